Background: an optimization exercise with open tools, aiming at a short achievable clock period and few clock cycles. Do not read the settings as production practice.
RTL that was checked went through simulation tests only; none was proved equivalent to the original.
Order is by start time. A run may have started before the one above it ended, and the first run may already hold edits.
Some runs may be left out. An edit can pass the tests and still lose a function that they never use.
For run 2, only the layout was checked, not whether the RTL still works.
Power and IR drop assume default switching activity.

<file path="flow/design.v">
`timescale  1ns / 1ps
module ProgramCounter (
         clk,
         reset,
         wen,
         pc_next,
         pc
       );
input clk, reset, wen;
input [31: 0] pc_next;
output reg [31: 0] pc;
always @(posedge clk)
  begin
    if (reset)
      begin
        pc <= 32'h80000000;
      end
    else
      begin
        if (wen)
          pc <= pc_next;
      end
  end
endmodule
`timescale 1ns / 1ps
module Register (
         clk,
         reset,
         wen,
         read_register_1,
         read_register_2,
         write_register,
         din,
         dout1,
         dout2
       );
input clk, reset, wen;
input [4: 0] read_register_1, read_register_2, write_register;
input [31: 0] din;
output [31: 0] dout1, dout2;
reg [31: 0] registers [31: 1];
assign dout1 = (read_register_1 == 5'b0) ? 32'h0 : registers[read_register_1];
assign dout2 = (read_register_2 == 5'b0) ? 32'h0 : registers[read_register_2];
integer i;
always @(posedge clk)
  if (reset)
    begin
      for (i = 1; i < 32; i = i + 1)
        registers[i] <= 32'h00000000;
      registers[29] <= 32'h00002000;
    end
  else if (wen && (write_register != 5'b00000))
    registers[write_register] <= din;
endmodule
`timescale  1ns / 1ps
module Control (
         OpCode,
         Funct,
         ImmSrc,
         PCSrc,
         BranchOp,
         RegDst,
         ALUSrc,
         ALUOp,
         ExtOp,
         RegWrite,
         MemWrite,
         MemRead,
         MemToReg,
         jump_hazard,
         Supervised,
         IRQ,
         Exception,
         Interrupt
       );
input [5: 0] OpCode, Funct;
input IRQ, Supervised;
output ImmSrc, RegWrite, MemWrite, MemRead, ExtOp, jump_hazard;
output [2: 0] PCSrc, ALUSrc, BranchOp;
output [3: 0] ALUOp;
output [1: 0] MemToReg, RegDst;
output reg Exception;
output Interrupt;
wire is_R;
assign is_R = OpCode == 6'h0;
assign Interrupt = ~Supervised && IRQ;
always @( * )
  begin
    if (is_R)
      begin
        case (Funct)
          6'h00:
            Exception <= 0;  
          6'h02:
            Exception <= 0;  
          6'h03:
            Exception <= 0;  
          6'h08:
            Exception <= 0;  
          6'h09:
            Exception <= 0;  
          6'h20:
            Exception <= 0;  
          6'h21:
            Exception <= 0;  
          6'h22:
            Exception <= 0;  
          6'h23:
            Exception <= 0;  
          6'h24:
            Exception <= 0;  
          6'h25:
            Exception <= 0;  
          6'h26:
            Exception <= 0;  
          6'h27:
            Exception <= 0;  
          6'h2A:
            Exception <= 0;  
          6'h2B:
            Exception <= 0;  
          default:
            Exception <= Supervised ? 0 : 1;
        endcase
      end
    else
      begin
        case (OpCode)
          6'h01:
            Exception <= 0;  
          6'h02:
            Exception <= 0;  
          6'h03:
            Exception <= 0;  
          6'h04:
            Exception <= 0;  
          6'h05:
            Exception <= 0;  
          6'h06:
            Exception <= 0;  
          6'h07:
            Exception <= 0;  
          6'h08:
            Exception <= 0;  
          6'h09:
            Exception <= 0;  
          6'h0A:
            Exception <= 0;  
          6'h0B:
            Exception <= 0;  
          6'h0C:
            Exception <= 0;  
          6'h0D:
            Exception <= 0;  
          6'h0E:
            Exception <= 0;  
          6'h0F:
            Exception <= 0;  
          6'h23:
            Exception <= 0;  
          6'h2B :
            Exception <= 0;  
          default:
            Exception <= Supervised ? 0 : 1;
        endcase
      end
  end
assign ImmSrc = ~(OpCode == 6'h0F);
assign ExtOp =
       ~is_R &&
       OpCode != 6'h0C &&
       OpCode != 6'h0D &&
       OpCode != 6'h0E;
assign PCSrc =
       Interrupt ? 3'b011 :
       Exception ? 3'b100 :
       (OpCode == 6'h02 || OpCode == 6'h03) ? 3'b001 :
       (OpCode == 6'h00 && (Funct == 6'h08 || Funct == 6'h09)) ? 3'b010 :
       3'b000;
assign BranchOp =
       ~Interrupt &&
       ~Exception &&
       (OpCode == 6'h1 ||
        OpCode == 6'h4 ||
        OpCode == 6'h5 ||
        OpCode == 6'h6 ||
        OpCode == 6'h7) ?
       OpCode[2 : 0] :
       3'h0;
assign RegWrite =
       Interrupt ||
       Exception ||
       ~(OpCode == 6'h2B ||
         ( | BranchOp) ||
         OpCode == 6'h02 ||
         (OpCode == 6'h00 && Funct == 6'h08));
assign MemRead = (OpCode == 6'h23) && ~(Interrupt || Exception);
assign MemWrite = (OpCode == 6'h2B) && ~(Interrupt || Exception);
assign RegDst =
       (Interrupt || Exception) ? 2'b11 :
       (OpCode == 6'h03 || (OpCode == 6'h00 && Funct == 6'h09)) ? 2'b10 :
       is_R ? 2'b01 :
       2'b00;
assign ALUOp[2: 0] =
       (OpCode == 6'h00) ? 3'b001 :
       (OpCode == 6'h0C) ? 3'b010 :
       (OpCode == 6'h0D) ? 3'b011 :
       (OpCode == 6'h0E) ? 3'b100 :
       (OpCode == 6'h0A || OpCode == 6'h0B) ? 3'b101 :
       3'b000;
assign ALUOp[3] = OpCode[0];
assign ALUSrc[1: 0] =
       (is_R &&
        (Funct == 6'h00 ||
         Funct == 6'h02 ||
         Funct == 6'h03)) ? 2'b01 :
       (OpCode == 6'h0F) ? 2'b10 :
       2'b00;
assign ALUSrc[2] = ~is_R;
assign MemToReg =
       (Interrupt ||
        Exception ||
        (OpCode == 6'h03 ||
         (OpCode == 6'h00 &&
          Funct == 6'h09))) ? 2'b10 :
       (OpCode == 6'h23) ? 2'b01 :
       2'b00;
assign jump_hazard =
       (OpCode == 6'h2) ||
       (OpCode == 6'h3) ||
       (is_R && (Funct == 6'h8 || Funct == 6'h9));
endmodule
`timescale  1ns / 1ps
module ALUControl (
         ALUOp,
         Funct,
         ALUCtrl,
         sign
       );
input [3: 0] ALUOp;
input [5: 0] Funct;
output reg [4: 0] ALUCtrl;
output sign;
parameter alu_AND = 5'b00000;
parameter alu_OR = 5'b00001;
parameter alu_ADD = 5'b00010;
parameter alu_SUB = 5'b00110;
parameter alu_SLT = 5'b00111;
parameter alu_NOR = 5'b01100;
parameter alu_XOR = 5'b01101;
parameter alu_SLL = 5'b10000;
parameter alu_SRL = 5'b10001;
parameter alu_SRA = 5'b10010;
assign sign = (ALUOp[2: 0] == 3'b001) ? ~Funct[0] : ~ALUOp[3];
reg [4: 0] alu_R_Funct;
always @( * )
  begin
    case (Funct)
      6'h00:
        alu_R_Funct <= alu_SLL;
      6'h02:
        alu_R_Funct <= alu_SRL;
      6'h03:
        alu_R_Funct <= alu_SRA;
      6'h20:
        alu_R_Funct <= alu_ADD;
      6'h21:
        alu_R_Funct <= alu_ADD;
      6'h22:
        alu_R_Funct <= alu_SUB;
      6'h23:
        alu_R_Funct <= alu_SUB;
      6'h24:
        alu_R_Funct <= alu_AND;
      6'h25:
        alu_R_Funct <= alu_OR;
      6'h26:
        alu_R_Funct <= alu_XOR;
      6'h27:
        alu_R_Funct <= alu_NOR;
      6'h2A:
        alu_R_Funct <= alu_SLT;
      6'h2B:
        alu_R_Funct <= alu_SLT;
      default:
        alu_R_Funct <= alu_ADD;
    endcase
  end
always @( * )
  begin
    case (ALUOp[2: 0])
      3'b000 :
        ALUCtrl <= alu_ADD;
      3'b001 :
        ALUCtrl <= alu_R_Funct;
      3'b010:
        ALUCtrl <= alu_AND;
      3'b011:
        ALUCtrl <= alu_OR;
      3'b100:
        ALUCtrl <= alu_XOR;
      3'b101:
        ALUCtrl <= alu_SLT;
      default:
        ALUCtrl <= alu_ADD;
    endcase
  end
endmodule
`timescale  1ns / 1ps
module ALU (
         input_1,
         input_2,
         ALUCtrl,
         sign,
         zero,
         result
       );
input [31: 0] input_1, input_2;
input [4: 0] ALUCtrl;
input sign;
output zero;
output reg [31 : 0] result;
assign zero = (result == 0);
wire [1: 0] ss;
assign ss = {input_1[31], input_2[31]};
wire lt_31;
assign lt_31 = (input_1[30: 0] < input_2[30: 0]);
wire lt_signed;
assign lt_signed = (input_1[31] ^ input_2[31]) ?
       ((ss == 2'b01) ? 0 : 1) : lt_31;
always @( * )
  begin
    case (ALUCtrl)
      5'b00000:
        result <= input_1 & input_2;
      5'b00001:
        result <= input_1 | input_2;
      5'b00010:
        result <= input_1 + input_2;
      5'b00110:
        result <= input_1 - input_2;
      5'b00111:
        result <= {31'h00000000, sign ? lt_signed : (input_1 < input_2)};
      5'b01100:
        result <= ~(input_1 | input_2);
      5'b01101:
        result <= input_1 ^ input_2;
      5'b10000:
        result <= (input_2 << input_1[10: 6]);
      5'b10001:
        result <= (input_2 >> input_1[10: 6]);
      5'b10010:
        result <= ({{32{input_2[31]}}, input_2} >> input_1[10: 6]);
      default:
        result <= 32'h00000000;
    endcase
  end
endmodule
`timescale  1ns / 1ps
module Branch (
         input_1,
         input_2,
         BranchOp,
         flag,
         branch_hazard
       );
input [31: 0] input_1, input_2;
input [2: 0] BranchOp;
input [4: 0] flag;
output reg branch_hazard;
always @( * )
  begin
    case (BranchOp)
      3'h4:        
        branch_hazard <= input_1 == input_2;
      3'h7:        
        branch_hazard <= ~input_1[31] && | input_1;
      3'h6:        
        branch_hazard <= input_1[31] || ~| input_1;
      3'h1:        
        branch_hazard <= (flag == 5'b00001) ? ~input_1[31] :
          (flag == 5'b0) ? input_1[31] : 0;
      3'h5:        
        branch_hazard <= ~(input_1 == input_2);
      default:
        branch_hazard <= 0;
    endcase
  end
endmodule
`timescale 1ns / 1ps
module Hazard (
         reset,
         PCSrc,
         branch_hazard,
         jump_hazard,
         ID_EX_MemRead,
         ID_EX_Rt,
         IF_ID_Rs,
         IF_ID_Rt,
         PC_wen,
         IF_Flush,
         IF_wen,
         ID_Flush
       );
input branch_hazard, jump_hazard, ID_EX_MemRead, reset;
input wire [2: 0] PCSrc;
input [4: 0] ID_EX_Rt, IF_ID_Rs, IF_ID_Rt;
output PC_wen, IF_Flush, IF_wen, ID_Flush;
wire load_use_hazard;
assign load_use_hazard =
       reset ? 1'b0 :
       ID_EX_MemRead &&
       (ID_EX_Rt == IF_ID_Rs ||
        ID_EX_Rt == IF_ID_Rt);
assign PC_wen = ~load_use_hazard;
assign IF_wen = ~load_use_hazard;
assign IF_Flush = reset ? 1'b0 : jump_hazard || branch_hazard || PCSrc == 3'b011 || PCSrc == 3'b100;
assign ID_Flush = reset ? 1'b0 : branch_hazard || load_use_hazard;
endmodule
`timescale  1ns / 1ps
module ID_Forward (
         EX_MEM_Rd,
         MEM_WB_Rd,
         EX_MEM_RegWrite,
         MEM_WB_RegWrite,
         IF_ID_Rs,
         IF_ID_Rt,
         ID_Forward_1,
         ID_Forward_2
       );
input EX_MEM_RegWrite, MEM_WB_RegWrite;
input [4: 0] EX_MEM_Rd, MEM_WB_Rd, IF_ID_Rs, IF_ID_Rt;
output [1: 0] ID_Forward_1;
output ID_Forward_2;
assign ID_Forward_1 =
       (EX_MEM_RegWrite &&
        (EX_MEM_Rd != 5'h00) &&
        (EX_MEM_Rd == IF_ID_Rs))
       ? 2'b01
       : (MEM_WB_RegWrite &&
          (MEM_WB_Rd != 5'h00) &&
          (MEM_WB_Rd == IF_ID_Rs))
       ? 2'b10
       : 2'b00;
assign ID_Forward_2 =
       (MEM_WB_RegWrite &&
        (MEM_WB_Rd != 5'h00) &&
        (MEM_WB_Rd == IF_ID_Rt));
endmodule
`timescale  1ns / 1ps
module EX_Forward (
         EX_MEM_Rd,
         MEM_WB_Rd,
         EX_MEM_RegWrite,
         MEM_WB_RegWrite,
         ID_EX_Rs,
         ID_EX_Rt,
         EX_Forward_1,
         EX_Forward_2
       );
input EX_MEM_RegWrite, MEM_WB_RegWrite;
input [4: 0] EX_MEM_Rd, MEM_WB_Rd, ID_EX_Rs, ID_EX_Rt;
output [1: 0] EX_Forward_1, EX_Forward_2;
assign EX_Forward_1 =
       (EX_MEM_RegWrite &&
        (EX_MEM_Rd != 5'h00) &&
        (EX_MEM_Rd == ID_EX_Rs))
       ? 2'b01
       : (MEM_WB_RegWrite &&
          (MEM_WB_Rd != 5'h00) &&
          (MEM_WB_Rd == ID_EX_Rs))
       ? 2'b10
       : 2'b00;
assign EX_Forward_2 =
       (EX_MEM_RegWrite &&
        (EX_MEM_Rd != 5'h00) &&
        (EX_MEM_Rd == ID_EX_Rt))
       ? 2'b01
       : (MEM_WB_RegWrite &&
          (MEM_WB_Rd != 5'h00) &&
          (MEM_WB_Rd == ID_EX_Rt))
       ? 2'b10
       : 2'b00;
endmodule
module IF_ID_Reg (
         clk,
         reset,
         wen,
         Flush,
         IF_Instruction,
         IF_PC_p4,
         Instruction,
         PC_p4
       );
input clk, reset, wen, Flush;
input [31: 0] IF_Instruction, IF_PC_p4;
output reg [31: 0] Instruction, PC_p4;
always @(posedge clk)
  begin
    if (reset)
      begin
        Instruction <= 32'h0;
        PC_p4 <= 32'h0;
      end
    else
      begin
        if (wen)
          begin
            Instruction <= Flush ? 32'h0 : IF_Instruction;
            PC_p4 <= IF_PC_p4;
          end
      end
  end
endmodule
module ID_EX_Reg (
         clk,
         reset,
         Flush,
         ID_PC_p4,
         ID_rs_data,
         ID_rt_data,
         ID_Imm,
         ID_Rs,
         ID_Rt,
         ID_Rd,
         ID_BranchOp,
         ID_ALUSrc,
         ID_ALUOp,
         ID_RegDst,
         ID_MemWrite,
         ID_MemRead,
         ID_MemToReg,
         ID_RegWrite,
         PC_p4,
         rs_data,
         rt_data,
         Imm,
         Rs,
         Rt,
         Rd,
         ALUOp,
         ALUSrc,
         BranchOp,
         RegDst,
         MemToReg,
         MemWrite,
         MemRead,
         RegWrite
       );
input clk, reset, Flush;
input [31: 0] ID_PC_p4, ID_rs_data, ID_rt_data, ID_Imm;
input [4: 0] ID_Rs, ID_Rt, ID_Rd;
input [3: 0] ID_ALUOp;
input [2: 0] ID_ALUSrc, ID_BranchOp;
input [1: 0] ID_RegDst, ID_MemToReg;
input ID_MemWrite, ID_MemRead, ID_RegWrite;
output reg [31: 0] PC_p4, rs_data, rt_data, Imm;
output reg [4: 0] Rs, Rt, Rd;
output reg [3: 0] ALUOp;
output reg [2: 0] ALUSrc, BranchOp;
output reg [1: 0] RegDst, MemToReg;
output reg MemWrite, MemRead, RegWrite;
always @(posedge clk)
  begin
    if (reset)
      begin
        PC_p4 <= 32'h0;
        rs_data <= 32'h0;
        rt_data <= 32'h0;
        Imm <= 32'h0;
        Rs <= 5'h0;
        Rt <= 5'h0;
        Rd <= 5'h0;
        ALUOp <= 4'h0;
        BranchOp <= 3'b0;
        ALUSrc <= 3'b0;
        RegDst <= 2'b0;
        MemToReg <= 2'b0;
        MemWrite <= 1'b0;
        MemRead <= 1'b0;
        RegWrite <= 1'b0;
      end
    else
      begin
        PC_p4 <= ID_PC_p4;
        rs_data <= ID_rs_data;
        rt_data <= ID_rt_data;
        Imm <= ID_Imm;
        Rs <= ID_Rs;
        Rt <= ID_Rt;
        Rd <= ID_Rd;
        ALUOp <= ID_ALUOp;
        BranchOp <= Flush ? 3'b0 : ID_BranchOp;
        ALUSrc <= ID_ALUSrc;
        RegDst <= ID_RegDst;
        MemToReg <= ID_MemToReg;
        MemWrite <= Flush ? 1'b0 : ID_MemWrite;
        MemRead <= Flush ? 1'b0 : ID_MemRead;
        RegWrite <= Flush ? 1'b0 : ID_RegWrite;
      end
  end
endmodule
module EX_MEM_Reg (
         clk,
         reset,
         EX_PC_p4,
         EX_alu_out,
         EX_rt_data,
         EX_Rd,
         EX_MemWrite,
         EX_MemRead,
         EX_MemToReg,
         EX_RegWrite,
         PC_p4,
         alu_out,
         rt_data,
         Rd,
         MemToReg,
         MemWrite,
         MemRead,
         RegWrite
       );
input clk, reset;
input [31: 0] EX_PC_p4, EX_alu_out, EX_rt_data;
input [4: 0] EX_Rd;
input [1: 0] EX_MemToReg;
input EX_MemWrite, EX_MemRead, EX_RegWrite;
output reg [31: 0] PC_p4, alu_out, rt_data;
output reg [4: 0] Rd;
output reg [1: 0] MemToReg;
output reg MemWrite, MemRead, RegWrite;
always @(posedge clk)
  begin
    if (reset)
      begin
        PC_p4 <= 32'h0;
        alu_out <= 32'h0;
        rt_data <= 32'h0;
        Rd <= 5'h0;
        MemToReg <= 2'h0;
        MemWrite <= 1'b0;
        MemRead <= 1'b0;
        RegWrite <= 1'b0;
      end
    else
      begin
        PC_p4 <= EX_PC_p4;
        alu_out <= EX_alu_out;
        rt_data <= EX_rt_data;
        Rd <= EX_Rd;
        MemToReg <= EX_MemToReg;
        MemWrite <= EX_MemWrite;
        MemRead <= EX_MemRead;
        RegWrite <= EX_RegWrite;
      end
  end
endmodule
module MEM_WB_Reg (
         clk,
         reset,
         MEM_write_data,
         MEM_Rd,
         MEM_RegWrite,
         write_data,
         Rd,
         RegWrite
       );
input clk, reset;
input [31: 0] MEM_write_data;
input [4: 0] MEM_Rd;
input MEM_RegWrite;
output reg [31: 0] write_data;
output reg [4: 0] Rd;
output reg RegWrite;
always @(posedge clk)
  begin
    if (reset)
      begin
        write_data <= 32'b0;
        Rd <= 5'b0;
        RegWrite <= 1'b0;
      end
    else
      begin
        write_data <= MEM_write_data;
        Rd <= MEM_Rd;
        RegWrite <= MEM_RegWrite;
      end
  end
endmodule
`timescale  1ns / 1ps
module CPU (
         clk,
         reset,
         imem_addr,
         imem_data,
         dmem_addr,
         dmem_wdata,
         dmem_wen,
         dmem_rdata
       );
input wire clk, reset;
output [8: 0] imem_addr;
input [31: 0] imem_data;
output [31: 0] dmem_addr;
output [31: 0] dmem_wdata;
output dmem_wen;
input [31: 0] dmem_rdata;
wire Supervised, Exception, Interrupt;
wire IF_wen, IF_Flush, ID_Flush;
wire IRQ;
assign IRQ = 1'b0;
wire [31: 0] if_id_Instruction, if_id_PC_p4;
wire [31: 0] id_ex_PC_p4, id_ex_rs_data, id_ex_rt_data, id_ex_Imm;
wire [4: 0] id_ex_Rs, id_ex_Rt, id_ex_Rd;
wire [3: 0] id_ex_ALUOp;
wire [2: 0] id_ex_ALUSrc, id_ex_BranchOp;
wire [1: 0] id_ex_RegDst, id_ex_MemToReg;
wire id_ex_MemWrite, id_ex_MemRead, id_ex_RegWrite;
wire [31: 0] ex_mem_PC_p4, ex_mem_alu_out, ex_mem_rt_data;
wire [4: 0] ex_mem_Rd;
wire [1: 0] ex_mem_MemToReg;
wire ex_mem_MemWrite, ex_mem_MemRead, ex_mem_RegWrite;
wire [31: 0] mem_wb_write_data;
wire [4: 0] mem_wb_Rd;
wire mem_wb_RegWrite;
wire ins_en, ins_wen;
wire [31: 0] branch_target;
wire [31: 0] jump_target;
wire [31: 0] jr_target;
wire branch_hazard;
wire [2: 0] PCSrc;
wire [31: 0] PC, PC_next, PC_p4;
wire PC_wen;
assign PC_p4 = {PC[31], PC[30: 0] + 31'd4};
assign PC_next =
       branch_hazard ? branch_target :
       (PCSrc == 3'b000) ? PC_p4 :
       (PCSrc == 3'b001) ? jump_target :
       (PCSrc == 3'b010) ? jr_target :
       (PCSrc == 3'b011) ? 32'h80000004 :
       (PCSrc == 3'b100) ? 32'h80000008 :
       32'h80000000;
ProgramCounter program_counter(
                 .clk(clk),
                 .reset(reset),
                 .wen(PC_wen),
                 .pc_next(PC_next),
                 .pc(PC)
               );
wire [31: 0] Instruction;
assign imem_addr = PC[10: 2];
assign Instruction = imem_data;
IF_ID_Reg if_id(
            .clk(clk),
            .reset(reset),
            .wen(IF_wen),
            .Flush(IF_Flush),
            .IF_Instruction(Instruction),
            .IF_PC_p4(PC_p4),
            .Instruction(if_id_Instruction),
            .PC_p4(if_id_PC_p4)
          );
assign Supervised = PC[31] || if_id_PC_p4[31];
wire ImmSrc;
wire [2: 0] BranchOp;
wire [1: 0] RegDst;
wire [2: 0] ALUSrc;
wire [3: 0] ALUOp;
wire ExtOp;
wire RegWrite;
wire MemWrite;
wire MemRead;
wire jump_hazard;
wire [1: 0] MemToReg;
Control ctrl(
          .OpCode(if_id_Instruction[31: 26]),
          .Funct(if_id_Instruction[5: 0]),
          .ImmSrc(ImmSrc),
          .PCSrc(PCSrc),
          .BranchOp(BranchOp),
          .RegDst(RegDst),
          .ALUSrc(ALUSrc),
          .ALUOp(ALUOp),
          .ExtOp(ExtOp),
          .RegWrite(RegWrite),
          .MemWrite(MemWrite),
          .MemRead(MemRead),
          .MemToReg(MemToReg),
          .jump_hazard(jump_hazard),
          .Supervised(Supervised),
          .IRQ(IRQ),
          .Exception(Exception),
          .Interrupt(Interrupt)
        );
Hazard hazard(
         .reset(reset),
         .PCSrc(PCSrc),
         .branch_hazard(branch_hazard),
         .jump_hazard(jump_hazard),
         .ID_EX_MemRead(id_ex_MemRead),
         .ID_EX_Rt(id_ex_Rt),
         .IF_ID_Rs(if_id_Instruction[25: 21]),
         .IF_ID_Rt(if_id_Instruction[20: 16]),
         .PC_wen(PC_wen),
         .IF_Flush(IF_Flush),
         .IF_wen(IF_wen),
         .ID_Flush(ID_Flush)
       );
wire [31: 0] rs_data, rt_data;
Register regs(
           .clk(clk),
           .reset(reset),
           .wen(mem_wb_RegWrite),
           .read_register_1(if_id_Instruction[25: 21]),
           .read_register_2(if_id_Instruction[20: 16]),
           .write_register(mem_wb_Rd),
           .din(mem_wb_write_data),
           .dout1(rs_data),
           .dout2(rt_data)
         );
wire [31: 0] Imm;
assign Imm = ImmSrc ?
       (ExtOp ?
        {{17{if_id_Instruction[15]}}, if_id_Instruction[14 : 0]}
        : {16'b0, if_id_Instruction[15 : 0]})
       : {if_id_Instruction[15 : 0], 16'b0};
assign jump_target = {if_id_PC_p4[31: 28], if_id_Instruction[25: 0], 2'b00};
wire [1: 0] id_forward_1;
wire id_forward_2;
ID_Forward ID_Forward_ctrl(
             .EX_MEM_Rd(ex_mem_Rd),
             .MEM_WB_Rd(mem_wb_Rd),
             .EX_MEM_RegWrite(ex_mem_RegWrite),
             .MEM_WB_RegWrite(mem_wb_RegWrite),
             .IF_ID_Rs(if_id_Instruction[25: 21]),
             .IF_ID_Rt(if_id_Instruction[20: 16]),
             .ID_Forward_1(id_forward_1),
             .ID_Forward_2(id_forward_2)
           );
wire [31: 0] rs_data_forward_id, rt_data_forward_id;
assign rs_data_forward_id =
       (id_forward_1 == 2'b00) ? rs_data :
       (id_forward_1 == 2'b01) ? ex_mem_alu_out :
       mem_wb_write_data;
assign rt_data_forward_id = id_forward_2 ? mem_wb_write_data : rt_data;
assign jr_target = rs_data_forward_id;
ID_EX_Reg id_ex(
            .clk(clk),
            .reset(reset),
            .Flush(ID_Flush),
            .ID_PC_p4(if_id_PC_p4),
            .ID_rs_data(rs_data_forward_id),
            .ID_rt_data(rt_data_forward_id),
            .ID_Imm(Imm),
            .ID_Rs(if_id_Instruction[25: 21]),
            .ID_Rt(if_id_Instruction[20: 16]),
            .ID_Rd(if_id_Instruction[15: 11]),
            .ID_BranchOp(BranchOp),
            .ID_ALUSrc(ALUSrc),
            .ID_ALUOp(ALUOp),
            .ID_RegDst(RegDst),
            .ID_MemWrite(MemWrite),
            .ID_MemRead(MemRead),
            .ID_MemToReg(MemToReg),
            .ID_RegWrite(RegWrite),
            .PC_p4(id_ex_PC_p4),
            .rs_data(id_ex_rs_data),
            .rt_data(id_ex_rt_data),
            .Imm(id_ex_Imm),
            .Rs(id_ex_Rs),
            .Rt(id_ex_Rt),
            .Rd(id_ex_Rd),
            .ALUOp(id_ex_ALUOp),
            .ALUSrc(id_ex_ALUSrc),
            .BranchOp(id_ex_BranchOp),
            .RegDst(id_ex_RegDst),
            .MemToReg(id_ex_MemToReg),
            .MemWrite(id_ex_MemWrite),
            .MemRead(id_ex_MemRead),
            .RegWrite(id_ex_RegWrite)
          );
wire [4: 0] ALUCtrl;
wire sign;
ALUControl ALU_ctrl(
             .ALUOp(id_ex_ALUOp),
             .Funct(id_ex_Imm[5: 0]),
             .ALUCtrl(ALUCtrl),
             .sign(sign)
           );
wire [1: 0] ex_forward_1, ex_forward_2;
EX_Forward EX_Forward_ctrl(
             .EX_MEM_Rd(ex_mem_Rd),
             .MEM_WB_Rd(mem_wb_Rd),
             .EX_MEM_RegWrite(ex_mem_RegWrite),
             .MEM_WB_RegWrite(mem_wb_RegWrite),
             .ID_EX_Rs(id_ex_Rs),
             .ID_EX_Rt(id_ex_Rt),
             .EX_Forward_1(ex_forward_1),
             .EX_Forward_2(ex_forward_2)
           );
wire [31: 0] rs_data_forward_ex, rt_data_forward_ex;
assign rs_data_forward_ex =
       (ex_forward_1 == 2'b01) ? ex_mem_alu_out :
       (ex_forward_1 == 2'b10) ? mem_wb_write_data :
       id_ex_rs_data;
assign rt_data_forward_ex =
       (ex_forward_2 == 2'b01) ? ex_mem_alu_out :
       (ex_forward_2 == 2'b10) ? mem_wb_write_data :
       id_ex_rt_data;
wire [31: 0] alu_src1, alu_src2;
assign alu_src1 =
       (id_ex_ALUSrc[1 : 0] == 2'b01) ? id_ex_Imm :
       (id_ex_ALUSrc[1 : 0] == 2'b10) ? 32'h0 :
       rs_data_forward_ex;
assign alu_src2 = id_ex_ALUSrc[2] ? id_ex_Imm : rt_data_forward_ex;
wire [31: 0] alu_out;
wire ZF;
ALU alu(
      .input_1(alu_src1),
      .input_2(alu_src2),
      .ALUCtrl(ALUCtrl),
      .sign(sign),
      .zero(ZF),
      .result(alu_out)
    );
assign branch_target = id_ex_PC_p4 + {id_ex_Imm[29: 0], 2'b00};
Branch branch(
         .input_1(rs_data_forward_ex),
         .input_2(rt_data_forward_ex),
         .BranchOp(id_ex_BranchOp),
         .flag(id_ex_Rt),
         .branch_hazard(branch_hazard)
       );
wire [4: 0] Rd;
assign Rd =
       (id_ex_RegDst == 2'b01) ? id_ex_Rd :
       (id_ex_RegDst == 2'b10) ? 5'd31 :
       (id_ex_RegDst == 2'b11) ? 5'd26 :
       id_ex_Rt;
EX_MEM_Reg ex_mem(
             .clk(clk),
             .reset(reset),
             .EX_PC_p4(id_ex_PC_p4),
             .EX_alu_out(alu_out),
             .EX_rt_data(rt_data_forward_ex),
             .EX_Rd(Rd),
             .EX_MemWrite(id_ex_MemWrite),
             .EX_MemRead(id_ex_MemRead),
             .EX_MemToReg(id_ex_MemToReg),
             .EX_RegWrite(id_ex_RegWrite),
             .PC_p4(ex_mem_PC_p4),
             .alu_out(ex_mem_alu_out),
             .rt_data(ex_mem_rt_data),
             .Rd(ex_mem_Rd),
             .MemToReg(ex_mem_MemToReg),
             .MemWrite(ex_mem_MemWrite),
             .MemRead(ex_mem_MemRead),
             .RegWrite(ex_mem_RegWrite)
           );
wire [31: 0] mem_out;
assign dmem_addr = ex_mem_alu_out;
assign dmem_wdata = ex_mem_rt_data;
assign dmem_wen = ex_mem_MemWrite;
assign mem_out = dmem_rdata;
wire [31: 0] write_data;
assign write_data =
       (ex_mem_MemToReg == 2'b10) ?
       (ex_mem_Rd == 5'd26 ?
        ex_mem_PC_p4 - 32'h4 :
        ex_mem_PC_p4) :
       (ex_mem_MemToReg == 2'b01) ? mem_out :
       ex_mem_alu_out;
MEM_WB_Reg mem_wb(
             .clk(clk),
             .reset(reset),
             .MEM_write_data(write_data),
             .MEM_Rd(ex_mem_Rd),
             .MEM_RegWrite(ex_mem_RegWrite),
             .write_data(mem_wb_write_data),
             .Rd(mem_wb_Rd),
             .RegWrite(mem_wb_RegWrite)
           );
endmodule
</file>
<file path="flow/run.sh">
#!/bin/bash
# synth_recipe.tcl (not shown) runs the flow's synth.tcl, then flattens the netlist and writes it again
# the make line also repeats each setting of config.mk as NAME=value (left out here)
make -C /OpenROAD-flow-scripts/flow DESIGN_CONFIG=/design/flow/config.mk WORK_HOME=/design/flow/orfs CLKGATE_MAP_FILE= SYNTH_SCRIPT=/design/flow/synth_recipe.tcl finish
</file>
<file path="flow/config.mk">
export PLATFORM = sky130hd
export DESIGN_NAME = CPU
export DESIGN_NICKNAME = CPU
export VERILOG_FILES = /design/flow/design.v
export SDC_FILE = /design/flow/constraint.sdc
export NUM_CORES = 4
export LEC_CHECK = 0
export CAP_MARGIN = 20
export CORE_MARGIN = 2
export CORE_UTILIZATION = 40
export SLEW_MARGIN = 20
</file>
<file path="flow/constraint.sdc">
create_clock -name core_clock -period 7.0 [get_ports {clk}]
set_input_delay 1.4000 -clock core_clock [delete_from_list [all_inputs] [get_ports {clk}]]
set_output_delay 1.4000 -clock core_clock [all_outputs]
set_load 0.01 [all_outputs]
</file>
==> results of run 1 <==
## placed cells by master (no fill, tap or decap), types with 41 or more instances in the layout
cell             instances
a211oi_1                52
a21o_1                  52
a21oi_1                237
a221oi_1                54
a22oi_1                 74
a31oi_1                 62
and2_1                1023
and3_1                  49
buf_4                  372
clkbuf_16              166
clkdlybuf4s50_1        138
dfxtp_1                398
edfxtp_1              1024
ha_1                   143
inv_1                  123
mux2_2                  48
mux2i_1                263
mux4_2                 642
nand2_1                319
nand3_1                118
nor2_1                 328
nor2b_1                102
nor3_1                 114
nor4_1                  53
o21ai_0                185
o22ai_1                 41
xnor2_1                104
xor2_1                  57
## metrics by stage
stage	cells	setup WS [ns]	total power [mW]	utilization
after floorplan	6954	0.190	13.5	-
after global placement	9602	0.0339	16.4	0.432
after detailed placement	9611	0.0234	16.4	0.433
after CTS	9905	0.0198	25.0	0.458
after global routing	9908	0.0662	25.8	0.459
final	9918	0.401	25.2	0.459
## metal layers
| metal | vias to the layer above | part of all wire | global-route usage |
|---|---|---|---|
| met3 | 871 | 0.11 | 0.0757 |
| met4 | 10 | 0.074 | 0.201 |
| li1 | 26273 | - | - |
| met1 | 31984 | 0.38 | 0.411 |
| met2 | 4057 | 0.44 | 0.488 |
| met5 | - | 0.00017 | 0 |
## worst paths after layout
check                                     from                             to  slack, ns  cells past startpoint
setup reg to reg       mem_wb.Rd[2]$_SDFF_PP0_  ex_mem.alu_out[31]$_SDFF_PP0_       0.40                     29
hold / removal    id_ex.MemToReg[0]$_SDFF_PP0_  ex_mem.MemToReg[0]$_SDFF_PP0_       0.44                      1
hold reg to reg   id_ex.MemToReg[0]$_SDFF_PP0_  ex_mem.MemToReg[0]$_SDFF_PP0_       0.44                      1
setup / recovery       mem_wb.Rd[2]$_SDFF_PP0_  ex_mem.alu_out[31]$_SDFF_PP0_       0.40                     29
## cell families (layout without fill, tap and decap cells)
kind of cell / Yosys count / in the layout / share of synthesized area
and+or+nand+nor: 2303 / 2303 / 0.151
DFF: 1437 / 1437 / 0.468
buffers and inverters: 794 / 959 / 0.0380
adders and majority gates: 147 / 147 / 0.0224
AOI/OAI and AO/OA: 1124 / 1124 / 0.0914
xor gates and xnor gates: 161 / 161 / 0.0169
other: 1 / 43 / 0.0000450
muxes: 956 / 956 / 0.212
## power by group
part / leakage, nW / internal, mW / switching [mW]
clock network: 2.58 / 4.97 / 3.74
logic: 17.7 / 2.37 / 4.04
registers: 13.9 / 9.51 / 0.597
total: 34.2 / 16.8 / 8.37
## area by class of cell
cell class	count	area [um^2]
antenna	11	27.5
clock buffer	204	4340
sequential	1437	39100
timing repair buffer	536	4730
inverter	129	487
fill	18634	112000
tap	2788	3490
multi-input combinational	4723	42000
clock inverter	90	953
## worst register-to-register path, delay by kind of cell (launching register included)
| kind | cells | cell delay, ns |
|---|---|---|
| AOI/OAI and AO/OA | 14 | 3.04 |
| buffers and inverters | 4 | 0.71 |
| adders and majority gates | 2 | 0.75 |
| muxes | 2 | 0.46 |
| DFF | 1 | 0.34 |
| and+or+nand+nor | 7 | 1.20 |
## registers in the layout, indices dropped and copies added, names as in the netlist, 4 cells and up, named ones only
register and count:
id_ex.Rd 5, if_id.Instruction 32, program_counter.pc 32, id_ex.Imm 32, id_ex.Rt 5, id_ex.Rs 5
regs.registers 1024, ex_mem.PC_p4 32, ALU_ctrl.alu_R_Funct 5, mem_wb.write_data 32, id_ex.ALUOp 4, id_ex.rt_data 32
if_id.PC_p4 32, id_ex.PC_p4 32, ex_mem.rt_data 32, id_ex.rs_data 32, ex_mem.Rd 5, mem_wb.Rd 5
ex_mem.alu_out 32
## what timing repair did
action,4_1_cts,5_1_grt
endpoints found under the setup margin,0,2
hold buffers,0,0
resized for setup,0,14
==> reports/qor.yml, run 1 <==
yosysMostFrequentCell: "edfxtp_1"
ant_nets: 0
synth-seq-cells: 1437
core-area_um2: 207000
synth_top_flop_cell: "edfxtp_1"
wirelength_um: 345000
numClockSinks: 1437
die_h_um: 460
num_vias: 63195
grt_pass1_vias: 61547
synth_cell_types: 93
finalWeightedCongestion: 1.04
synth_common_cells: "edfxtp_1 (1,024), and2_1 (1,023), mux4_2 (642)"
die-area_um2: 212000
drc_errors: 0
syn2layout_area_growth_pct: 14.1
relSlewSlack: 0.170
initialDrtViolationCount: 9253
hold_slack_ns: 0.443
clk_latency_ns: 0.85
synth_cells: 6923
synth_area_leader_cell: "edfxtp_1"
yosysTopAreaCellShare: 0.369
yosysWarningCount: 10
cpPeakStageDelay_ns: 0.43
hpwl_um: 233000
cts_setup_buffers: 0
cts_max_path_buffers: 3
grt_pass1_wl_um: 477000
rows: 167
cap_violations: 0
synth_edf_count: 1024
leakage_nw: 34.2
power_density_nw_per_um2: 265
cts-root-buf: "clkbuf_16"
firstDrtPassIters: 9
fin_crit_sh: 0.943
rsz0062_at_grt: "false"
crit_top_cell: "buf_4"
timing.fmax_mhz: 152
track_usage: 0.320
overflow: 0
path_class: "flop to flop"
die_w_um: 460
crit_arrival_ns: 7.30
clk_pin_slew_worst_paths_ns: 0.07
crit_path_start_kind: "flop"
worst_slew_pin_slew_ns: 1.23
setup_violations: 0
setup_tns_ns: 0
synth.avg_cell_area_um2: 12.0
placedInstanceArea_um2: 89600
period_needed_ns: 6.60
wl_per_cell_um: 34.8
cts_buffers: 161
nNetsFinal: 7201
cp-end-kind: "flop"
cpLargestDelayFamily: "compound AO/OA/AOI/OAI gates"
async_reset_ff_frac: 0
critPathRequiredTime_ns: 7.70
via_per_inst: 6.37
synth-seq-area-share: 0.468
crit_fanout: 6
drv_slew: 0
design_area_um2: 95100
io_pins: 140
synthTopCellsByArea: "edfxtp_1 (37%), mux4_2 (17%), dfxtp_1 (9.9%), and2_1 (7.7%), mux2i_1 (3.2%)"
io_buffers: 139
status: "finished clean"
path_buf_inv: 4
h-tree-depth: 4
netlist_area_um2: 83300
hold_viol_final: 0
fin_worst_skew_ns: 0.0451
worstHoldPathType: "flop to flop"
grt_max_degree: 109
cts_tree: "built"
drive_gt1_frac: 0.209
slowest_stage: "o311a_1"
floorplan.initialDensity: 0.402
antenna_found_initial: 23
ir_drop_mv: 0.238
Testbench counts, summed over its fixed seeds: cycles 74,786.
==> run 2, diff against run 1 <==
==> flow/design.v (replaced) <==
`timescale 1ns / 1ps
module Register (
         input  wire        clk,
         input  wire        reset,
         input  wire        wen,
         input  wire [4: 0] read_register_1,
         input  wire [4: 0] read_register_2,
         input  wire [4: 0] write_register,
         input  wire [31: 0] din,
         output wire [31: 0] dout1,
         output wire [31: 0] dout2
       );
reg [31: 0] registers [31: 1];
assign dout1 = (read_register_1 == 5'b0) ? 32'h0 : registers[read_register_1];
assign dout2 = (read_register_2 == 5'b0) ? 32'h0 : registers[read_register_2];
integer i;
always @(posedge clk)
  if (reset)
    begin
      for (i = 1; i < 32; i = i + 1)
        registers[i] <= 32'h00000000;
      registers[29] <= 32'h00002000;
    end
  else if (wen && (write_register != 5'b00000))
    registers[write_register] <= din;
endmodule
`timescale  1ns / 1ps
module CPU (
         clk,
         reset,
         imem_addr,
         imem_data,
         dmem_addr,
         dmem_wdata,
         dmem_wen,
         dmem_rdata
       );
input wire clk, reset;
output [8: 0] imem_addr;
input [31: 0] imem_data;
output [31: 0] dmem_addr;
output [31: 0] dmem_wdata;
output dmem_wen;
input [31: 0] dmem_rdata;
reg [31: 0] pc;
reg [31: 0] ras;        
reg [31: 0] jlast;      
reg         d_v;
reg [31: 0] d_ins, d_pc4, d_pnpc;
reg         d_pt;
reg         e_we, e_load, e_store, e_br, e_jr, e_jalr, e_pt;
reg [4: 0]  e_rd, e_sh;
reg [31: 0] e_a, e_b, e_sd, e_jt, e_pnpc, e_alt;
reg         e_fa, e_fb, e_fsa, e_fsl;
reg         e_add, e_sub, e_and, e_or, e_xor, e_nor, e_slt, e_sltu, e_sll, e_srl, e_sra;
reg         e_beq, e_bne, e_blez, e_bgtz, e_bltz, e_bgez;
reg         m_we, m_load, m_store;
reg [4: 0]  m_rd;
reg [31: 0] m_res, m_sd;
reg         w_we;
reg [4: 0]  w_rd;
reg [31: 0] w_d;
wire stall, d_exc, ex_redir;
wire [31: 0] ex_tgt;
wire [31: 0] pc4 = {pc[31], pc[30: 0] + 31'd4};
assign imem_addr = pc[10: 2];
wire [31: 0] fi = imem_data;
wire [5: 0] f_op = fi[31: 26];
wire [5: 0] f_fn = fi[5: 0];
wire f_j = (f_op[5: 1] == 5'b00001);
wire f_jal = (f_op == 6'h03);
wire f_jr = (f_op == 6'h00) && (f_fn == 6'h08);
wire f_jalr = (f_op == 6'h00) && (f_fn == 6'h09);
wire f_bt = ((f_op == 6'h01) || (f_op[5: 2] == 4'b0001)) && fi[15];
wire [18: 0] f_lo = {1'b0, pc4[17: 0]} + {1'b0, fi[15: 0], 2'b00};
wire [13: 0] pc4_hi_m1 = pc4[31: 18] - 14'd1;
wire [31: 0] f_btgt = {f_lo[18] ? pc4[31: 18] : pc4_hi_m1, f_lo[17: 0]};
wire [31: 0] f_jtgt = {pc4[31: 28], fi[25: 0], 2'b00};
wire [31: 0] f_pred =
       f_j ? f_jtgt :
       f_bt ? f_btgt :
       f_jr ? ras :
       f_jalr ? jlast :
       pc4;
always @(posedge clk)
  if (reset)
    pc <= 32'h80000000;
  else if (ex_redir)
    pc <= ex_tgt;
  else if (d_exc)
    pc <= 32'h80000008;
  else if (!stall)
    pc <= f_pred;
always @(posedge clk)
  if (reset)
    ras <= 32'h0;
  else if (!ex_redir && !d_exc && !stall && (f_jal || f_jalr))
    ras <= pc4;
always @(posedge clk)
  if (reset)
    d_v <= 1'b0;
  else if (ex_redir || d_exc)
    d_v <= 1'b0;
  else if (!stall)
    d_v <= 1'b1;
always @(posedge clk)
  if (reset)
    begin
      d_ins <= 32'h0;
      d_pc4 <= 32'h0;
      d_pnpc <= 32'h0;
      d_pt <= 1'b0;
    end
  else if (!stall)
    begin
      d_ins <= fi;
      d_pc4 <= pc4;
      d_pnpc <= f_pred;
      d_pt <= f_bt;
    end
wire [5: 0] op = d_ins[31: 26];
wire [5: 0] fn = d_ins[5: 0];
wire [4: 0] rs = d_ins[25: 21];
wire [4: 0] rt = d_ins[20: 16];
wire [4: 0] rd = d_ins[15: 11];
wire [15: 0] imm = d_ins[15: 0];
wire r = (op == 6'h00);
wire r_sll = r && fn == 6'h00;
wire r_srl = r && fn == 6'h02;
wire r_sra = r && fn == 6'h03;
wire r_jr = r && fn == 6'h08;
wire r_jalr = r && fn == 6'h09;
wire r_add = r && (fn == 6'h20 || fn == 6'h21);
wire r_sub = r && (fn == 6'h22 || fn == 6'h23);
wire r_and = r && fn == 6'h24;
wire r_or = r && fn == 6'h25;
wire r_xor = r && fn == 6'h26;
wire r_nor = r && fn == 6'h27;
wire r_slt = r && fn == 6'h2A;
wire r_sltu = r && fn == 6'h2B;
wire r_shift = r_sll | r_srl | r_sra;
wire r_alu = r_add | r_sub | r_and | r_or | r_xor | r_nor | r_slt | r_sltu;
wire i_bz = (op == 6'h01);
wire i_jal = (op == 6'h03);
wire i_beq = (op == 6'h04);
wire i_bne = (op == 6'h05);
wire i_blez = (op == 6'h06);
wire i_bgtz = (op == 6'h07);
wire i_addi = (op == 6'h08) || (op == 6'h09);
wire i_slti = (op == 6'h0A);
wire i_sltiu = (op == 6'h0B);
wire i_andi = (op == 6'h0C);
wire i_ori = (op == 6'h0D);
wire i_xori = (op == 6'h0E);
wire i_lui = (op == 6'h0F);
wire i_lw = (op == 6'h23);
wire i_sw = (op == 6'h2B);
wire i_alu = i_addi | i_slti | i_sltiu | i_andi | i_ori | i_xori;
wire i_br = i_bz | i_beq | i_bne | i_blez | i_bgtz;
wire defined = r_shift | r_alu | r_jr | r_jalr | (op[5: 4] == 2'b00 && op[3: 0] != 4'h0) | i_lw | i_sw;
wire kernel = d_pc4[31];
assign d_exc = d_v && !kernel && !defined;
wire ok = d_v && (kernel || defined);
wire link = i_jal | r_jalr;
wire [4: 0] dest = d_exc ? 5'd26 : link ? 5'd31 : r ? rd : rt;
wire writes = d_exc || (ok && (r_shift | r_alu | link | i_alu | i_lui | i_lw));
wire d_we = writes && (dest != 5'd0);
wire use_rs = ok && (r_alu | r_jr | r_jalr | i_br | i_alu | i_lw | i_sw) && (rs != 5'd0);
wire use_rt = ok && (r_alu | r_shift | i_beq | i_bne) && (rt != 5'd0);
wire use_sd = ok && i_sw && (rt != 5'd0);
wire [31: 0] rf_rs, rf_rt;
Register regs(
           .clk(clk),
           .reset(reset),
           .wen(w_we),
           .read_register_1(rs),
           .read_register_2(rt),
           .write_register(w_rd),
           .din(w_d),
           .dout1(rf_rs),
           .dout2(rf_rt)
         );
wire [31: 0] m_wd = m_load ? dmem_rdata : m_res;
wire [31: 0] rs_val =
       (m_we && m_rd == rs) ? m_wd :
       (w_we && w_rd == rs) ? w_d :
       rf_rs;
wire [31: 0] rt_val =
       (m_we && m_rd == rt) ? m_wd :
       (w_we && w_rd == rt) ? w_d :
       rf_rt;
assign stall = e_load && ((use_rs && e_rd == rs) || (use_rt && e_rd == rt)) && !ex_redir;
wire [31: 0] sext = {{16{imm[15]}}, imm};
wire [31: 0] zext = {16'h0, imm};
wire [31: 0] btgt = d_pc4 + {sext[29: 0], 2'b00};
wire [31: 0] epc = d_pc4 - 32'd4;
wire [31: 0] a_next =
       d_exc ? epc :
       link ? d_pc4 :
       i_lui ? 32'h0 :
       rs_val;
wire [31: 0] b_next =
       (d_exc || link) ? 32'h0 :
       i_lui ? {imm, 16'h0} :
       (i_andi | i_ori | i_xori) ? zext :
       (i_addi | i_slti | i_sltiu | i_lw | i_sw) ? sext :
       rt_val;
wire d_br = ok && i_br && (imm != 16'h0);
wire bubble = reset || ex_redir || stall;
always @(posedge clk)
  if (bubble)
    begin
      e_we <= 1'b0;
      e_load <= 1'b0;
      e_store <= 1'b0;
      e_br <= 1'b0;
      e_jr <= 1'b0;
      e_jalr <= 1'b0;
    end
  else
    begin
      e_we <= d_we;
      e_load <= ok && i_lw;
      e_store <= ok && i_sw;
      e_br <= d_br;
      e_jr <= ok && (r_jr | r_jalr);
      e_jalr <= ok && r_jalr;
    end
always @(posedge clk)
  if (reset)
    begin
      e_pt <= 1'b0;
      e_rd <= 5'h0;
      e_sh <= 5'h0;
      e_a <= 32'h0;
      e_b <= 32'h0;
      e_sd <= 32'h0;
      e_jt <= 32'h0;
      e_pnpc <= 32'h0;
      e_alt <= 32'h0;
      e_fa <= 1'b0;
      e_fb <= 1'b0;
      e_fsa <= 1'b0;
      e_fsl <= 1'b0;
      e_add <= 1'b0;
      e_sub <= 1'b0;
      e_and <= 1'b0;
      e_or <= 1'b0;
      e_xor <= 1'b0;
      e_nor <= 1'b0;
      e_slt <= 1'b0;
      e_sltu <= 1'b0;
      e_sll <= 1'b0;
      e_srl <= 1'b0;
      e_sra <= 1'b0;
      e_beq <= 1'b0;
      e_bne <= 1'b0;
      e_blez <= 1'b0;
      e_bgtz <= 1'b0;
      e_bltz <= 1'b0;
      e_bgez <= 1'b0;
    end
  else
    begin
      e_pt <= d_pt;
      e_rd <= dest;
      e_sh <= d_ins[10: 6];
      e_a <= a_next;
      e_b <= b_next;
      e_sd <= rt_val;
      e_jt <= rs_val;
      e_pnpc <= d_pnpc;
      e_alt <= d_pt ? d_pc4 : btgt;
      e_fa <= use_rs && e_we && e_rd == rs;
      e_fb <= use_rt && e_we && e_rd == rt;
      e_fsa <= use_sd && e_we && !e_load && e_rd == rt;
      e_fsl <= use_sd && e_load && e_rd == rt;
      e_add <= !d_exc && (r_add | i_addi | i_lw | i_sw | i_lui | link) || d_exc;
      e_sub <= !d_exc && r_sub;
      e_and <= !d_exc && (r_and | i_andi);
      e_or <= !d_exc && (r_or | i_ori);
      e_xor <= !d_exc && (r_xor | i_xori);
      e_nor <= !d_exc && r_nor;
      e_slt <= !d_exc && (r_slt | i_slti);
      e_sltu <= !d_exc && (r_sltu | i_sltiu);
      e_sll <= !d_exc && r_sll;
      e_srl <= !d_exc && r_srl;
      e_sra <= !d_exc && r_sra;
      e_beq <= i_beq;
      e_bne <= i_bne;
      e_blez <= i_blez;
      e_bgtz <= i_bgtz;
      e_bltz <= i_bz && rt == 5'd0;
      e_bgez <= i_bz && rt == 5'd1;
    end
wire [31: 0] ea = e_fa ? m_res : e_a;
wire [31: 0] eb = e_fb ? m_res : e_b;
wire [31: 0] sum = ea + eb;
wire [32: 0] dif = {1'b0, ea} - {1'b0, eb};
wire lt = (ea[31] ^ eb[31]) ? ea[31] : dif[31];
wire ltu = dif[32];
wire [31: 0] shl = eb << e_sh;
wire [31: 0] shr = eb >> e_sh;
wire [31: 0] sha = $signed(eb) >>> e_sh;
wire [31: 0] result =
       ({32{e_add}} & sum) |
       ({32{e_sub}} & dif[31: 0]) |
       ({32{e_and}} & (ea & eb)) |
       ({32{e_or}} & (ea | eb)) |
       ({32{e_xor}} & (ea ^ eb)) |
       ({32{e_nor}} & ~(ea | eb)) |
       {31'h0, (e_slt & lt) | (e_sltu & ltu)} |
       ({32{e_sll}} & shl) |
       ({32{e_srl}} & shr) |
       ({32{e_sra}} & sha);
wire eq = (ea == eb);
wire az = (ea == 32'h0);
wire taken =
     (e_beq & eq) |
     (e_bne & ~eq) |
     (e_blez & (ea[31] | az)) |
     (e_bgtz & ~ea[31] & ~az) |
     (e_bltz & ea[31]) |
     (e_bgez & ~ea[31]);
wire br_redir = e_br && (taken != e_pt);
wire jr_redir = e_jr && (e_jt != e_pnpc);
assign ex_redir = br_redir || jr_redir;
assign ex_tgt = e_jr ? e_jt : e_alt;
always @(posedge clk)
  if (reset)
    jlast <= 32'h0;
  else if (e_jalr)
    jlast <= e_jt;
wire [31: 0] sd = e_fsa ? m_res : e_fsl ? dmem_rdata : e_sd;
always @(posedge clk)
  if (reset)
    begin
      m_we <= 1'b0;
      m_load <= 1'b0;
      m_store <= 1'b0;
      m_rd <= 5'h0;
      m_res <= 32'h0;
      m_sd <= 32'h0;
    end
  else
    begin
      m_we <= e_we;
      m_load <= e_load;
      m_store <= e_store;
      m_rd <= e_rd;
      m_res <= result;
      m_sd <= sd;
    end
assign dmem_addr = m_res;
assign dmem_wdata = m_sd;
assign dmem_wen = m_store;
always @(posedge clk)
  if (reset)
    begin
      w_we <= 1'b0;
      w_rd <= 5'h0;
      w_d <= 32'h0;
    end
  else
    begin
      w_we <= m_we;
      w_rd <= m_rd;
      w_d <= m_wd;
    end
endmodule
--- a/flow/config.mk
+++ b/flow/config.mk
@@ -8,4 +8,5 @@
 export CAP_MARGIN = 20
 export CORE_MARGIN = 2
 export CORE_UTILIZATION = 40
+export SETUP_SLACK_MARGIN = 3.5
 export SLEW_MARGIN = 20
==> reports/qor.yml, run 2 <==
setup_slack_ns: 2.33  # +1.93 ns
synth.avg_cell_area_um2: 11.8  # -1.8%
die-area_um2: 225000  # +6.3%
top_register: "regs.registers"
period_needed_ns: 4.67  # -1.93 ns
min_to: "e_pnpc[4]$_SDFF_PP0_"
finalWeightedCongestion: 1.00  # -3.2%
cpPeakStageDelay_ns: 0.51  # +0.08 ns
slowest_stage: "fa_2"
status: "finished clean"
hpwl_um: 224000  # -4.2%
setup_violations: 0  # unchanged
synth_cells: 7501  # +8.3%
yosysMostFrequentCell: "and2_1"
fin_worst_skew_ns: 0.0660  # +0.0209 ns
cp-end-kind: "flop"
layout_commonest_cell: "and2_1"
r2r_slack_ns: 2.33  # +1.93 ns
yosysWarningCount: 2  # -8
clk_pin_slew_worst_paths_ns: 0.06  # about the same
synth_cell_types: 90  # -3.2%
place_ws_ns: 1.28  # +1.25 ns
fin_crit_sh: 0.666  # -0.276
wl_per_cell_um: 33.7  # -3.2%
hold_viol_final: 0  # unchanged
path_buf_inv: 4  # unchanged
rr_worst_depth: 22  # -24%
crit_fanout: 5  # -1
setup_tns_ns: 0  # unchanged
drc_errors: 0  # unchanged
rows: 172  # +3.0%
synth-seq-cells: 1568  # +9.1%
path_class: "flop to flop"
worst_slew_pin_slew_ns: 1.22  # -0.0152 ns
grt_max_degree: 160  # +47%
min_from: "d_pnpc[4]$_SDFFE_PP0N_"
netlist_area_um2: 88600  # +6.4%
die_h_um: 475  # +3.1%
num_vias: 68435  # +8.3%
cts_max_path_buffers: 3  # unchanged
synth_edf_count: 1024  # unchanged
drv_slew: 0  # unchanged
relSlewSlack: 0.165  # -0.00437
floorplan.initialDensity: 0.403  # +0.000582
reg2reg_to: "m_res[31]$_SDFF_PP0_"
cp_cell_sequence: "buf_12 > buf_16 > mux2i_4 > buf_4 > buf_6 > ha_4 > nand2b_1 > a221oi_4 > o221ai_4 > a31oi_4 > o22a_1 > a21o_1 > a221o_1 > a21oi_2 > nor2_1 > nor2_2 > fa_2 > o21ai_1 > a21oi_1 > nand3_1 > a221oi_2 > o221ai_1"
core-area_um2: 220000  # +6.2%
leakage_nw: 38.8  # +13%
clk_latency_ns: 0.85  # about the same
wirelength_um: 362000  # +4.8%
overflow: 0  # unchanged
layout_common_cells: "and2_1 (1,047), edfxtp_1 (1,024), mux4_2 (670), nor2_1 (530), dfxtp_1 (467)"
fin_total_pwr_mw: 24.4  # -3.3%
timing.fmax_mhz: 214  # +41%
cts_tree: "built"
firstDrtPassIters: 9  # unchanged
worstHoldPathType: "flop to flop"
io_buffers: 139  # unchanged
power_density_nw_per_um2: 228  # -14%
grt_pass1_wl_um: 498000  # +4.3%
ir_drop_mv: 0.243  # +2.1%
antenna_found_initial: 20  # -13%
r2r-start: "e_fb$_SDFF_PP0_"
crit_arrival_ns: 5.29  # -2.01 ns
numClockSinks: 1568  # +9.1%
drive_gt1_frac: 0.276  # +0.0672
synth_common_cells: "and2_1 (1,049), edfxtp_1 (1,024), mux4_2 (670)"
async_reset_ff_frac: 0  # unchanged
synthTopCellsByArea: "edfxtp_1 (35%), mux4_2 (17%), dfxtp_1 (12%), and2_1 (7.4%), mux2i_1 (3.5%)"
cpLargestDelayFamily: "compound AO/OA/AOI/OAI gates"
largest_reg_flops: 1024  # unchanged
nNetsFinal: 7849  # +9.0%
cts-root-buf: "clkbuf_16"
synth_top_flop_cell: "edfxtp_1"
io_pins: 140  # unchanged
syn2layout_area_growth_pct: 21.0
cap_violations: 0  # unchanged
synth-seq-area-share: 0.470  # +0.00155
cts_buffers: 170  # +5.6%
die_w_um: 475  # +3.1%
ant_nets: 0  # unchanged
via_per_inst: 6.37  # about the same
h-tree-depth: 4  # unchanged
critPathRequiredTime_ns: 7.63  # -0.07 ns
crit_path_start_kind: "flop"
yosysTopAreaCellShare: 0.347  # -0.0221
initialDrtViolationCount: 9513  # +2.8%
rsz0062_at_grt: "true"
track_usage: 0.310  # -0.0101
synth_area_leader_cell: "edfxtp_1"
grt_pass1_vias: 66163  # +7.5%
hold_path_depth: 1  # unchanged
-- run 2: cell types whose count changed in the layout (fill, tap and decap cells not counted), sizes merged, moves of 49 or more --
cell,before,now
a21oi,239,422
buf,397,456
dfxtp,413,544
mux2,50,121
mux2i,264,313
nand3,123,58
nor2,362,601
-- run 2: area by class of cell --
type | instances | area (um^2)
clock inverters | 90 | 986
clock buffers | 222 | 4680
well taps | 2958 | 3700
diodes | 5 | 12.5
repair buffers | 619 | 7620
inverters | 123 | 479
multi-input cells | 5152 | 47900
fillers | 19310 | 113000
flip-flops and latches | 1568 | 41800
-- run 2: worst max path at each step --
stage	start	to	depth (start not counted)
3_5_place_dp	e_fb$_SDFF_PP0_	m_res[31]$_SDFF_PP0_	19
6_report	e_fb$_SDFF_PP0_	m_res[31]$_SDFF_PP0_	22
3_3_place_gp	e_fb$_SDFF_PP0_	d_ins[0]$_SDFFE_PP0N_	15
5_1_grt	e_fb$_SDFF_PP0_	m_res[31]$_SDFF_PP0_	21
4_1_cts	e_fa$_SDFF_PP0_	m_res[31]$_SDFF_PP0_	19
2_1_floorplan	e_fa$_SDFF_PP0_	ras[27]$_SDFFE_PP0P_	18
-- run 2: per-stage QoR --
stage	cell area, um^2	hold WS, ns	std cells	util
2_1_floorplan	89100	0.414	7532	-
3_3_place_gp	93600	0.442	10125	0.426
3_5_place_dp	93800	0.446	10134	0.427
4_1_cts	103000	0.449	10588	0.471
5_1_grt	107000	0.471	10733	0.487
6_report	107000	0.444	10737	0.487
-- run 2: cell families (layout without fill, tap and decap cells) --
kind of cell / Yosys count / after routing / synth area share
AND/OR/NAND/NOR: 2483 / 2489 / 0.147
flip-flops: 1568 / 1568 / 0.470
AO/OA/AOI/OAI: 1233 / 1234 / 0.0903
multiplexers: 1104 / 1104 / 0.221
buffers and inverters: 819 / 1054 / 0.0357
adder cells (fa/ha/maj): 149 / 149 / 0.0215
XOR/XNOR: 144 / 144 / 0.0143
other: 1 / 37 / 0.0000423
-- run 2: repair_timing --
item,CTS,global route
endpoints found under the setup margin,415,323
hold buffers,0,0
pin swaps,61,162
buffers inserted,110,110
gates cloned,32,30
resized for setup,428,408
-- run 2: where the power goes --
group | internal (mW) | switching, mW | total [mW]
clock network | 5.28 | 3.99 | 9.27
registers | 10.2 | 0.436 | 10.6
logic | 1.83 | 2.63 | 4.46
total | 17.3 | 7.06 | 24.4
-- run 2: worst register-to-register path, delay by kind of cell, from the launching register on --
kind / cells / cell delay, ns
and+or+nand+nor: 4 / 0.42
buffers and inverters: 4 / 0.53
muxes: 1 / 0.27
adders and majority gates: 2 / 0.66
DFF: 1 / 0.39
AOI/OAI and AO/OA: 11 / 2.21
-- run 2: metal layers --
| layer | part of all wire | global-route usage | up-vias |
|---|---|---|---|
| met5 | 0.000030 | 0 | - |
| met4 | 0.073 | 0.189 | 2 |
| met3 | 0.11 | 0.0826 | 967 |
| met2 | 0.45 | 0.480 | 4358 |
| met1 | 0.37 | 0.388 | 34796 |
| li1 | - | - | 28312 |
==> run 3, diff against run 2 <==
--- a/flow/design.v
+++ b/flow/design.v
@@ -25,6 +25,36 @@
     registers[write_register] <= din;
 endmodule
 `timescale  1ns / 1ps
+module PrefixAdder #(parameter W = 32, parameter L = 5) (
+         input  wire [W - 1: 0] a,
+         input  wire [W - 1: 0] b,
+         input  wire            cin,
+         output wire [W - 1: 0] s,
+         output wire            cout
+       );
+wire [W - 1: 0] p0 = a ^ b;
+wire [W - 1: 0] g0 = (a & b) | {{(W - 1){1'b0}}, p0[0] & cin};
+wire [W * (L + 1) - 1: 0] gs, ps;
+assign gs[W - 1: 0] = g0;
+assign ps[W - 1: 0] = p0;
+genvar l;
+generate
+  for (l = 0; l < L; l = l + 1)
+    begin : lvl
+      localparam D = 1 << l;
+      wire [W - 1: 0] gi = gs[W * l + W - 1: W * l];
+      wire [W - 1: 0] pi = ps[W * l + W - 1: W * l];
+      wire [W - 1: 0] gsh = {gi[W - 1 - D: 0], {D{1'b0}}};
+      wire [W - 1: 0] psh = {pi[W - 1 - D: 0], {D{1'b1}}};
+      assign gs[W * (l + 1) + W - 1: W * (l + 1)] = gi | (pi & gsh);
+      assign ps[W * (l + 1) + W - 1: W * (l + 1)] = pi & psh;
+    end
+endgenerate
+wire [W: 0] c = {gs[W * L + W - 1: W * L], cin};
+assign s = p0 ^ c[W - 1: 0];
+assign cout = c[W];
+endmodule
+`timescale  1ns / 1ps
 module CPU (
          clk,
          reset,
@@ -51,7 +81,7 @@
 reg         e_we, e_load, e_store, e_br, e_jr, e_jalr, e_pt;
 reg [4: 0]  e_rd, e_sh;
 reg [31: 0] e_a, e_b, e_sd, e_jt, e_pnpc, e_alt;
-reg         e_fa, e_fb, e_fsa, e_fsl;
+reg         e_fa, e_fb, e_fs;
 reg         e_add, e_sub, e_and, e_or, e_xor, e_nor, e_slt, e_sltu, e_sll, e_srl, e_sra;
 reg         e_beq, e_bne, e_blez, e_bgtz, e_bltz, e_bgez;
 reg         m_we, m_load, m_store;
@@ -72,7 +102,8 @@
 wire f_jr = (f_op == 6'h00) && (f_fn == 6'h08);
 wire f_jalr = (f_op == 6'h00) && (f_fn == 6'h09);
 wire f_bt = ((f_op == 6'h01) || (f_op[5: 2] == 4'b0001)) && fi[15];
-wire [18: 0] f_lo = {1'b0, pc4[17: 0]} + {1'b0, fi[15: 0], 2'b00};
+wire [18: 0] f_lo;
+PrefixAdder #(18, 5) fadd_u(.a(pc4[17: 0]), .b({fi[15: 0], 2'b00}), .cin(1'b0), .s(f_lo[17: 0]), .cout(f_lo[18]));
 wire [13: 0] pc4_hi_m1 = pc4[31: 18] - 14'd1;
 wire [31: 0] f_btgt = {f_lo[18] ? pc4[31: 18] : pc4_hi_m1, f_lo[17: 0]};
 wire [31: 0] f_jtgt = {pc4[31: 28], fi[25: 0], 2'b00};
@@ -94,7 +125,7 @@
 always @(posedge clk)
   if (reset)
     ras <= 32'h0;
-  else if (!ex_redir && !d_exc && !stall && (f_jal || f_jalr))
+  else if (f_jal || f_jalr)
     ras <= pc4;
 always @(posedge clk)
   if (reset)
@@ -189,10 +220,11 @@
        (m_we && m_rd == rt) ? m_wd :
        (w_we && w_rd == rt) ? w_d :
        rf_rt;
-assign stall = e_load && ((use_rs && e_rd == rs) || (use_rt && e_rd == rt)) && !ex_redir;
+assign stall = e_load && ok && (r_jr | r_jalr) && e_rd == rs;
 wire [31: 0] sext = {{16{imm[15]}}, imm};
 wire [31: 0] zext = {16'h0, imm};
-wire [31: 0] btgt = d_pc4 + {sext[29: 0], 2'b00};
+wire [31: 0] btgt;
+PrefixAdder #(32, 5) badd_u(.a(d_pc4), .b({sext[29: 0], 2'b00}), .cin(1'b0), .s(btgt), .cout());
 wire [31: 0] epc = d_pc4 - 32'd4;
 wire [31: 0] a_next =
        d_exc ? epc :
@@ -240,8 +272,7 @@
       e_alt <= 32'h0;
       e_fa <= 1'b0;
       e_fb <= 1'b0;
-      e_fsa <= 1'b0;
-      e_fsl <= 1'b0;
+      e_fs <= 1'b0;
       e_add <= 1'b0;
       e_sub <= 1'b0;
       e_and <= 1'b0;
@@ -273,8 +304,7 @@
       e_alt <= d_pt ? d_pc4 : btgt;
       e_fa <= use_rs && e_we && e_rd == rs;
       e_fb <= use_rt && e_we && e_rd == rt;
-      e_fsa <= use_sd && e_we && !e_load && e_rd == rt;
-      e_fsl <= use_sd && e_load && e_rd == rt;
+      e_fs <= use_sd && e_we && e_rd == rt;
       e_add <= !d_exc && (r_add | i_addi | i_lw | i_sw | i_lui | link) || d_exc;
       e_sub <= !d_exc && r_sub;
       e_and <= !d_exc && (r_and | i_andi);
@@ -293,18 +323,21 @@
       e_bltz <= i_bz && rt == 5'd0;
       e_bgez <= i_bz && rt == 5'd1;
     end
-wire [31: 0] ea = e_fa ? m_res : e_a;
-wire [31: 0] eb = e_fb ? m_res : e_b;
-wire [31: 0] sum = ea + eb;
-wire [32: 0] dif = {1'b0, ea} - {1'b0, eb};
+wire [31: 0] ea = e_fa ? m_wd : e_a;
+wire [31: 0] eb = e_fb ? m_wd : e_b;
+wire [31: 0] sum, dif;
+wire dif_c;
+PrefixAdder #(32, 5) add_u(.a(ea), .b(eb), .cin(1'b0), .s(sum), .cout());
+PrefixAdder #(32, 5) sub_u(.a(ea), .b(~eb), .cin(1'b1), .s(dif), .cout(dif_c));
 wire lt = (ea[31] ^ eb[31]) ? ea[31] : dif[31];
-wire ltu = dif[32];
+wire ltu = ~dif_c;
 wire [31: 0] shl = eb << e_sh;
 wire [31: 0] shr = eb >> e_sh;
-wire [31: 0] sha = $signed(eb) >>> e_sh;
+wire [63: 0] sha64 = {{32{eb[31]}}, eb} >> e_sh;
+wire [31: 0] sha = sha64[31: 0];
 wire [31: 0] result =
        ({32{e_add}} & sum) |
-       ({32{e_sub}} & dif[31: 0]) |
+       ({32{e_sub}} & dif) |
        ({32{e_and}} & (ea & eb)) |
        ({32{e_or}} & (ea | eb)) |
        ({32{e_xor}} & (ea ^ eb)) |
@@ -313,8 +346,11 @@
        ({32{e_sll}} & shl) |
        ({32{e_srl}} & shr) |
        ({32{e_sra}} & sha);
-wire eq = (ea == eb);
-wire az = (ea == 32'h0);
+wire eq_nn = (e_a == e_b);
+wire eq_fn = (m_wd == e_b);
+wire eq_nf = (e_a == m_wd);
+wire eq = e_fa ? (e_fb ? 1'b1 : eq_fn) : (e_fb ? eq_nf : eq_nn);
+wire az = e_fa ? (m_wd == 32'h0) : (e_a == 32'h0);
 wire taken =
      (e_beq & eq) |
      (e_bne & ~eq) |
@@ -331,7 +367,7 @@
     jlast <= 32'h0;
   else if (e_jalr)
     jlast <= e_jt;
-wire [31: 0] sd = e_fsa ? m_res : e_fsl ? dmem_rdata : e_sd;
+wire [31: 0] sd = e_fs ? m_wd : e_sd;
 always @(posedge clk)
   if (reset)
     begin
==> reports/qor.yml, run 3 <==
status: "finished clean"
yosysTopAreaCellShare: 0.345  # -0.00160
synth_area_leader_cell: "edfxtp_1"
hpwl_um: 239000  # +7.0%
synth_edf_count: 1024  # unchanged
fin_crit_sh: 0.674  # +0.00766
cts_tree: "built"
h-tree-depth: 4  # unchanged
cts_max_path_buffers: 3  # unchanged
ir_drop_mv: 0.269  # +10%
leakage_nw: 38.2  # -1.4%
yosysWarningCount: 2  # unchanged
setup_tns_ns: 0  # unchanged
ant_nets: 0  # unchanged
yosysMostFrequentCell: "and2_1"
track_usage: 0.319  # +0.00922
async_reset_ff_frac: 0  # unchanged
synth_cells: 7493  # -0.11%
setup_violations: 0  # unchanged
grt_max_degree: 121  # -24%
rows: 173  # +0.58%
floorplan.initialDensity: 0.402  # -0.00126
numClockSinks: 1567  # -0.064%
die_h_um: 476  # +0.23%
worstHoldPathType: "flop to flop"
cts-root-buf: "clkbuf_16"
cpLargestDelayFamily: "compound AO/OA/AOI/OAI gates"
min_to: "d_pnpc[16]$_SDFFE_PP0N_"
rsz0062_at_grt: "true"
synth_cell_types: 89  # -1.1%
initialDrtViolationCount: 9001  # -5.4%
path_class: "primary input to flop"
slowest_stage: "fa_2"
crit_path_start_kind: "primary input"
power_density_nw_per_um2: 229  # +0.48%
period_needed_ns: 4.72  # +0.0536 ns
drv_slew: 0  # unchanged
r2r_slack_ns: 2.29  # -0.04 ns
cap_violations: 0  # unchanged
worst_slew_pin_slew_ns: 1.24  # +0.0276 ns
wirelength_um: 372000  # +2.8%
nFillCells: 19596  # +1.5%
setup_slack_ns: 2.28  # -0.0536 ns
drc_errors: 0  # unchanged
nNetsFinal: 7891  # +0.54%
layout_commonest_cell: "and2_1"
finalWeightedCongestion: 1.04  # +3.8%
io_pins: 140  # unchanged
fin_worst_skew_ns: 0.0489  # -0.0172 ns
cp_cell_sequence: "dlygate4sd2_1 > mux2i_4 > a21o_1 > buf_4 > ha_1 > nor3_4 > nand2_1 > a31oi_1 > o21bai_1 > a21oi_2 > a311oi_4 > o211ai_1 > a31oi_1 > o21bai_1 > fa_2 > a222oi_1 > o211ai_1 > a221oi_2 > nor2_1"
via_per_inst: 6.39  # +0.20%
layout_common_cells: "and2_1 (1,039), edfxtp_1 (1,024), mux4_2 (690), nor2_1 (529), dfxtp_1 (477)"
timing.fmax_mhz: 212  # -1.1%
synth-seq-cells: 1567  # -0.064%
synth_top_flop_cell: "edfxtp_1"
rr_worst_depth: 18  # -18%
hold_path_depth: 2  # +1
grt_pass1_vias: 66555  # +0.59%
io_buffers: 139  # unchanged
die_w_um: 476  # +0.23%
firstDrtPassIters: 8  # -1
netlist_area_um2: 89000  # +0.46%
cts_buffers: 170  # unchanged
synth-seq-area-share: 0.468  # -0.00239
regArea_um2: 41800  # about the same
r2r-start: "m_load$_SDFF_PP0_"
post-route-util: 0.482  # -0.00538
antenna_found_initial: 16  # -20%
min_from: "d_pnpc[16]$_SDFFE_PP0N_"
placedInstanceArea_um2: 95000  # +1.2%
synth_common_cells: "and2_1 (1,040), edfxtp_1 (1,024), mux4_2 (690)"
syn2layout_area_growth_pct: 20.0
cpPeakStageDelay_ns: 0.47  # -0.04 ns
critPathRequiredTime_ns: 7.70  # +0.07 ns
path_buf_inv: 2  # -2
grt_pass1_wl_um: 512000  # +2.8%
die-area_um2: 226000  # +0.46%
hold_viol_final: 0  # unchanged
clk_latency_ns: 0.85  # about the same
wl_per_cell_um: 34.4  # +2.2%
reg2reg_to: "m_res[31]$_SDFF_PP0_"
relSlewSlack: 0.168  # +0.00285
overflow: 0  # unchanged
synth.avg_cell_area_um2: 11.9  # +0.57%
core-area_um2: 222000  # +0.78%
synthTopCellsByArea: "edfxtp_1 (35%), mux4_2 (17%), dfxtp_1 (12%), and2_1 (7.3%), clkbuf_1 (2.4%)"
place_ws_ns: 0.643  # -0.634 ns
cp-end-kind: "flop"
multi_input_area_um2: 48200  # +0.66%
crit_arrival_ns: 5.42  # +0.13 ns
crit_fanout: 3  # -2
largest_reg_flops: 1024  # unchanged
clk_pin_slew_worst_paths_ns: 0.07  # about the same
top_register: "regs.registers"
drive_gt1_frac: 0.280  # +0.00371
design_area_um2: 107000  # -0.33%
num_vias: 68999  # +0.82%
fin_total_pwr_mw: 24.4  # +0.14%
## run 3: cell count changes in the layout (fill, tap and decap cells not counted), sizes merged, moves of 19 or more
cell / previous run / this run
inv: 121 / 166
buf: 456 / 532
o21ai: 226 / 174
a21oi: 422 / 329
mux4: 670 / 690
nor2: 601 / 573
mux2i: 313 / 210
nor3: 116 / 97
a211oi: 93 / 170
xnor2: 65 / 118
nand4: 27 / 48
a21o: 57 / 115
## run 3: worst max-delay path by stage
stage	from	endpoint	cells past startpoint
floorplan	dmem_rdata[16]	m_res[31]$_SDFF_PP0_	19
global placement	dmem_rdata[4]	m_res[31]$_SDFF_PP0_	19
detailed placement	dmem_rdata[10]	m_res[31]$_SDFF_PP0_	17
CTS	dmem_rdata[6]	m_res[31]$_SDFF_PP0_	18
global route	m_load$_SDFF_PP0_	m_res[31]$_SDFF_PP0_	22
finish	dmem_rdata[15]	m_res[31]$_SDFF_PP0_	19
## run 3: cell families (layout without fill, tap and decap cells)
family,after synthesis,in the layout,synth area share
AOI/OAI and AO/OA,1251,1251,0.0949
xor gates and xnor gates,197,197,0.0194
adders and majority gates,149,149,0.0214
buffers and inverters,863,1155,0.0377
DFF,1567,1567,0.468
muxes,1014,1014,0.214
other,1,40,0.0000421
and+or+nand+nor,2451,2456,0.145
## run 3: area by class of cell
| class | count | area share |
|---|---|---|
| clock inverter | 97 | 0.00993 |
| clock buffer | 220 | 0.0432 |
| sequential | 1567 | 0.391 |
| timing repair buffer | 674 | 0.0634 |
| tap | 2975 | 0.0349 |
| multi-input combinational | 5099 | 0.451 |
| inverter | 164 | 0.00596 |
| antenna | 8 | 0.000187 |
## run 3: what timing repair did
item | CTS | global route
hold buffers | 0 | 0
setup buffers | 192 | 71
pin swaps | 118 | 119
gates cloned | 9 | 12
setup endpoints to repair | 491 | 381
gates resized for setup | 532 | 190
## run 3: power breakdown
group	switching (mW)	internal, mW	total, mW	leakage [nW]
clock	4.05	5.25	9.31	2.76
sequential	0.398	10.2	10.6	15.0
combinational	2.65	1.88	4.53	20.4
## run 3: worst reg2reg max path: cells and delay by family (launching register included)
family,cells,cell delay [ns]
AO/OA/AOI/OAI,9,2.19
adder cells (fa/ha/maj),2,0.61
buffers and inverters,3,0.42
flip-flops,1,0.41
multiplexers,1,0.37
AND/OR/NAND/NOR,3,0.53
## run 3: stage by stage
| step | instances | hold slack (ns) |
|---|---|---|
| floorplan | 7524 | 0.414 |
| global placement | 10192 | 0.439 |
| detailed placement | 10195 | 0.442 |
| CTS | 10713 | 0.450 |
| global route | 10796 | 0.468 |
| finish | 10804 | 0.448 |
## run 3: layer usage
layer | vias to the layer above | GRT usage | wire, um
met2 | 4408 | 0.502 | 170000
met5 | - | 0 | 26
met4 | 4 | 0.157 | 21300
met3 | 892 | 0.0736 | 39900
met1 | 35231 | 0.416 | 141000
li1 | 28464 | - | -
Testbench counts for the RTL of run 3, summed over its fixed seeds: cycles 64,628.
==> run 4, diff against run 3 <==
--- a/flow/design.v
+++ b/flow/design.v
@@ -25,34 +25,54 @@
     registers[write_register] <= din;
 endmodule
 `timescale  1ns / 1ps
-module PrefixAdder #(parameter W = 32, parameter L = 5) (
+module PrefixAdder #(parameter W = 32, parameter L = 6) (
          input  wire [W - 1: 0] a,
          input  wire [W - 1: 0] b,
          input  wire            cin,
          output wire [W - 1: 0] s,
          output wire            cout
        );
-wire [W - 1: 0] p0 = a ^ b;
-wire [W - 1: 0] g0 = (a & b) | {{(W - 1){1'b0}}, p0[0] & cin};
-wire [W * (L + 1) - 1: 0] gs, ps;
-assign gs[W - 1: 0] = g0;
-assign ps[W - 1: 0] = p0;
+localparam N = W + 1;
+wire [N - 1: 0] xa = {a, cin};
+wire [N - 1: 0] xb = {b, cin};
+wire [N - 1: 0] g = xa & xb;
+wire [N - 1: 0] t = xa | xb;
+wire [N - 1: 0] p = xa ^ xb;
+wire [N * (L + 1) - 1: 0] hs, is;
+assign hs[N - 1: 0] = g;
+assign is[N - 1: 0] = {t[N - 2: 0], 1'b0};
 genvar l;
 generate
   for (l = 0; l < L; l = l + 1)
     begin : lvl
       localparam D = 1 << l;
-      wire [W - 1: 0] gi = gs[W * l + W - 1: W * l];
-      wire [W - 1: 0] pi = ps[W * l + W - 1: W * l];
-      wire [W - 1: 0] gsh = {gi[W - 1 - D: 0], {D{1'b0}}};
-      wire [W - 1: 0] psh = {pi[W - 1 - D: 0], {D{1'b1}}};
-      assign gs[W * (l + 1) + W - 1: W * (l + 1)] = gi | (pi & gsh);
-      assign ps[W * (l + 1) + W - 1: W * (l + 1)] = pi & psh;
+      wire [N - 1: 0] hi = hs[N * l + N - 1: N * l];
+      wire [N - 1: 0] ii = is[N * l + N - 1: N * l];
+      wire [N - 1: 0] hsh;
+      wire [N - 1: 0] ish;
+      if (D < N)
+        begin : sh
+          assign hsh = {hi[N - 1 - D: 0], {D{1'b0}}};
+          assign ish = {ii[N - 1 - D: 0], {D{1'b1}}};
+        end
+      else
+        begin : nsh
+          assign hsh = {N{1'b0}};
+          assign ish = {N{1'b1}};
+        end
+      assign hs[N * (l + 1) + N - 1: N * (l + 1)] = hi | (ii & hsh);
+      assign is[N * (l + 1) + N - 1: N * (l + 1)] = ii & ish;
     end
 endgenerate
-wire [W: 0] c = {gs[W * L + W - 1: W * L], cin};
-assign s = p0 ^ c[W - 1: 0];
-assign cout = c[W];
+wire [N - 1: 0] h = hs[N * L + N - 1: N * L];
+genvar k;
+generate
+  for (k = 1; k < N; k = k + 1)
+    begin : sum
+      assign s[k - 1] = h[k - 1] ? (p[k] ^ t[k - 1]) : p[k];
+    end
+endgenerate
+assign cout = t[N - 1] & h[N - 1];
 endmodule
 `timescale  1ns / 1ps
 module CPU (
@@ -76,20 +96,20 @@
 reg [31: 0] ras;        
 reg [31: 0] jlast;      
 reg         d_v;
-reg [31: 0] d_ins, d_pc4, d_pnpc;
+reg [31: 0] d_ins, d_pc4, d_pnpc, d_rsv, d_rtv;
 reg         d_pt;
 reg         e_we, e_load, e_store, e_br, e_jr, e_jalr, e_pt;
 reg [4: 0]  e_rd, e_sh;
 reg [31: 0] e_a, e_b, e_sd, e_jt, e_pnpc, e_alt;
-reg         e_fa, e_fb, e_fs;
+reg         e_fa, e_fb, e_fs, e_fal, e_fam, e_fbl, e_fbm;
 reg         e_add, e_sub, e_and, e_or, e_xor, e_nor, e_slt, e_sltu, e_sll, e_srl, e_sra;
 reg         e_beq, e_bne, e_blez, e_bgtz, e_bltz, e_bgez;
 reg         m_we, m_load, m_store;
 reg [4: 0]  m_rd;
 reg [31: 0] m_res, m_sd;
-reg         w_we;
-reg [4: 0]  w_rd;
-reg [31: 0] w_d;
+reg         w_we, w2_we;
+reg [4: 0]  w_rd, w2_rd;
+reg [31: 0] w_d, w2_d;
 wire stall, d_exc, ex_redir;
 wire [31: 0] ex_tgt;
 wire [31: 0] pc4 = {pc[31], pc[30: 0] + 31'd4};
@@ -135,14 +155,18 @@
   else if (!stall)
     d_v <= 1'b1;
 always @(posedge clk)
-  if (reset)
+  if (stall)
     begin
-      d_ins <= 32'h0;
-      d_pc4 <= 32'h0;
-      d_pnpc <= 32'h0;
-      d_pt <= 1'b0;
+      d_rsv <= rs_val;
+      d_rtv <= rt_val;
     end
-  else if (!stall)
+  else
+    begin
+      d_rsv <= rf_rs;
+      d_rtv <= rf_rt;
+    end
+always @(posedge clk)
+  if (!stall)
     begin
       d_ins <= fi;
       d_pc4 <= pc4;
@@ -204,27 +228,35 @@
            .clk(clk),
            .reset(reset),
            .wen(w_we),
-           .read_register_1(rs),
-           .read_register_2(rt),
+           .read_register_1(fi[25: 21]),
+           .read_register_2(fi[20: 16]),
            .write_register(w_rd),
            .din(w_d),
            .dout1(rf_rs),
            .dout2(rf_rt)
          );
 wire [31: 0] m_wd = m_load ? dmem_rdata : m_res;
+wire rs_m = m_we && m_rd == rs;
+wire rs_w = w_we && w_rd == rs;
+wire rs_w2 = w2_we && w2_rd == rs;
+wire rt_m = m_we && m_rd == rt;
+wire rt_w = w_we && w_rd == rt;
+wire rt_w2 = w2_we && w2_rd == rt;
 wire [31: 0] rs_val =
-       (m_we && m_rd == rs) ? m_wd :
-       (w_we && w_rd == rs) ? w_d :
-       rf_rs;
+       rs_m ? m_wd :
+       rs_w ? w_d :
+       rs_w2 ? w2_d :
+       d_rsv;
 wire [31: 0] rt_val =
-       (m_we && m_rd == rt) ? m_wd :
-       (w_we && w_rd == rt) ? w_d :
-       rf_rt;
+       rt_m ? m_wd :
+       rt_w ? w_d :
+       rt_w2 ? w2_d :
+       d_rtv;
 assign stall = e_load && ok && (r_jr | r_jalr) && e_rd == rs;
 wire [31: 0] sext = {{16{imm[15]}}, imm};
 wire [31: 0] zext = {16'h0, imm};
 wire [31: 0] btgt;
-PrefixAdder #(32, 5) badd_u(.a(d_pc4), .b({sext[29: 0], 2'b00}), .cin(1'b0), .s(btgt), .cout());
+PrefixAdder #(32, 6) badd_u(.a(d_pc4), .b({sext[29: 0], 2'b00}), .cin(1'b0), .s(btgt), .cout());
 wire [31: 0] epc = d_pc4 - 32'd4;
 wire [31: 0] a_next =
        d_exc ? epc :
@@ -263,15 +295,12 @@
     begin
       e_pt <= 1'b0;
       e_rd <= 5'h0;
-      e_sh <= 5'h0;
-      e_a <= 32'h0;
-      e_b <= 32'h0;
-      e_sd <= 32'h0;
-      e_jt <= 32'h0;
-      e_pnpc <= 32'h0;
-      e_alt <= 32'h0;
       e_fa <= 1'b0;
       e_fb <= 1'b0;
+      e_fal <= 1'b0;
+      e_fam <= 1'b0;
+      e_fbl <= 1'b0;
+      e_fbm <= 1'b0;
       e_fs <= 1'b0;
       e_add <= 1'b0;
       e_sub <= 1'b0;
@@ -295,15 +324,12 @@
     begin
       e_pt <= d_pt;
       e_rd <= dest;
-      e_sh <= d_ins[10: 6];
-      e_a <= a_next;
-      e_b <= b_next;
-      e_sd <= rt_val;
-      e_jt <= rs_val;
-      e_pnpc <= d_pnpc;
-      e_alt <= d_pt ? d_pc4 : btgt;
       e_fa <= use_rs && e_we && e_rd == rs;
       e_fb <= use_rt && e_we && e_rd == rt;
+      e_fal <= use_rs && e_we && e_load && e_rd == rs;
+      e_fam <= use_rs && e_we && !e_load && e_rd == rs;
+      e_fbl <= use_rt && e_we && e_load && e_rd == rt;
+      e_fbm <= use_rt && e_we && !e_load && e_rd == rt;
       e_fs <= use_sd && e_we && e_rd == rt;
       e_add <= !d_exc && (r_add | i_addi | i_lw | i_sw | i_lui | link) || d_exc;
       e_sub <= !d_exc && r_sub;
@@ -323,29 +349,41 @@
       e_bltz <= i_bz && rt == 5'd0;
       e_bgez <= i_bz && rt == 5'd1;
     end
-wire [31: 0] ea = e_fa ? m_wd : e_a;
-wire [31: 0] eb = e_fb ? m_wd : e_b;
+always @(posedge clk)
+  begin
+    e_sh <= d_ins[10: 6];
+    e_a <= a_next;
+    e_b <= b_next;
+    e_sd <= rt_val;
+    e_jt <= rs_val;
+    e_pnpc <= d_pnpc;
+    e_alt <= d_pt ? d_pc4 : btgt;
+  end
+wire [31: 0] ea = ({32{e_fal}} & dmem_rdata) | ({32{e_fam}} & m_res) | ({32{~e_fa}} & e_a);
+wire [31: 0] eb = ({32{e_fbl}} & dmem_rdata) | ({32{e_fbm}} & m_res) | ({32{~e_fb}} & e_b);
 wire [31: 0] sum, dif;
 wire dif_c;
-PrefixAdder #(32, 5) add_u(.a(ea), .b(eb), .cin(1'b0), .s(sum), .cout());
-PrefixAdder #(32, 5) sub_u(.a(ea), .b(~eb), .cin(1'b1), .s(dif), .cout(dif_c));
+PrefixAdder #(32, 6) add_u(.a(ea), .b(eb), .cin(1'b0), .s(sum), .cout());
+PrefixAdder #(32, 6) sub_u(.a(ea), .b(~eb), .cin(1'b1), .s(dif), .cout(dif_c));
 wire lt = (ea[31] ^ eb[31]) ? ea[31] : dif[31];
 wire ltu = ~dif_c;
 wire [31: 0] shl = eb << e_sh;
 wire [31: 0] shr = eb >> e_sh;
 wire [63: 0] sha64 = {{32{eb[31]}}, eb} >> e_sh;
 wire [31: 0] sha = sha64[31: 0];
-wire [31: 0] result =
-       ({32{e_add}} & sum) |
-       ({32{e_sub}} & dif) |
+wire [31: 0] other =
        ({32{e_and}} & (ea & eb)) |
        ({32{e_or}} & (ea | eb)) |
        ({32{e_xor}} & (ea ^ eb)) |
        ({32{e_nor}} & ~(ea | eb)) |
-       {31'h0, (e_slt & lt) | (e_sltu & ltu)} |
        ({32{e_sll}} & shl) |
        ({32{e_srl}} & shr) |
        ({32{e_sra}} & sha);
+wire slt_bit = (e_slt & lt) | (e_sltu & ltu);
+wire [31: 0] result =
+       ({32{e_add}} & sum) |
+       ({32{e_sub}} & dif) |
+       {other[31: 1], other[0] | slt_bit};
 wire eq_nn = (e_a == e_b);
 wire eq_fn = (m_wd == e_b);
 wire eq_nf = (e_a == m_wd);
@@ -375,8 +413,6 @@
       m_load <= 1'b0;
       m_store <= 1'b0;
       m_rd <= 5'h0;
-      m_res <= 32'h0;
-      m_sd <= 32'h0;
     end
   else
     begin
@@ -384,9 +420,12 @@
       m_load <= e_load;
       m_store <= e_store;
       m_rd <= e_rd;
-      m_res <= result;
-      m_sd <= sd;
     end
+always @(posedge clk)
+  begin
+    m_res <= result;
+    m_sd <= sd;
+  end
 assign dmem_addr = m_res;
 assign dmem_wdata = m_sd;
 assign dmem_wen = m_store;
@@ -395,12 +434,26 @@
     begin
       w_we <= 1'b0;
       w_rd <= 5'h0;
-      w_d <= 32'h0;
     end
   else
     begin
       w_we <= m_we;
       w_rd <= m_rd;
-      w_d <= m_wd;
+    end
+always @(posedge clk)
+  begin
+    w_d <= m_wd;
+    w2_d <= w_d;
+  end
+always @(posedge clk)
+  if (reset)
+    begin
+      w2_we <= 1'b0;
+      w2_rd <= 5'h0;
+    end
+  else
+    begin
+      w2_we <= w_we;
+      w2_rd <= w_rd;
     end
 endmodule
--- a/flow/config.mk
+++ b/flow/config.mk
@@ -7,6 +7,6 @@
 export LEC_CHECK = 0
 export CAP_MARGIN = 20
 export CORE_MARGIN = 2
-export CORE_UTILIZATION = 40
-export SETUP_SLACK_MARGIN = 3.5
+export CORE_UTILIZATION = 55
+export SETUP_SLACK_MARGIN = 4.5
 export SLEW_MARGIN = 20
==> reports/qor.yml, run 4 <==
largest_reg_flops: 1024  # unchanged
clk_latency_ns: 0.88  # +0.03 ns
synth-seq-cells: 1663  # +6.1%
drv_slew: 0  # unchanged
setup_violations: 0  # unchanged
cts_buffers: 177  # +4.1%
timing.fmax_mhz: 258  # +22%
synth_compound_area_frac: 0.0813  # -0.0136
worstHoldPathType: "flop to flop"
nNetsFinal: 9233  # +17%
place_inst: 9888  # -3.0%
grt_pass1_wl_um: 561000  # +9.6%
synthTopCellsByArea: "edfxtp_1 (36%), mux4_2 (16%), dfxtp_1 (12%), and2_1 (6.7%), ha_1 (4.1%)"
cpPeakStageDelay_ns: 0.52  # +0.05 ns
slowest_stage: "a222oi_1"
switching_share: 0.313  # +0.0224
hold_viol_final: 0  # unchanged
yosysWarningCount: 2  # unchanged
synth_common_cells: "edfxtp_1 (1,121), and2_1 (1,008), mux4_2 (658)"
worst_slew_pin_slew_ns: 1.20  # -0.0409 ns
synth-simple-area-share: 0.147  # +0.00155
p_clk_frac: 0.343  # -0.038
synth_cells: 7978  # +6.5%
synth-seq-area-share: 0.473  # +0.00574
internal_power_mw: 19.3  # +12%
h-tree-depth: 4  # unchanged
overflow: 0  # unchanged
hpwl_um: 230000  # -3.9%
power.share.sequential: 0.414  # -0.019
synth_top_flop_cell: "edfxtp_1"
wirelength_um: 419000  # +13%
p_sw_mw: 8.82  # +24%
layout.cells.non_filler: 11238  # +4.0%
antenna_found_initial: 27  # +11
synth_cell_types: 84  # -5.6%
cp-end-kind: "flop"
cts_max_path_buffers: 3  # unchanged
cts-root-buf: "clkbuf_16"
async_reset_ff_frac: 0  # unchanged
crit_fanout: 5  # +2
crit_path_start_kind: "primary input"
finalWeightedCongestion: 1.00  # -3.8%
relSlewSlack: 0.196  # +0.0281
drc_errors: 0  # unchanged
setup_tns_ns: 0  # unchanged
grt_pass1_vias: 75086  # +13%
path_class: "primary input to flop"
setup_slack_ns: 3.12  # +0.840 ns
leakage_nw: 47.6  # +24%
syn2layout_area_growth_pct: 31.8
top_register: "regs.registers"
period_needed_ns: 3.88  # -0.840 ns
rsz0062_at_grt: "true"
ir_drop_mv: 0.314  # +17%
synthAdderAreaFrac: 0.0411  # +0.0197
place_ws_ns: 1.17  # +0.525 ns
die_w_um: 417  # -12%
fin_worst_skew_ns: 0.0757  # +0.0268 ns
power_density_nw_per_um2: 227  # -0.65%
synthMuxAreaShare: 0.197  # -0.0163
io_buffers: 139  # unchanged
numClockSinks: 1663  # +6.1%
initialDrtViolationCount: 12908  # +43%
synth.avg_cell_area_um2: 11.8  # -0.77%
yosysTopAreaCellShare: 0.358  # +0.0125
status: "finished clean"
wl_per_cell_um: 37.3  # +8.2%
track_usage: 0.456  # +0.137
drive_gt1_frac: 0.388  # +0.108
core-area_um2: 170000  # -23%
synth_edf_count: 1121  # +9.5%
floorplan.initialDensity: 0.554  # +0.153
ant_nets: 0  # unchanged
firstDrtPassIters: 8  # unchanged
ctsHoldBuffers: 0  # unchanged
clk_pin_slew_worst_paths_ns: 0.07  # about the same
cts_tree: "built"
critPathRequiredTime_ns: 7.78  # +0.08 ns
io_pins: 140  # unchanged
synth_top_family_by_area: "multiplexers"
layout_common_cells: "edfxtp_1 (1,121), and2_1 (998), mux4_2 (658), buf_4 (597)"
cap_violations: 0  # unchanged
comb_power_share: 0.244  # +0.059
rows: 151  # -13%
netlist_area_um2: 94000  # +5.7%
synthXorXnorAreaFrac: 0.0217  # +0.00232
layout_commonest_cell: "edfxtp_1"
die_h_um: 417  # -12%
via_per_inst: 7.01  # +9.8%
die-area_um2: 174000  # -23%
grt_max_degree: 75  # -38%
fin_crit_sh: 0.554  # -0.120
crit_top_cell: "or4_4"
post-route-util: 0.730  # +0.249
num_vias: 78823  # +14%
yosysMostFrequentCell: "edfxtp_1"
crit_arrival_ns: 4.66  # -0.76 ns
cp_cell_sequence: "buf_4 > mux2i_4 > buf_6 > inv_4 > a21o_1 > a222oi_1 > o221ai_2 > nor4_4 > a221oi_2 > or4_4 > a31o_4 > buf_12 > buf_16 > or4_4 > o31ai_4"
synth_area_leader_cell: "edfxtp_1"
run 4: cell types whose count changed after synthesis, sizes merged, moves of 97 or more:
cell	change
inv	+136
edfxtp	+97
a21o	-102
ha	+165
o21ai	+135
nand2	+97
run 4: stage by stage:
step	total power, mW	cell area (um^2)	hold WS (ns)
after floorplan	14.7	97300	0.323
after global placement	16.6	99000	0.324
after global routing	28.7	124000	0.345
after detailed placement	16.6	99000	0.327
after CTS	27.3	119000	0.342
final	28.1	124000	0.341
run 4: worst max-delay path, delay by kind of cell:
kind                   cells  cell delay, ns
AO/OA/AOI/OAI              6            1.39
multiplexers               1            0.17
buffers and inverters      5            0.59
AND/OR/NAND/NOR            3            1.11
run 4: path summary, 6_finish.rpt:
kind / startpoint / end / slack, ns / depth (start not counted)
setup reg to reg: m_load$_SDFF_PP0_ / pc[8]$_SDFFE_PP0P_ / 3.13 / 15
hold reg to reg: d_pnpc[10]$_DFFE_PN_ / e_pnpc[10]$_DFF_P_ / 0.34 / 0
hold / removal: d_pnpc[10]$_DFFE_PN_ / e_pnpc[10]$_DFF_P_ / 0.34 / 0
setup / recovery: dmem_rdata[14] / pc[8]$_SDFFE_PP0P_ / 3.12 / 15
run 4: cell type report:
class	instances	area (um^2)
fillers	10810	45800
multi-input cells	5448	53300
diodes	17	42.5
flip-flops and latches	1663	44700
inverters	299	1270
repair buffers	1258	15800
repair inverters	11	199
clock inverters	80	890
clock buffers	244	4970
well taps	2218	2780
run 4: timing repair:
action,in CTS,in global routing
endpoints found under the setup margin,2009,1572
setup buffers,599,243
gates resized for setup,1878,553
gates cloned,144,23
pin swaps,339,268
endpoints found under the hold margin,0,0
run 4: cell families after synthesis:
kind of cell,after synthesis
flops,1663
mux,1017
simple gates,2638
buf+inv,940
fa+ha+maj,309
xor+xnor,233
compound gates,1177
other cells,1
run 4: routing by layer:
layer,vias up,share of wire,track usage
li1,31206,-,-
met5,-,0.00038,0
met1,38931,0.34,0.570
met3,1959,0.13,0.129
met2,6707,0.44,0.700
met4,20,0.089,0.292
run 4: power groups by stage:
| stage | Sequential (mW) | Clock [mW] | Combinational (mW) |
|---|---|---|---|
| 5_1_grt | 11.7 | 10.0 | 7.04 |
| 3_5_place_dp | 11.8 | 0 | 4.82 |
| 2_1_floorplan | 11.5 | 0 | 3.23 |
| 6_report | 11.6 | 9.64 | 6.85 |
| 4_1_cts | 11.6 | 9.58 | 6.10 |
| 3_3_place_gp | 11.8 | 0 | 4.81 |
Testbench counts for the RTL of run 4, summed over its fixed seeds: cycles 64,628.
==> run 5, diff against run 4 <==
--- a/flow/design.v
+++ b/flow/design.v
@@ -252,7 +252,8 @@
        rt_w ? w_d :
        rt_w2 ? w2_d :
        d_rtv;
-assign stall = e_load && ok && (r_jr | r_jalr) && e_rd == rs;
+assign stall = e_load && ok && (((r_jr | r_jalr | i_br) && use_rs && e_rd == rs) ||
+                                (i_br && use_rt && e_rd == rt));
 wire [31: 0] sext = {{16{imm[15]}}, imm};
 wire [31: 0] zext = {16'h0, imm};
 wire [31: 0] btgt;
@@ -385,17 +386,18 @@
        ({32{e_sub}} & dif) |
        {other[31: 1], other[0] | slt_bit};
 wire eq_nn = (e_a == e_b);
-wire eq_fn = (m_wd == e_b);
-wire eq_nf = (e_a == m_wd);
+wire eq_fn = (m_res == e_b);
+wire eq_nf = (e_a == m_res);
 wire eq = e_fa ? (e_fb ? 1'b1 : eq_fn) : (e_fb ? eq_nf : eq_nn);
-wire az = e_fa ? (m_wd == 32'h0) : (e_a == 32'h0);
+wire az = e_fa ? (m_res == 32'h0) : (e_a == 32'h0);
+wire an = e_fa ? m_res[31] : e_a[31];
 wire taken =
      (e_beq & eq) |
      (e_bne & ~eq) |
-     (e_blez & (ea[31] | az)) |
-     (e_bgtz & ~ea[31] & ~az) |
-     (e_bltz & ea[31]) |
-     (e_bgez & ~ea[31]);
+     (e_blez & (an | az)) |
+     (e_bgtz & ~an & ~az) |
+     (e_bltz & an) |
+     (e_bgez & ~an);
 wire br_redir = e_br && (taken != e_pt);
 wire jr_redir = e_jr && (e_jt != e_pnpc);
 assign ex_redir = br_redir || jr_redir;
==> reports/qor.yml, run 5 <==
status: "finished clean"
setup_violations: 0  # unchanged
io_pins: 140  # unchanged
yosysWarningCount: 2  # unchanged
wirelength_um: 397000  # -5.3%
layout.cells.non_filler: 10983  # -2.3%
h-tree-depth: 4  # unchanged
track_usage: 0.438  # -0.0180
power_density_nw_per_um2: 229  # +0.91%
fin_crit_sh: 0.538  # -0.0163
critPathRequiredTime_ns: 7.72  # -0.06 ns
synthTopCellsByArea: "edfxtp_1 (36%), mux4_2 (16%), dfxtp_1 (12%), and2_1 (6.7%), ha_1 (4.1%)"
synth.avg_cell_area_um2: 12.1  # +2.3%
leakage_nw: 46.6  # -1.9%
cpPeakStageDelay_ns: 0.54  # +0.02 ns
synth_common_cells: "edfxtp_1 (1,121), and2_1 (1,005), mux4_2 (654)"
cp_cell_sequence: "nor2b_1 > a221o_1 > inv_1 > ha_1 > nor2_4 > nand3_1 > o21ai_2 > nand3_2 > a311oi_4 > and4b_1 > or4_4 > o32ai_2 > o21ai_1"
clk_latency_ns: 0.87  # about the same
synth_edf_count: 1121  # unchanged
hold_viol_final: 0  # unchanged
cts_tree: "built"
period_needed_ns: 3.76  # -0.114 ns
grt_max_degree: 62  # -17%
drv_slew: 0  # unchanged
wl_per_cell_um: 36.1  # -3.1%
die-area_um2: 174000  # about the same
path_class: "flop to flop"
layout_commonest_cell: "edfxtp_1"
rsz0062_at_grt: "true"
numClockSinks: 1663  # unchanged
grt_pass1_vias: 73731  # -1.8%
relSlewSlack: 0.176  # -0.0200
grt_pass1_wl_um: 541000  # -3.4%
synth-seq-cells: 1663  # unchanged
num_vias: 76087  # -3.5%
async_reset_ff_frac: 0  # unchanged
slowest_stage: "or4_4"
clk_pin_slew_worst_paths_ns: 0.06  # about the same
antenna_found_initial: 33  # +22%
setup_tns_ns: 0  # unchanged
hpwl_um: 221000  # -3.7%
drive_gt1_frac: 0.399  # +0.0118
via_per_inst: 6.93  # -1.2%
fin_worst_skew_ns: 0.0416  # -0.0341 ns
synth_cell_types: 86  # +2.4%
cap_violations: 0  # unchanged
syn2layout_area_growth_pct: 30.0
worst_slew_pin_slew_ns: 1.23  # +0.0300 ns
finalWeightedCongestion: 1.05  # +4.4%
cts-root-buf: "clkbuf_16"
cts_max_path_buffers: 3  # unchanged
yosysTopAreaCellShare: 0.358  # about the same
nFillCells: 11165  # +3.3%
core-area_um2: 169000  # -0.11%
timing.fmax_mhz: 266  # +3.0%
cts_buffers: 179  # +1.1%
ant_nets: 0  # unchanged
largest_reg_flops: 1024  # unchanged
rows: 151  # unchanged
crit_path_start_kind: "flop"
worstHoldPathType: "flop to flop"
crit_fanout: 5  # unchanged
drc_errors: 0  # unchanged
layout_common_cells: "edfxtp_1 (1,121), and2_1 (1,001), mux4_2 (654), buf_4 (534), dfxtp_1 (438)"
crit_arrival_ns: 4.49  # -0.17 ns
initialDrtViolationCount: 11031  # -15%
synth_area_leader_cell: "edfxtp_1"
place_inst: 9681  # -2.1%
fin_total_pwr_mw: 28.0  # -0.53%
ir_drop_mv: 0.289  # -8.0%
firstDrtPassIters: 9  # +1
top_register: "regs.registers"
die_h_um: 417  # about the same
cp-end-kind: "flop"
floorplan.initialDensity: 0.555  # about the same
netlist_area_um2: 94000  # about the same
synth_top_flop_cell: "edfxtp_1"
die_w_um: 417  # about the same
io_buffers: 139  # unchanged
synth_cells: 7796  # -2.3%
synth-seq-area-share: 0.474  # about the same
nNetsFinal: 8976  # -2.8%
yosysMostFrequentCell: "edfxtp_1"
overflow: 0  # unchanged
run 5: changes by cell type in the layout (fill, tap and decap cells not counted), sizes merged, moves of 20 or more:
| cell | delta |
|---|---|
| buf | -73 |
| nand2 | -142 |
| nor2 | -79 |
| nand3 | -20 |
| nor2b | +47 |
| nand2b | -39 |
| a31oi | +20 |
| mux2 | +40 |
| o21ai | -58 |
| inv | -37 |
| a221o | +30 |
| xor2 | +25 |
| or3 | +59 |
| mux2i | +51 |
run 5: worst max-delay path: cells and delay by family, from the launching register on:
| family | cells | cell delay [ns] |
|---|---|---|
| compound gates | 5 | 1.07 |
| fa+ha+maj | 1 | 0.27 |
| buf+inv | 1 | 0.10 |
| flops | 1 | 0.49 |
| simple gates | 6 | 1.70 |
run 5: logic make-up after synthesis:
kind of cell,share of synthesized area
AND/OR/NAND/NOR,0.142
XOR/XNOR,0.0226
other,0.0000399
adder cells (fa/ha/maj),0.0411
AO/OA/AOI/OAI,0.0771
multiplexers,0.206
flip-flops,0.474
buffers and inverters,0.0372
run 5: repair_timing:
| action | CTS | global route |
|---|---|---|
| setup buffers | 669 | 167 |
| hold buffers | 0 | 0 |
| cloned | 106 | 15 |
| pin swaps | 350 | 197 |
| gates resized for setup | 1790 | 526 |
| endpoints found under the hold margin | 0 | 0 |
| endpoints found under the setup margin | 2552 | 1295 |
run 5: final cells by class:
type                    count  area, um^2  share of cell area
clock buffers             246        4940              0.0405
flip-flops and latches   1663       44800               0.366
multi-input cells        5305       53100               0.435
repair buffers           1192       14500               0.119
clock inverters            87         871             0.00713
well taps                2218        2780              0.0227
diodes                     12        30.0            0.000246
inverters                 252        1010             0.00827
repair inverters            8         144             0.00118
run 5: final timing paths:
kind	slack [ns]	cells past startpoint	start	to
worst max-delay path	3.24	13	e_a[7]$_DFF_P_	m_res[30]$_DFF_P_
worst min-delay path	0.34	0	d_pnpc[30]$_DFFE_PN_	e_pnpc[30]$_DFF_P_
worst max register to register	3.24	13	e_a[7]$_DFF_P_	m_res[30]$_DFF_P_
worst min register to register	0.34	0	d_pnpc[30]$_DFFE_PN_	e_pnpc[30]$_DFF_P_
run 5: stage by stage:
stage / area [um^2] / worst slack, ns / hold slack [ns] / utilization
after floorplan: 96900 / 2.89 / 0.323 / -
after global placement: 98500 / 1.46 / 0.324 / 0.581
after detailed placement: 98500 / 1.44 / 0.327 / 0.581
after CTS: 118000 / 3.41 / 0.339 / 0.697
after global routing: 122000 / 3.20 / 0.346 / 0.721
final: 122000 / 3.24 / 0.339 / 0.721
run 5: per-layer routing:
metal,vias to the layer above,GRT usage,part of all wire
met5,-,0,0.00058
met4,32,0.297,0.088
met3,1699,0.115,0.12
met2,5849,0.676,0.45
met1,37883,0.544,0.34
li1,30624,-,-
run 5: power breakdown:
group / switching [mW] / leakage (nW) / internal (mW)
combinational: 3.72 / 27.6 / 2.93
sequential: 0.672 / 16.2 / 11.1
clock: 4.23 / 2.86 / 5.38
Testbench counts for the RTL of run 5, summed over its fixed seeds: cycles 64,629.
==> run 6, diff against run 5 <==
--- a/flow/config.mk
+++ b/flow/config.mk
@@ -7,6 +7,6 @@
 export LEC_CHECK = 0
 export CAP_MARGIN = 20
 export CORE_MARGIN = 2
-export CORE_UTILIZATION = 55
-export SETUP_SLACK_MARGIN = 4.5
+export CORE_UTILIZATION = 45
+export SETUP_SLACK_MARGIN = 5.0
 export SLEW_MARGIN = 20
==> reports/qor.yml, run 6 <==
cts_buffers: 186  # +3.9%
via_per_inst: 6.95  # +0.38%
drc_errors: 0  # unchanged
hold_viol_final: 0  # unchanged
status: "finished clean"
synth-seq-cells: 1663  # unchanged
synth_top_flop_cell: "edfxtp_1"
drv_slew: 0  # unchanged
numClockSinks: 1663  # unchanged
io_pins: 140  # unchanged
multi_input_area_um2: 56800  # +7.0%
die_w_um: 461  # +10%
rows: 167  # +11%
synthTopCellsByArea: "edfxtp_1 (36%), mux4_2 (16%), dfxtp_1 (12%), and2_1 (6.7%), ha_1 (4.1%)"
rsz0062_at_grt: "true"
place_inst: 10244  # +5.8%
hpwl_um: 227000  # +2.6%
fin_worst_skew_ns: 0.101  # +0.0591 ns
netlist_area_um2: 94000  # unchanged
floorplan.initialDensity: 0.453  # -0.101
crit_fanout: 5  # unchanged
power_density_nw_per_um2: 217  # -5.5%
period_needed_ns: 3.81  # +0.0437 ns
relSlewSlack: 0.231  # +0.0552
initialDrtViolationCount: 14157  # +28%
hold_slack_ns: 0.341  # +0.00224 ns
wirelength_um: 497000  # +25%
clk_pin_slew_worst_paths_ns: 0.06  # about the same
yosysTopAreaCellShare: 0.358  # unchanged
h-tree-depth: 4  # unchanged
leakage_nw: 52.8  # +13%
timing.fmax_mhz: 263  # -1.1%
grt_pass1_vias: 79583  # +7.9%
layout_commonest_cell: "edfxtp_1"
cts_tree: "built"
synth.avg_cell_area_um2: 12.1  # unchanged
synth-seq-area-share: 0.474  # unchanged
wl_per_cell_um: 40.8  # +13%
syn2layout_area_growth_pct: 46.1
track_usage: 0.427  # -0.0111
clk_latency_ns: 0.94  # +0.07 ns
core-area_um2: 207000  # +22%
path_class: "flop to flop"
crit_path_start_kind: "flop"
grt_pass1_wl_um: 631000  # +16%
synth_cell_types: 86  # unchanged
cts-root-buf: "clkbuf_16"
setup_violations: 0  # unchanged
worst_slew_pin_slew_ns: 1.15  # -0.0812 ns
hold_path_depth: 0  # unchanged
grt_max_degree: 81  # +31%
cp-end-kind: "flop"
finalWeightedCongestion: 1.04  # -0.36%
synth_common_cells: "edfxtp_1 (1,121), and2_1 (1,005), mux4_2 (654)"
critPathRequiredTime_ns: 7.76  # +0.04 ns
regArea_um2: 44800  # about the same
synth_cells: 7796  # unchanged
drive_gt1_frac: 0.520  # +0.121
synth_area_leader_cell: "edfxtp_1"
layout.cells.non_filler: 12169  # +11%
cts_max_path_buffers: 3  # unchanged
fin_crit_sh: 0.544  # +0.00624
firstDrtPassIters: 10  # +1
largest_reg_flops: 1024  # unchanged
ir_drop_mv: 0.301  # +4.1%
top_register: "regs.registers"
die-area_um2: 213000  # +22%
yosysWarningCount: 2  # unchanged
cap_violations: 0  # unchanged
worstHoldPathType: "flop to flop"
overflow: 0  # unchanged
rr_worst_depth: 22  # +9
async_reset_ff_frac: 0  # unchanged
layout_common_cells: "edfxtp_1 (1,121), mux4_2 (654), buf_4 (539), buf_6 (515), and2_4 (504)"
setup_tns_ns: 0  # unchanged
die_h_um: 461  # +10%
num_vias: 84626  # +11%
synth_edf_count: 1121  # unchanged
antenna_found_initial: 62  # +88%
crit_arrival_ns: 4.57  # +0.08 ns
ant_nets: 0  # unchanged
io_buffers: 139  # unchanged
nFillCells: 14034  # +26%
nNetsFinal: 9541  # +6.3%
yosysMostFrequentCell: "edfxtp_1"
-- run 6: cell counts after synthesis --
No cell type changed its count.
-- run 6: worst paths after layout --
| kind | startpoint | end | slack (ns) |
|---|---|---|---|
| worst max-delay path | pc[3]$_SDFFE_PP0P_ | pc[23]$_SDFFE_PP0P_ | 3.19 |
| worst min-delay path | d_pnpc[27]$_DFFE_PN_ | e_pnpc[27]$_DFF_P_ | 0.34 |
| worst max register to register | pc[3]$_SDFFE_PP0P_ | pc[23]$_SDFFE_PP0P_ | 3.19 |
| worst min register to register | d_pnpc[27]$_DFFE_PN_ | e_pnpc[27]$_DFF_P_ | 0.34 |
-- run 6: what timing repair did --
action,CTS,global route
endpoints found under the setup margin,2601,2554
gates cloned,234,40
setup buffers,966,282
resized for setup,2540,1239
hold buffers,0,0
pin swaps,481,361
-- run 6: critical path, cell delays in order, from the launching register on --
cell	delay, ns
dfxtp_4	0.40
ha_4	0.18
buf_6	0.09
and3_4	0.20
and4_4	0.27
nand2_4	0.07
xor2_4	0.16
buf_6	0.13
ha_4	0.17
nor4_4	0.28
o21ai_2	0.11
a31oi_4	0.29
o21ai_4	0.11
o211ai_1	0.10
buf_4	0.19
buf_4	0.13
buf_6	0.09
nor2_4	0.04
buf_4	0.17
a211oi_4	0.24
o21ai_2	0.10
nand2_1	0.07
a21oi_1	0.06
-- run 6: routing by layer --
layer	GRT usage	vias up	share of wire
li1	-	31875	-
met1	0.497	41642	0.32
met2	0.626	8091	0.42
met3	0.151	2960	0.14
met4	0.369	58	0.12
met5	0.00712	-	0.0014
-- run 6: kinds of logic (layout without fill, tap and decap cells) --
kind of cell               after synthesis  in the layout  synth area share
and+or+nand+nor                       2462           2507             0.142
DFF                                   1663           1663             0.474
AOI/OAI and AO/OA                     1116           1116            0.0771
muxes                                 1104           1104             0.206
buffers and inverters                  898           2350            0.0372
adders and majority gates              309            309            0.0411
xor gates and xnor gates               243            243            0.0226
other                                    1             89         0.0000399
-- run 6: through the flow --
stage | util | cell area (um^2) | total power, mW | worst slack (ns)
floorplan | - | 98600 | 14.9 | 2.89
global placement | 0.483 | 100000 | 16.8 | 1.24
detailed placement | 0.483 | 100000 | 16.8 | 1.27
CTS | 0.623 | 129000 | 28.5 | 3.28
global route | 0.662 | 137000 | 30.2 | 3.10
finish | 0.663 | 137000 | 29.8 | 3.19
-- run 6: power breakdown --
part	leakage [nW]	internal (mW)	switching, mW
registers	16.2	11.1	0.800
clock network	3.13	5.97	4.65
logic	33.5	3.24	4.03
total	52.8	20.3	9.48
-- run 6: cell type report --
type	count	area share
diodes	57	0.00104
repair buffers	1745	0.179
flip-flops and latches	1663	0.326
clock inverters	118	0.00962
multi-input cells	5311	0.414
well taps	2788	0.0254
clock buffers	228	0.0370
repair inverters	7	0.000756
inverters	252	0.00752
==> run 7, diff against run 6 <==
==> flow/config.mk (replaced) <==
export PLATFORM = sky130hd
export DESIGN_NAME = CPU
export DESIGN_NICKNAME = CPU
export VERILOG_FILES = /design/flow/design.v
export SDC_FILE = /design/flow/constraint.sdc
export NUM_CORES = 4
export LEC_CHECK = 0
export ABC_CLOCK_PERIOD_IN_PS = 3500
export CAP_MARGIN = 20
export CORE_MARGIN = 2
export CORE_UTILIZATION = 55
export SETUP_SLACK_MARGIN = 4.5
export SLEW_MARGIN = 20
==> reports/qor.yml, run 7 <==
status: "finished clean"
cpLargestDelayFamily: "simple AND/OR/NAND/NOR gates"
ir_drop_mv: 0.289  # -3.9%
cp-end-kind: "flop"
cp_cell_sequence: "nor2b_1 > a221o_1 > inv_1 > ha_1 > nor2_4 > nand3_1 > o21ai_2 > nand3_2 > a311oi_4 > and4b_1 > or4_4 > o32ai_2 > o21ai_1"
place_ws_ns: 1.44  # +0.171 ns
antenna_found_initial: 33  # -47%
timing.fmax_mhz: 266  # +1.2%
setup_slack_ns: 3.24  # +0.0437 ns
finalWeightedCongestion: 1.05  # +0.36%
multi_input_area_um2: 53100  # -6.5%
wl_met1_um: 136000  # -14%
synth_edf_count: 1121  # unchanged
wirelength_um: 397000  # -20%
core-area_um2: 169000  # -18%
layout_commonest_cell: "edfxtp_1"
path_class: "flop to flop"
slowest_stage: "or4_4"
yosysWarningCount: 2  # unchanged
p_clk_frac: 0.343  # -0.014
cpPeakStageDelay_ns: 0.54  # +0.14 ns
via_per_inst: 6.93  # -0.38%
synthTopCellsByArea: "edfxtp_1 (36%), mux4_2 (16%), dfxtp_1 (12%), and2_1 (6.7%), ha_1 (4.1%)"
floorplan.initialDensity: 0.555  # +0.101
setup_violations: 0  # unchanged
worstHoldPathType: "flop to flop"
switching_share: 0.308  # -0.0106
rows: 151  # -9.6%
track_usage: 0.438  # +0.0111
numClockSinks: 1663  # unchanged
grt_pass1_vias: 73731  # -7.4%
wl_per_cell_um: 36.1  # -12%
clk_latency_ns: 0.87  # -0.07 ns
nFillCells: 11165  # -20%
drive_gt1_frac: 0.399  # -0.121
initialDrtViolationCount: 11031  # -22%
dr_wl_met3_um: 48800  # -32%
power_density_nw_per_um2: 229  # +5.8%
hold_viol_final: 0  # unchanged
leakage_nw: 46.6  # -12%
worst_slew_pin_slew_ns: 1.23  # +0.0812 ns
firstDrtPassIters: 9  # -1
layout_common_cells: "edfxtp_1 (1,121), and2_1 (1,001), mux4_2 (654), buf_4 (534), dfxtp_1 (438)"
power.share.sequential: 0.419  # +0.020
wl_met2_um: 177000  # -15%
synth-seq-cells: 1663  # unchanged
p_sw_mw: 8.62  # -9.1%
fin_total_pwr_mw: 28.0  # -5.9%
syn2layout_area_growth_pct: 30.0
regArea_um2: 44800  # about the same
async_reset_ff_frac: 0  # unchanged
grt_max_degree: 62  # -23%
maxUsedRoutingLayer: "met5"
synth-seq-area-share: 0.474  # unchanged
yosysTopAreaCellShare: 0.358  # unchanged
die-area_um2: 174000  # -18%
die_h_um: 417  # -9.5%
synth.avg_cell_area_um2: 12.1  # unchanged
synth_common_cells: "edfxtp_1 (1,121), and2_1 (1,005), mux4_2 (654)"
critPathRequiredTime_ns: 7.72  # -0.04 ns
cts-root-buf: "clkbuf_16"
crit_arrival_ns: 4.49  # -0.08 ns
cts_tree: "built"
relSlewSlack: 0.176  # -0.0552
overflow: 0  # unchanged
top_register: "regs.registers"
synth_cell_types: 86  # unchanged
io_buffers: 139  # unchanged
crit_fanout: 5  # unchanged
io_pins: 140  # unchanged
comb_power_share: 0.237  # -0.007
h-tree-depth: 4  # unchanged
clk_pin_slew_worst_paths_ns: 0.06  # about the same
crit_path_start_kind: "flop"
internal_power_mw: 19.4  # -4.5%
rsz0062_at_grt: "true"
nNetsFinal: 8976  # -5.9%
synth_area_leader_cell: "edfxtp_1"
synth_top_flop_cell: "edfxtp_1"
drc_errors: 0  # unchanged
fin_worst_skew_ns: 0.0416  # -0.0591 ns
ant_nets: 0  # unchanged
yosysMostFrequentCell: "edfxtp_1"
drv_slew: 0  # unchanged
hpwl_um: 221000  # -2.5%
period_needed_ns: 3.76  # -0.0437 ns
cts_max_path_buffers: 3  # unchanged
setup_tns_ns: 0  # unchanged
die_w_um: 417  # -9.5%
cts_buffers: 179  # -3.8%
netlist_area_um2: 94000  # unchanged
path_buf_inv: 1  # -5
num_vias: 76087  # -10%
largest_reg_flops: 1024  # unchanged
synth_cells: 7796  # unchanged
fin_crit_sh: 0.538  # -0.00624
grt_pass1_wl_um: 541000  # -14%
cap_violations: 0  # unchanged
## run 7: cell counts after synthesis
No cell type changed its count.
## run 7: through the flow
stage	instances	area, um^2	hold slack (ns)	util
finish	10983	122000	0.339	0.721
global route	10975	122000	0.346	0.721
global placement	9681	98500	0.324	0.581
detailed placement	9681	98500	0.327	0.581
floorplan	7827	96900	0.323	-
CTS	10789	118000	0.339	0.697
## run 7: cell families (layout without fill, tap and decap cells)
family | Yosys count | count (layout) | synth area share
other cells | 1 | 44 | 0.0000399
fa+ha+maj | 309 | 309 | 0.0411
compound gates | 1116 | 1116 | 0.0771
flops | 1663 | 1663 | 0.474
buf+inv | 898 | 1785 | 0.0372
xor+xnor | 243 | 243 | 0.0226
simple gates | 2462 | 2501 | 0.142
mux | 1104 | 1104 | 0.206
## run 7: what timing repair did
item | CTS | global route
cloned | 106 | 15
resized for setup | 1790 | 526
hold buffers | 0 | 0
endpoints found under the setup margin | 2552 | 1295
pin swaps | 350 | 197
buffers inserted | 669 | 167
## run 7: layer usage
| layer | track usage | vias up |
|---|---|---|
| met4 | 0.297 | 32 |
| li1 | - | 30624 |
| met5 | 0 | - |
| met2 | 0.676 | 5849 |
| met1 | 0.544 | 37883 |
| met3 | 0.115 | 1699 |
## run 7: power by group through the flow
stage / logic (mW) / registers [mW] / clock network [mW]
floorplan: 3.20 / 11.5 / 0
global placement: 4.72 / 11.9 / 0
detailed placement: 4.73 / 11.9 / 0
CTS: 6.00 / 11.7 / 9.58
global route: 6.83 / 11.8 / 9.99
finish: 6.64 / 11.7 / 9.61
## run 7: path summary, 6_finish.rpt
| kind | endpoint | depth (start not counted) | startpoint | slack (ns) |
|---|---|---|---|---|
| worst min register to register | e_pnpc[30]$_DFF_P_ | 0 | d_pnpc[30]$_DFFE_PN_ | 0.34 |
| worst min-delay path | e_pnpc[30]$_DFF_P_ | 0 | d_pnpc[30]$_DFFE_PN_ | 0.34 |
| worst max register to register | m_res[30]$_DFF_P_ | 13 | e_a[7]$_DFF_P_ | 3.24 |
| worst max-delay path | m_res[30]$_DFF_P_ | 13 | e_a[7]$_DFF_P_ | 3.24 |
## run 7: area by class of cell
cell class / count / area share
repair buffers: 1192 / 0.119
multi-input cells: 5305 / 0.435
clock inverters: 87 / 0.00713
diodes: 12 / 0.000246
clock buffers: 246 / 0.0405
well taps: 2218 / 0.0227
inverters: 252 / 0.00827
repair inverters: 8 / 0.00118
flip-flops and latches: 1663 / 0.366
==> run 8, diff against run 7 <==
==> flow/config.mk (replaced) <==
export PLATFORM = sky130hd
export DESIGN_NAME = CPU
export DESIGN_NICKNAME = CPU
export VERILOG_FILES = /design/flow/design.v
export SDC_FILE = /design/flow/constraint.sdc
export NUM_CORES = 4
export LEC_CHECK = 0
export CAP_MARGIN = 20
export CORE_MARGIN = 2
export CORE_UTILIZATION = 65
export SETUP_SLACK_MARGIN = 4.5
export SLEW_MARGIN = 20
==> reports/qor.yml, run 8 <==
status: "did not finish"
haltStage: "global routing (5_1_grt)"
tool.error: "[ERROR GRT-0232] Routing congestion too high. Check the congestion heatmap in the GUI."
synth_edf_count: 1121  # unchanged
hpwl_um: 217000  # -1.9%
async_reset_ff_frac: 0  # unchanged
io_pins: 140  # unchanged
synth_area_leader_cell: "edfxtp_1"
worst_path_end_type: "sequential cell input"
h-tree-depth: 4  # unchanged
finalWeightedCongestion: 1.05  # +0.72%
die_h_um: 384  # -7.9%
cts_buffers: 170  # -5.0%
track_usage: 0.733
overflow: 14
synth_top_flop_cell: "edfxtp_1"
cts-root-buf: "clkbuf_16"
synth_common_cells: "edfxtp_1 (1,121), and2_1 (1,005), mux4_2 (654)"
place_ws_ns: 1.35  # -0.0936 ns
ctsHoldBuffers: 0  # unchanged
synth_cell_types: 86  # unchanged
synth-seq-area-share: 0.474  # unchanged
yosysMostFrequentCell: "edfxtp_1"
yosysWarningCount: 2  # unchanged
rows: 139  # -7.9%
numClockSinks: 1663  # unchanged
synthTopCellsByArea: "edfxtp_1 (36%), mux4_2 (16%), dfxtp_1 (12%), and2_1 (6.7%), ha_1 (4.1%)"
yosysTopAreaCellShare: 0.358  # unchanged
cts_max_path_buffers: 3  # unchanged
synth.avg_cell_area_um2: 12.1  # unchanged
io_buffers: 139  # unchanged
synth_cells: 7796  # unchanged
floorplan.initialDensity: 0.655  # +0.100
netlist_area_um2: 94000  # unchanged
worstEndpointGrtRepair: "m_res[28]$_DFF_P_/D"
grt_max_degree: 86
die_w_um: 384  # -7.9%
synth-seq-cells: 1663  # unchanged
antenna_found_initial: 97
[run 8: cell counts after synthesis]
No cell type changed its count.
[run 8: worst max-delay path by stage]
stage | end | slack [ns]
after floorplan | m_res[30]$_DFF_P_ | 2.89
after global placement | m_res[31]$_DFF_P_ | 1.38
after detailed placement | m_res[31]$_DFF_P_ | 1.35
after CTS | m_res[31]$_DFF_P_ | 3.26
[run 8: power groups by stage]
stage                     Combinational [mW]  Sequential (mW)  Clock [mW]
after global placement                  4.65             11.8           0
after floorplan                         3.20             11.5           0
after CTS                               5.78             11.7        9.06
after detailed placement                4.68             11.9           0
[run 8: routing by layer]
metal,GRT overflow,GRT usage
met4,9,0.715
met2,4,0.900
met3,1,0.576
met5,0,0.304
met1,0,0.737
[run 8: cell families after synthesis]
logic type / Yosys count / share of synthesized area
compound gates: 1116 / 0.0771
xor+xnor: 243 / 0.0226
simple gates: 2462 / 0.142
mux: 1104 / 0.206
other cells: 1 / 0.0000399
fa+ha+maj: 309 / 0.0411
buf+inv: 898 / 0.0372
flops: 1663 / 0.474
[run 8: what timing repair did]
item | CTS
resized for setup | 1671
setup endpoints to repair | 2546
pin swaps | 357
gates cloned | 102
setup buffers | 566
[run 8: metrics by stage]
step | instances | total power, mW | hold WS (ns) | cell area [um^2]
2_1_floorplan | 7827 | 14.7 | 0.323 | 96900
3_3_place_gp | 9357 | 16.5 | 0.325 | 98000
3_5_place_dp | 9359 | 16.6 | 0.328 | 98000
4_1_cts | 10334 | 26.5 | 0.321 | 115000

[separate check: timing with driven ports]
How much do the figures lean on ideal ports? The routed layouts below were timed once more, with nothing changed but the port constraints.
Step 1, drivers: a clkbuf_16 drives clk and a buf_2 each remaining input, both assumed.
Step 2 moves the port delays by t, midway between the first and last clock arrival at a register: inputs arrive t later, outputs are due t later. That takes back most of the time a late clock gives input paths.
Three values: ideal ports, drivers, drivers and shift; two values: the first two.
| run | shift t [ns] | setup slack, ns | worst hold slack (ns) | worst setup path after step 2 | slew at the worst register clock pin (ns) |
|---|---|---|---|---|---|
| run 1 | 0.931 | 0.401 / 0.401 / 0.401 | 0.443 / 0.443 / 0.443 | register to register | 0.07 / 0.07 |
| run 2 | 0.903 | 2.335 / 2.335 / 1.802 | 0.444 / 0.444 / 0.444 | input to register | 0.07 / 0.07 |
| run 3 | 0.916 | 2.281 / 2.294 / 1.426 | 0.448 / 0.448 / 0.448 | input to register | 0.07 / 0.07 |
| run 4 | 0.943 | 3.122 / 3.125 / 2.245 | 0.341 / 0.341 / 0.341 | input to register | 0.08 / 0.08 |
| run 5 | 0.939 | 3.236 / 3.236 / 2.367 | 0.339 / 0.339 / 0.339 | input to register | 0.07 / 0.07 |
| run 6 | 0.984 | 3.192 / 3.192 / 2.295 | 0.341 / 0.341 / 0.341 | input to register | 0.08 / 0.08 |
| run 7 | 0.939 | 3.236 / 3.236 / 2.367 | 0.339 / 0.339 / 0.339 | input to register | 0.07 / 0.07 |
After both steps every run listed still meets setup and hold. For run 6, which loses most, drivers alone change the setup slack by 0.000 ns; drivers and shift together by -0.897 ns.
